Source: an optimization exercise on an open RTL-to-GDS flow (aim: small area, a short achievable clock period and few clock cycles). Production flows keep margins and buffers that such runs may drop.
The RTL was checked by simulation tests, not by an equivalence proof against the original design.
The runs stand in the order in which they began. Some may have run side by side, so a run need not build on the results above it, and the first need not be the original design.
Not every run is shown, and edits may drop behaviour that the tests do not exercise.

==> design.v <==
module mul #(parameter M=8,parameter N=16,parameter logN=4)
(
	input wire clk,
	input wire valid,
	input wire [M*N-1:0]u,
	output reg ready,
	output reg [N*(M+logN)-1:0]y
);
localparam SPLIT = 2;
localparam W = M+logN;
wire [W-1:0] s [0:logN][0:N-1];
reg  [M+SPLIT-1:0] r [0:N-1];
genvar t, i;
generate
	for (i = 0; i < N; i = i + 1) begin : g_in
		assign s[0][i] = {{logN{u[M*i+M-1]}}, u[M*i +: M]};
	end
	for (t = 0; t < logN; t = t + 1) begin : g_stage
		for (i = 0; i < N; i = i + 1) begin : g_bf
			wire [M+t:0] a, b;
			if (t == SPLIT) begin : g_reg
				assign a = {r[i & ~(1<<t)][M+t-1], r[i & ~(1<<t)]};
				assign b = {r[i | (1<<t)][M+t-1], r[i | (1<<t)]};
			end else begin : g_wire
				assign a = s[t][i & ~(1<<t)][M+t:0];
				assign b = s[t][i | (1<<t)][M+t:0];
			end
			wire [M+t:0] v = (i & (1<<t)) ? a - b : a + b;
			assign s[t+1][i] = {{(W-M-t-1){v[M+t]}}, v};
		end
	end
	for (i = 0; i < N; i = i + 1) begin : g_reg
		always @(posedge clk)
			if (valid)
				r[i] <= s[SPLIT][i][M+SPLIT-1:0];
	end
endgenerate
always @(posedge clk)
	if (valid)
		ready <= 1'b1;
integer k;
always @(*)
	for (k = 0; k < N; k = k + 1)
		y[W*k +: W] = s[logN][k];
endmodule
==> run.sh <==
#!/bin/bash
# synth_recipe.tcl (not shown) runs the flow's synth.tcl, then flattens the netlist and writes it again
# the make line also repeats each setting of config.mk as NAME=value (left out here)
make -C /OpenROAD-flow-scripts/flow DESIGN_CONFIG=/design/flow/config.mk WORK_HOME=/design/flow/orfs CLKGATE_MAP_FILE= SYNTH_SCRIPT=/design/flow/synth_recipe.tcl finish
==> config.mk <==
export PLATFORM = sky130hd
export DESIGN_NAME = mul
export DESIGN_NICKNAME = mul
export VERILOG_FILES = /design/flow/design.v
export SDC_FILE = /design/flow/constraint.sdc
export NUM_CORES = 4
export LEC_CHECK = 0
export CAP_MARGIN = 20
export CORE_MARGIN = 2
export CORE_UTILIZATION = 40
export SLEW_MARGIN = 20
==> constraint.sdc <==
create_clock -name core_clock -period 7.5 [get_ports {clk}]
set_input_delay 1.5000 -clock core_clock [delete_from_list [all_inputs] [get_ports {clk}]]
set_output_delay 1.5000 -clock core_clock [all_outputs]
set_load 0.01 [all_outputs]
==> results of run 1 <==
==> per-layer routing <==
layer	routed length (µm)	GRT usage (%)	share of wire, %	up-vias
met1	44500	32.0	50	12700
met4	448	1.89	0.50	24
met5	139	0	0.16	-
li1	-	-	-	13400
met3	4990	3.44	5.6	58
met2	39500	34.1	44	596
==> final timing paths <==
kind	slack, ns	from	endpoint	depth (start not counted)
max	0.79	r[11][0]	y[190]	16
min	1.64	valid	r[7][5]	1
==> final cells by class <==
type,instances,area (µm²)
Fill cell,7765,41900
Multi-Input combinational cell,3018,24100
Sequential cell,152,4560
Timing Repair Buffer,322,3220
Inverter,462,1730
Tap cell,1040,1300
Clock buffer,20,437
Clock inverter,11,108
Antenna cell,1,2.50
==> synth_stat cells, types with 10 or more instances <==
master,n
clkbuf_1,134
or3_1,20
xnor2_1,340
nand4_1,10
or4_1,13
and2_1,15
o31ai_1,35
a31o_2,18
o31a_1,28
o22ai_1,11
o21a_1,36
nor3b_1,17
a2111oi_0,24
nand3b_1,11
o211ai_1,43
o221ai_1,13
nor3_1,84
and3_1,18
nor2b_1,106
a211oi_1,17
xor2_1,172
o21ai_0,104
o2111ai_1,12
a21o_1,41
buf_4,12
o21ai_1,11
a221oi_1,15
nor4_1,26
o41a_1,12
nand3_1,67
or2_2,30
inv_1,461
buf_2,28
nand2b_1,49
fa_1,64
a31oi_1,29
nand2_1,136
a21oi_1,255
ha_1,594
o21bai_1,72
nor2_1,326
o41ai_1,29
edfxtp_1,152
==> per-stage QoR <==
| stage | hold WS, ns | worst slack [ns] | cell area (µm²) | util, % | std cells |
|---|---|---|---|---|---|
| after CTS | 1.66 | 0.761 | 35500 | 45.8 | 5025 |
| after global placement | 2.14 | 1.48 | 34900 | 45.1 | 4994 |
| after global routing | 1.69 | 0.353 | 35500 | 45.8 | 5025 |
| after detailed placement | 2.15 | 1.27 | 34900 | 45.1 | 4994 |
| after floorplan | 1.61 | 2.37 | 31200 | - | 3817 |
| final | 1.64 | 0.790 | 35500 | 45.8 | 5026 |
==> cell families (layout without fill, tap and decap cells) <==
| group | count (synthesis) | after routing |
|---|---|---|
| and+or+nand+nor | 944 | 944 |
| AOI/OAI and AO/OA | 900 | 900 |
| adders and majority gates | 658 | 658 |
| buffers and inverters | 647 | 815 |
| xor gates and xnor gates | 512 | 512 |
| DFF | 152 | 152 |
| muxes | 3 | 3 |
| other | 1 | 2 |
==> impl_metrics.py, run 1 <==
metrics = {
    "drt": {
        "first_pass_iters": 5,
        "drc": 0,
        "drt-wirelength-per-cell_um": 17.8,
        "antenna_left": 0,
        "vias_per_cell": 5.34,
        "routed_wl_mm": 89.6,
        "drt-initial-drc-count": 1820,
        "vias": 26800,
    },
    "die": {
        "start_util_pct": 40.3,
        "fp.dieH_um": 283,
        "ios": 323,
        "std_cell_rows": 102,
        "core_area_um2": 77300,
        "dieArea_um2": 80200,
        "die_x_um": 283,
    },
    "timing": {
        "hold_viol": 0,
        "worst_slew_pin_slew_ns": 1.02,
        "slew_viol_final": 0,
        "grt_setup_unrepaired": "false",
        "max_freq_mhz": 149,
        "period_needed_ns": 6.71,
        "setup-violations-final": 0,
        "relSlewSlack_pct": 30.5,
        "period_share_pct": 89.5,
        "setup_tns_ns": 0,
    },
    "yosys": {
        "async_flop_share_pct": 0,
        "synthDistinctLibCells": 90,
        "synth_nets": 4605,
        "synth-edff-count": 152,
        "synth_top_family_by_area": "adder cells",
        "synth_simple_gate_area_share_pct": 14.9,
        "synthMuxAreaShare_pct": 0.104,
        "synth_area_leaders": "ha_1 (24%), edfxtp_1 (15%), xnor2_1 (9.6%), inv_1 (5.5%), xor2_1 (4.8%)",
        "synth_cells": 3817,
        "synth_area_per_cell_um2": 8.17,
        "synth_ff_type": "edfxtp_1",
        "synth_compound_area_share_pct": 19.9,
        "ys_seq_area_share_pct": 14.6,
        "synth-seq-cells": 152,
        "synthAdderAreaFrac_pct": 27.9,
        "yosysWarnings": 2,
        "synth_top_area_cell": "ha_1",
        "synth_top_area_share_pct": 23.8,
        "synth_xor_area_share_pct": 14.4,
        "syn_area_um2": 31200,
    },
    "worst_setup_path": {
        "cp_top_family": "compound AO/OA/AOI/OAI gates",
        "critPathMaxStageDelay_ns": 0.57,
        "worst_path_max_delay_cell": "or4_1",
        "crit_chain": "inv_1 > ha_1 > inv_1 > fa_1 > a21o_1 > a2111o_1 > a21o_1 > a21o_1 > xnor2_1 > ha_1 > or4_1 > a2111oi_0 > nor4_1 > o21bai_1 > xnor2_1 > clkdlybuf4s50_1",
        "cp_data_arrival_time_ns": 5.21,
        "path_common_cell": "a21o_1",
        "worstPathMaxFanout": 11,
        "path_class": "flop to output pin",
        "start_kind": "flop",
        "path_buf_inv": 3,
        "worstPathRequired_ns": 6.00,
        "endpoint_kind": "output pin",
    },
    "clock_network": {
        "holdBufCountCts": 0,
        "clkSlewWorstSetupHoldPaths_ns": 0.06,
        "h-tree-depth": 4,
        "post_cts_buffers": 0,
        "cts_tree": "yes",
        "cts_buffers": 17,
        "cts.sinks": 152,
        "root_buffer": "clkbuf_16",
        "cts_resized": 0,
        "clockBufferDepth": 2,
    },
    "final_layout": {
        "largest_reg_flops": 152,
        "final_cell_mix": "ha_1 (594), inv_1 (461), xnor2_1 (340), nor2_1 (326), clkdlybuf4s50_1 (320)",
        "layout_commonest_cell": "ha_1",
        "reg_top3": "r x152",
        "top_register": "r",
        "drive_gt1_share_pct": 2.63,
        "nets": 4761,
        "areaGrowthSynthToFinish_pct": 13.7,
    },
    "flow_run": {
        "cap_violations": 0,
    },
    "status": {
        "outcome": "no timing/DRC/antenna violations",
    },
    "grt": {
        "overflow": 0,
        "grt_pass1_vias": 25000,
        "track_usage_pct": 21.7,
        "antenna_found_initial": 14,
        "grt_max_degree": 100,
        "grt_pass1_wl_mm": 140,
    },
    "placement": {
        "gp_congestion": 0.937,
        "portBuffers": 321,
        "hpwl_mm": 76.9,
    },
    "worst_hold_path": {
        "hold_path.class": "input port to flop",
    },
}
Testbench counts, summed over its fixed seeds: cycles 800.
Power of run 1 is left out: the tool's default activity adds up to more than one toggle a clock period on the data nets, which glitch-free logic cannot reach.
==> inputs of run 2 (changes only) <==
==> design.v (replaced) <==
module mul #(parameter M=8,parameter N=16,parameter logN=4)
(
	input wire clk,
	input wire valid,
	input wire [M*N-1:0]u,
	output reg ready,
	output reg [N*(M+logN)-1:0]y
);
wire p1, c2, s3, k4, s5, k6, s7, k8, s9, k10, s11, k12, s13, k14, n15, s16, k17, c18, n19, s20, k21, n22, s23, k24, n25, s26, k27, n28, s29, k30, n31, s32, k33, n34, s35, k36, n37, s38, k39, p40, c41, s42, k43, s44, k45, s46, k47, s48, k49, s50, k51, s52, k53, n54, s55, k56, c57, n58, s59, k60, n61, s62, k63, n64, s65, k66, n67, s68, k69, n70, s71, k72, n73, s74, k75, n76, s77, k78, p79, c80, s81, k82, s83, k84, s85, k86, s87, k88, s89, k90, s91, k92, n93, s94, k95, c96, n97, s98, k99, n100, s101, k102, n103, s104, k105, n106, s107, k108, n109, s110, k111, n112, s113, k114, n115, s116, k117, p118, c119, s120, k121, s122, k123, s124, k125, s126, k127, s128, k129, s130, k131, n132, s133, k134, c135, n136, s137, k138, n139, s140, k141, n142, s143, k144, n145, s146, k147, n148, s149, k150, n151, s152, k153, n154, s155, k156, p157, c158, s159, k160, s161, k162, s163, k164, s165, k166, s167, k168, s169, k170, n171, s172, k173, c174, n175, s176, k177, n178, s179, k180, n181, s182, k183, n184, s185, k186, n187, s188, k189, n190, s191, k192, n193, s194, k195, p196, c197, s198, k199, s200, k201, s202, k203, s204, k205, s206, k207, s208, k209, n210, s211, k212, c213, n214, s215, k216, n217, s218, k219, n220, s221, k222, n223, s224, k225, n226, s227, k228, n229, s230, k231, n232, s233, k234, p235, c236, s237, k238, s239, k240, s241, k242, s243, k244, s245, k246, s247, k248, n249, s250, k251, c252, n253, s254, k255, n256, s257, k258, n259, s260, k261, n262, s263, k264, n265, s266, k267, n268, s269, k270, n271, s272, k273, p274, c275, s276, k277, s278, k279, s280, k281, s282, k283, s284, k285, s286, k287, n288, s289, k290, c291, n292, s293, k294, n295, s296, k297, n298, s299, k300, n301, s302, k303, n304, s305, k306, n307, s308, k309, n310, s311, k312, p313, c314, s315, k316, s317, k318, s319, k320, s321, k322, s323, k324, s325, k326, n327, s328, k329, s330, k331, c332, n333, s334, k335, n336, s337, k338, n339, s340, k341, n342, s343, k344, n345, s346, k347, n348, s349, k350, n351, s352, k353, n354, s355, k356, c357, s358, k359, s360, k361, s362, k363, s364, k365, s366, k367, s368, k369, s370, k371, s372, k373, c374, n375, s376, k377, n378, s379, k380, n381, s382, k383, n384, s385, k386, n387, s388, k389, n390, s391, k392, n393, s394, k395, n396, s397, k398, p399, c400, s401, k402, s403, k404, s405, k406, s407, k408, s409, k410, s411, k412, n413, s414, k415, s416, k417, c418, n419, s420, k421, n422, s423, k424, n425, s426, k427, n428, s429, k430, n431, s432, k433, n434, s435, k436, n437, s438, k439, n440, s441, k442, c443, s444, k445, s446, k447, s448, k449, s450, k451, s452, k453, s454, k455, s456, k457, s458, k459, c460, n461, s462, k463, n464, s465, k466, n467, s468, k469, n470, s471, k472, n473, s474, k475, n476, s477, k478, n479, s480, k481, n482, s483, k484, p485, c486, s487, k488, s489, k490, s491, k492, s493, k494, s495, k496, s497, k498, n499, s500, k501, s502, k503, c504, n505, s506, k507, n508, s509, k510, n511, s512, k513, n514, s515, k516, n517, s518, k519, n520, s521, k522, n523, s524, k525, n526, s527, k528, c529, s530, k531, s532, k533, s534, k535, s536, k537, s538, k539, s540, k541, s542, k543, s544, k545, c546, n547, s548, k549, n550, s551, k552, n553, s554, k555, n556, s557, k558, n559, s560, k561, n562, s563, k564, n565, s566, k567, n568, s569, k570, p571, c572, s573, k574, s575, k576, s577, k578, s579, k580, s581, k582, s583, k584, n585, s586, k587, s588, k589, c590, n591, s592, k593, n594, s595, k596, n597, s598, k599, n600, s601, k602, n603, s604, k605, n606, s607, k608, n609, s610, k611, n612, s613, k614, c615, s616, k617, s618, k619, s620, k621, s622, k623, s624, k625, s626, k627, s628, k629, s630, k631, c632, n633, s634, k635, n636, s637, k638, n639, s640, k641, n642, s643, k644, n645, s646, k647, n648, s649, k650, n651, s652, k653, n654, s655, k656, p657, c658, s659, k660, s661, k662, s663, k664, s665, k666, s667, k668, s669, k670, n671, s672, k673, s674, k675, s676, k677, c678, n679, s680, k681, n682, s683, k684, n685, s686, k687, n688, s689, k690, n691, s692, k693, n694, s695, k696, n697, s698, k699, n700, s701, k702, n703, s704, k705, c706, s707, k708, s709, k710, s711, k712, s713, k714, s715, k716, s717, k718, s719, k720, s721, k722, s723, k724, c725, n726, s727, k728, n729, s730, k731, n732, s733, k734, n735, s736, k737, n738, s739, k740, n741, s742, k743, n744, s745, k746, n747, s748, k749, n750, s751, k752, c753, s754, k755, s756, k757, s758, k759, s760, k761, s762, k763, s764, k765, s766, k767, s768, k769, s770, k771, c772, n773, s774, k775, n776, s777, k778, n779, s780, k781, n782, s783, k784, n785, s786, k787, n788, s789, k790, n791, s792, k793, n794, s795, k796, n797, s798, k799, c800, s801, k802, s803, k804, s805, k806, s807, k808, s809, k810, s811, k812, s813, k814, s815, k816, s817, k818, c819, n820, s821, k822, n823, s824, k825, n826, s827, k828, n829, s830, k831, n832, s833, k834, n835, s836, k837, n838, s839, k840, n841, s842, k843, n844, s845, k846, p847, c848, s849, k850, s851, k852, s853, k854, s855, k856, s857, k858, s859, k860, n861, s862, k863, s864, k865, s866, k867, c868, n869, s870, k871, n872, s873, k874, n875, s876, k877, n878, s879, k880, n881, s882, k883, n884, s885, k886, n887, s888, k889, n890, s891, k892, n893, s894, k895, c896, s897, k898, s899, k900, s901, k902, s903, k904, s905, k906, s907, k908, s909, k910, s911, k912, s913, k914, c915, n916, s917, k918, n919, s920, k921, n922, s923, k924, n925, s926, k927, n928, s929, k930, n931, s932, k933, n934, s935, k936, n937, s938, k939, n940, s941, k942, c943, s944, k945, s946, k947, s948, k949, s950, k951, s952, k953, s954, k955, s956, k957, s958, k959, s960, k961, c962, n963, s964, k965, n966, s967, k968, n969, s970, k971, n972, s973, k974, n975, s976, k977, n978, s979, k980, n981, s982, k983, n984, s985, k986, n987, s988, k989, c990, s991, k992, s993, k994, s995, k996, s997, k998, s999, k1000, s1001, k1002, s1003, k1004, s1005, k1006, s1007, k1008, c1009, n1010, s1011, k1012, n1013, s1014, k1015, n1016, s1017, k1018, n1019, s1020, k1021, n1022, s1023, k1024, n1025, s1026, k1027, n1028, s1029, k1030, n1031, s1032, k1033, n1034, s1035, k1036, p1037, c1038, s1039, k1040, s1041, k1042, s1043, k1044, s1045, k1046, s1047, k1048, s1049, k1050, n1051, s1052, k1053, s1054, k1055, s1056, k1057, s1058, k1059, c1060, n1061, s1062, k1063, n1064, s1065, k1066, n1067, s1068, k1069, n1070, s1071, k1072, n1073, s1074, k1075, n1076, s1077, k1078, n1079, s1080, k1081, n1082, s1083, k1084, n1085, s1086, k1087, n1088, s1089, k1090, c1091, s1092, k1093, s1094, k1095, s1096, k1097, s1098, k1099, s1100, k1101, s1102, k1103, s1104, k1105, s1106, k1107, s1108, k1109, s1110, k1111, c1112, n1113, s1114, k1115, n1116, s1117, k1118, n1119, s1120, k1121, n1122, s1123, k1124, n1125, s1126, k1127, n1128, s1129, k1130, n1131, s1132, k1133, n1134, s1135, k1136, n1137, s1138, k1139, n1140, s1141, k1142, c1143, s1144, k1145, s1146, k1147, s1148, k1149, s1150, k1151, s1152, k1153, s1154, k1155, s1156, k1157, s1158, k1159, s1160, k1161, s1162, k1163, c1164, n1165, s1166, k1167, n1168, s1169, k1170, n1171, s1172, k1173, n1174, s1175, k1176, n1177, s1178, k1179, n1180, s1181, k1182, n1183, s1184, k1185, n1186, s1187, k1188, n1189, s1190, k1191, n1192, s1193, k1194, c1195, s1196, k1197, s1198, k1199, s1200, k1201, s1202, k1203, s1204, k1205, s1206, k1207, s1208, k1209, s1210, k1211, s1212, k1213, s1214, k1215, c1216, n1217, s1218, k1219, n1220, s1221, k1222, n1223, s1224, k1225, n1226, s1227, k1228, n1229, s1230, k1231, n1232, s1233, k1234, n1235, s1236, k1237, n1238, s1239, k1240, n1241, s1242, k1243, n1244, s1245, k1246, c1247, s1248, k1249, s1250, k1251, s1252, k1253, s1254, k1255, s1256, k1257, s1258, k1259, s1260, k1261, s1262, k1263, s1264, k1265, s1266, k1267, c1268, n1269, s1270, k1271, n1272, s1273, k1274, n1275, s1276, k1277, n1278, s1279, k1280, n1281, s1282, k1283, n1284, s1285, k1286, n1287, s1288, k1289, n1290, s1291, k1292, n1293, s1294, k1295, n1296, s1297, k1298, c1299, s1300, k1301, s1302, k1303, s1304, k1305, s1306, k1307, s1308, k1309, s1310, k1311, s1312, k1313, s1314, k1315, s1316, k1317, s1318, k1319, c1320, n1321, s1322, k1323, n1324, s1325, k1326, n1327, s1328, k1329, n1330, s1331, k1332, n1333, s1334, k1335, n1336, s1337, k1338, n1339, s1340, k1341, n1342, s1343, k1344, n1345, s1346, k1347, n1348, s1349, k1350, c1351, s1352, k1353, s1354, k1355, s1356, k1357, s1358, k1359, s1360, k1361, s1362, k1363, s1364, k1365, s1366, k1367, s1368, k1369, s1370, k1371, c1372, n1373, s1374, k1375, n1376, s1377, k1378, n1379, s1380, k1381, n1382, s1383, k1384, n1385, s1386, k1387, n1388, s1389, k1390, n1391, s1392, k1393, n1394, s1395, k1396, n1397, s1398, k1399, n1400, s1401, k1402, c1403, s1404, k1405, s1406, k1407, s1408, k1409, s1410, k1411, s1412, k1413, s1414, k1415, s1416, k1417, s1418, k1419, s1420, k1421, s1422, k1423, c1424, n1425, s1426, k1427, n1428, s1429, k1430, n1431, s1432, k1433, n1434, s1435, k1436, n1437, s1438, k1439, n1440, s1441, k1442, n1443, s1444, k1445, n1446, s1447, k1448, n1449, s1450, k1451, n1452, s1453, k1454, n1455, n1456, n1457, n1458, n1459, n1460, n1461, n1462, n1463, n1464, n1465, n1466, n1467, n1468, n1469, n1470, n1471, n1472, n1473;
reg rs16;
reg rk17;
reg rs38;
reg rk39;
reg rs55;
reg rk56;
reg rs77;
reg rk78;
reg rs94;
reg rk95;
reg rs116;
reg rk117;
reg rs133;
reg rk134;
reg rs155;
reg rk156;
reg rs172;
reg rk173;
reg rs194;
reg rk195;
reg rs211;
reg rk212;
reg rs233;
reg rk234;
reg rs250;
reg rk251;
reg rs272;
reg rk273;
reg rs289;
reg rk290;
reg rs311;
reg rk312;
reg rs323;
reg rs325;
reg rk326;
reg rs346;
reg rs349;
reg rk350;
reg rs366;
reg rs368;
reg rk369;
reg rs388;
reg rs391;
reg rk392;
reg rs409;
reg rs411;
reg rk412;
reg rs432;
reg rs435;
reg rk436;
reg rs452;
reg rs454;
reg rk455;
reg rs474;
reg rs477;
reg rk478;
reg rs495;
reg rs497;
reg rk498;
reg rs518;
reg rs521;
reg rk522;
reg rs538;
reg rs540;
reg rk541;
reg rs560;
reg rs563;
reg rk564;
reg rs581;
reg rs583;
reg rk584;
reg rs604;
reg rs607;
reg rk608;
reg rs624;
reg rs626;
reg rk627;
reg rs646;
reg rs649;
reg rk650;
reg rs665;
reg rk666;
reg rs689;
reg rk690;
reg rs713;
reg rk714;
reg rs736;
reg rk737;
reg rs760;
reg rk761;
reg rs783;
reg rk784;
reg rs807;
reg rk808;
reg rs830;
reg rk831;
reg rs855;
reg rk856;
reg rs879;
reg rk880;
reg rs903;
reg rk904;
reg rs926;
reg rk927;
reg rs950;
reg rk951;
reg rs973;
reg rk974;
reg rs997;
reg rk998;
reg rs1020;
reg rk1021;
reg rp1037;
reg rs1039;
reg rs1041;
reg rs1043;
reg rk1044;
reg rs1062;
reg rs1065;
reg rs1068;
reg rk1069;
reg rs1092;
reg rs1094;
reg rs1096;
reg rk1097;
reg rs1114;
reg rs1117;
reg rs1120;
reg rk1121;
reg rs1144;
reg rs1146;
reg rs1148;
reg rk1149;
reg rs1166;
reg rs1169;
reg rs1172;
reg rk1173;
reg rs1196;
reg rs1198;
reg rs1200;
reg rk1201;
reg rs1218;
reg rs1221;
reg rs1224;
reg rk1225;
reg rs1248;
reg rs1250;
reg rs1252;
reg rk1253;
reg rs1270;
reg rs1273;
reg rs1276;
reg rk1277;
reg rs1300;
reg rs1302;
reg rs1304;
reg rk1305;
reg rs1322;
reg rs1325;
reg rs1328;
reg rk1329;
reg rs1352;
reg rs1354;
reg rs1356;
reg rk1357;
reg rs1374;
reg rs1377;
reg rs1380;
reg rk1381;
reg rs1404;
reg rs1406;
reg rs1408;
reg rk1409;
reg rs1426;
reg rs1429;
reg rs1432;
reg rk1433;
always @(posedge clk)
	if (valid) begin
		ready <= 1'b1;
		rs16 <= s16;
		rk17 <= k17;
		rs38 <= s38;
		rk39 <= k39;
		rs55 <= s55;
		rk56 <= k56;
		rs77 <= s77;
		rk78 <= k78;
		rs94 <= s94;
		rk95 <= k95;
		rs116 <= s116;
		rk117 <= k117;
		rs133 <= s133;
		rk134 <= k134;
		rs155 <= s155;
		rk156 <= k156;
		rs172 <= s172;
		rk173 <= k173;
		rs194 <= s194;
		rk195 <= k195;
		rs211 <= s211;
		rk212 <= k212;
		rs233 <= s233;
		rk234 <= k234;
		rs250 <= s250;
		rk251 <= k251;
		rs272 <= s272;
		rk273 <= k273;
		rs289 <= s289;
		rk290 <= k290;
		rs311 <= s311;
		rk312 <= k312;
		rs323 <= s323;
		rs325 <= s325;
		rk326 <= k326;
		rs346 <= s346;
		rs349 <= s349;
		rk350 <= k350;
		rs366 <= s366;
		rs368 <= s368;
		rk369 <= k369;
		rs388 <= s388;
		rs391 <= s391;
		rk392 <= k392;
		rs409 <= s409;
		rs411 <= s411;
		rk412 <= k412;
		rs432 <= s432;
		rs435 <= s435;
		rk436 <= k436;
		rs452 <= s452;
		rs454 <= s454;
		rk455 <= k455;
		rs474 <= s474;
		rs477 <= s477;
		rk478 <= k478;
		rs495 <= s495;
		rs497 <= s497;
		rk498 <= k498;
		rs518 <= s518;
		rs521 <= s521;
		rk522 <= k522;
		rs538 <= s538;
		rs540 <= s540;
		rk541 <= k541;
		rs560 <= s560;
		rs563 <= s563;
		rk564 <= k564;
		rs581 <= s581;
		rs583 <= s583;
		rk584 <= k584;
		rs604 <= s604;
		rs607 <= s607;
		rk608 <= k608;
		rs624 <= s624;
		rs626 <= s626;
		rk627 <= k627;
		rs646 <= s646;
		rs649 <= s649;
		rk650 <= k650;
		rs665 <= s665;
		rk666 <= k666;
		rs689 <= s689;
		rk690 <= k690;
		rs713 <= s713;
		rk714 <= k714;
		rs736 <= s736;
		rk737 <= k737;
		rs760 <= s760;
		rk761 <= k761;
		rs783 <= s783;
		rk784 <= k784;
		rs807 <= s807;
		rk808 <= k808;
		rs830 <= s830;
		rk831 <= k831;
		rs855 <= s855;
		rk856 <= k856;
		rs879 <= s879;
		rk880 <= k880;
		rs903 <= s903;
		rk904 <= k904;
		rs926 <= s926;
		rk927 <= k927;
		rs950 <= s950;
		rk951 <= k951;
		rs973 <= s973;
		rk974 <= k974;
		rs997 <= s997;
		rk998 <= k998;
		rs1020 <= s1020;
		rk1021 <= k1021;
		rp1037 <= p1037;
		rs1039 <= s1039;
		rs1041 <= s1041;
		rs1043 <= s1043;
		rk1044 <= k1044;
		rs1062 <= s1062;
		rs1065 <= s1065;
		rs1068 <= s1068;
		rk1069 <= k1069;
		rs1092 <= s1092;
		rs1094 <= s1094;
		rs1096 <= s1096;
		rk1097 <= k1097;
		rs1114 <= s1114;
		rs1117 <= s1117;
		rs1120 <= s1120;
		rk1121 <= k1121;
		rs1144 <= s1144;
		rs1146 <= s1146;
		rs1148 <= s1148;
		rk1149 <= k1149;
		rs1166 <= s1166;
		rs1169 <= s1169;
		rs1172 <= s1172;
		rk1173 <= k1173;
		rs1196 <= s1196;
		rs1198 <= s1198;
		rs1200 <= s1200;
		rk1201 <= k1201;
		rs1218 <= s1218;
		rs1221 <= s1221;
		rs1224 <= s1224;
		rk1225 <= k1225;
		rs1248 <= s1248;
		rs1250 <= s1250;
		rs1252 <= s1252;
		rk1253 <= k1253;
		rs1270 <= s1270;
		rs1273 <= s1273;
		rs1276 <= s1276;
		rk1277 <= k1277;
		rs1300 <= s1300;
		rs1302 <= s1302;
		rs1304 <= s1304;
		rk1305 <= k1305;
		rs1322 <= s1322;
		rs1325 <= s1325;
		rs1328 <= s1328;
		rk1329 <= k1329;
		rs1352 <= s1352;
		rs1354 <= s1354;
		rs1356 <= s1356;
		rk1357 <= k1357;
		rs1374 <= s1374;
		rs1377 <= s1377;
		rs1380 <= s1380;
		rk1381 <= k1381;
		rs1404 <= s1404;
		rs1406 <= s1406;
		rs1408 <= s1408;
		rk1409 <= k1409;
		rs1426 <= s1426;
		rs1429 <= s1429;
		rs1432 <= s1432;
		rk1433 <= k1433;
	end
assign p1 = u[0] ^ u[8];
assign c2 = u[0] & u[8];
mul_fa f1_0_1 (.a(u[1]), .b(u[9]), .c(c2), .s(s3), .co(k4));
mul_fa f1_0_2 (.a(u[2]), .b(u[10]), .c(k4), .s(s5), .co(k6));
mul_fa f1_0_3 (.a(u[3]), .b(u[11]), .c(k6), .s(s7), .co(k8));
mul_fa f1_0_4 (.a(u[4]), .b(u[12]), .c(k8), .s(s9), .co(k10));
mul_fa f1_0_5 (.a(u[5]), .b(u[13]), .c(k10), .s(s11), .co(k12));
mul_fa f1_0_6 (.a(u[6]), .b(u[14]), .c(k12), .s(s13), .co(k14));
assign n15 = ~k14;
mul_fa f1_0_7 (.a(u[7]), .b(u[15]), .c(n15), .s(s16), .co(k17));
assign c18 = u[0] | ~u[8];
assign n19 = ~u[9];
mul_fa f1_1_1 (.a(u[1]), .b(n19), .c(c18), .s(s20), .co(k21));
assign n22 = ~u[10];
mul_fa f1_1_2 (.a(u[2]), .b(n22), .c(k21), .s(s23), .co(k24));
assign n25 = ~u[11];
mul_fa f1_1_3 (.a(u[3]), .b(n25), .c(k24), .s(s26), .co(k27));
assign n28 = ~u[12];
mul_fa f1_1_4 (.a(u[4]), .b(n28), .c(k27), .s(s29), .co(k30));
assign n31 = ~u[13];
mul_fa f1_1_5 (.a(u[5]), .b(n31), .c(k30), .s(s32), .co(k33));
assign n34 = ~u[14];
mul_fa f1_1_6 (.a(u[6]), .b(n34), .c(k33), .s(s35), .co(k36));
assign n37 = ~u[7];
mul_fa f1_1_7 (.a(n37), .b(u[15]), .c(k36), .s(s38), .co(k39));
assign p40 = u[16] ^ u[24];
assign c41 = u[16] & u[24];
mul_fa f1_2_1 (.a(u[17]), .b(u[25]), .c(c41), .s(s42), .co(k43));
mul_fa f1_2_2 (.a(u[18]), .b(u[26]), .c(k43), .s(s44), .co(k45));
mul_fa f1_2_3 (.a(u[19]), .b(u[27]), .c(k45), .s(s46), .co(k47));
mul_fa f1_2_4 (.a(u[20]), .b(u[28]), .c(k47), .s(s48), .co(k49));
mul_fa f1_2_5 (.a(u[21]), .b(u[29]), .c(k49), .s(s50), .co(k51));
mul_fa f1_2_6 (.a(u[22]), .b(u[30]), .c(k51), .s(s52), .co(k53));
assign n54 = ~k53;
mul_fa f1_2_7 (.a(u[23]), .b(u[31]), .c(n54), .s(s55), .co(k56));
assign c57 = u[16] | ~u[24];
assign n58 = ~u[25];
mul_fa f1_3_1 (.a(u[17]), .b(n58), .c(c57), .s(s59), .co(k60));
assign n61 = ~u[26];
mul_fa f1_3_2 (.a(u[18]), .b(n61), .c(k60), .s(s62), .co(k63));
assign n64 = ~u[27];
mul_fa f1_3_3 (.a(u[19]), .b(n64), .c(k63), .s(s65), .co(k66));
assign n67 = ~u[28];
mul_fa f1_3_4 (.a(u[20]), .b(n67), .c(k66), .s(s68), .co(k69));
assign n70 = ~u[29];
mul_fa f1_3_5 (.a(u[21]), .b(n70), .c(k69), .s(s71), .co(k72));
assign n73 = ~u[30];
mul_fa f1_3_6 (.a(u[22]), .b(n73), .c(k72), .s(s74), .co(k75));
assign n76 = ~u[23];
mul_fa f1_3_7 (.a(n76), .b(u[31]), .c(k75), .s(s77), .co(k78));
assign p79 = u[32] ^ u[40];
assign c80 = u[32] & u[40];
mul_fa f1_4_1 (.a(u[33]), .b(u[41]), .c(c80), .s(s81), .co(k82));
mul_fa f1_4_2 (.a(u[34]), .b(u[42]), .c(k82), .s(s83), .co(k84));
mul_fa f1_4_3 (.a(u[35]), .b(u[43]), .c(k84), .s(s85), .co(k86));
mul_fa f1_4_4 (.a(u[36]), .b(u[44]), .c(k86), .s(s87), .co(k88));
mul_fa f1_4_5 (.a(u[37]), .b(u[45]), .c(k88), .s(s89), .co(k90));
mul_fa f1_4_6 (.a(u[38]), .b(u[46]), .c(k90), .s(s91), .co(k92));
assign n93 = ~k92;
mul_fa f1_4_7 (.a(u[39]), .b(u[47]), .c(n93), .s(s94), .co(k95));
assign c96 = u[32] | ~u[40];
assign n97 = ~u[41];
mul_fa f1_5_1 (.a(u[33]), .b(n97), .c(c96), .s(s98), .co(k99));
assign n100 = ~u[42];
mul_fa f1_5_2 (.a(u[34]), .b(n100), .c(k99), .s(s101), .co(k102));
assign n103 = ~u[43];
mul_fa f1_5_3 (.a(u[35]), .b(n103), .c(k102), .s(s104), .co(k105));
assign n106 = ~u[44];
mul_fa f1_5_4 (.a(u[36]), .b(n106), .c(k105), .s(s107), .co(k108));
assign n109 = ~u[45];
mul_fa f1_5_5 (.a(u[37]), .b(n109), .c(k108), .s(s110), .co(k111));
assign n112 = ~u[46];
mul_fa f1_5_6 (.a(u[38]), .b(n112), .c(k111), .s(s113), .co(k114));
assign n115 = ~u[39];
mul_fa f1_5_7 (.a(n115), .b(u[47]), .c(k114), .s(s116), .co(k117));
assign p118 = u[48] ^ u[56];
assign c119 = u[48] & u[56];
mul_fa f1_6_1 (.a(u[49]), .b(u[57]), .c(c119), .s(s120), .co(k121));
mul_fa f1_6_2 (.a(u[50]), .b(u[58]), .c(k121), .s(s122), .co(k123));
mul_fa f1_6_3 (.a(u[51]), .b(u[59]), .c(k123), .s(s124), .co(k125));
mul_fa f1_6_4 (.a(u[52]), .b(u[60]), .c(k125), .s(s126), .co(k127));
mul_fa f1_6_5 (.a(u[53]), .b(u[61]), .c(k127), .s(s128), .co(k129));
mul_fa f1_6_6 (.a(u[54]), .b(u[62]), .c(k129), .s(s130), .co(k131));
assign n132 = ~k131;
mul_fa f1_6_7 (.a(u[55]), .b(u[63]), .c(n132), .s(s133), .co(k134));
assign c135 = u[48] | ~u[56];
assign n136 = ~u[57];
mul_fa f1_7_1 (.a(u[49]), .b(n136), .c(c135), .s(s137), .co(k138));
assign n139 = ~u[58];
mul_fa f1_7_2 (.a(u[50]), .b(n139), .c(k138), .s(s140), .co(k141));
assign n142 = ~u[59];
mul_fa f1_7_3 (.a(u[51]), .b(n142), .c(k141), .s(s143), .co(k144));
assign n145 = ~u[60];
mul_fa f1_7_4 (.a(u[52]), .b(n145), .c(k144), .s(s146), .co(k147));
assign n148 = ~u[61];
mul_fa f1_7_5 (.a(u[53]), .b(n148), .c(k147), .s(s149), .co(k150));
assign n151 = ~u[62];
mul_fa f1_7_6 (.a(u[54]), .b(n151), .c(k150), .s(s152), .co(k153));
assign n154 = ~u[55];
mul_fa f1_7_7 (.a(n154), .b(u[63]), .c(k153), .s(s155), .co(k156));
assign p157 = u[64] ^ u[72];
assign c158 = u[64] & u[72];
mul_fa f1_8_1 (.a(u[65]), .b(u[73]), .c(c158), .s(s159), .co(k160));
mul_fa f1_8_2 (.a(u[66]), .b(u[74]), .c(k160), .s(s161), .co(k162));
mul_fa f1_8_3 (.a(u[67]), .b(u[75]), .c(k162), .s(s163), .co(k164));
mul_fa f1_8_4 (.a(u[68]), .b(u[76]), .c(k164), .s(s165), .co(k166));
mul_fa f1_8_5 (.a(u[69]), .b(u[77]), .c(k166), .s(s167), .co(k168));
mul_fa f1_8_6 (.a(u[70]), .b(u[78]), .c(k168), .s(s169), .co(k170));
assign n171 = ~k170;
mul_fa f1_8_7 (.a(u[71]), .b(u[79]), .c(n171), .s(s172), .co(k173));
assign c174 = u[64] | ~u[72];
assign n175 = ~u[73];
mul_fa f1_9_1 (.a(u[65]), .b(n175), .c(c174), .s(s176), .co(k177));
assign n178 = ~u[74];
mul_fa f1_9_2 (.a(u[66]), .b(n178), .c(k177), .s(s179), .co(k180));
assign n181 = ~u[75];
mul_fa f1_9_3 (.a(u[67]), .b(n181), .c(k180), .s(s182), .co(k183));
assign n184 = ~u[76];
mul_fa f1_9_4 (.a(u[68]), .b(n184), .c(k183), .s(s185), .co(k186));
assign n187 = ~u[77];
mul_fa f1_9_5 (.a(u[69]), .b(n187), .c(k186), .s(s188), .co(k189));
assign n190 = ~u[78];
mul_fa f1_9_6 (.a(u[70]), .b(n190), .c(k189), .s(s191), .co(k192));
assign n193 = ~u[71];
mul_fa f1_9_7 (.a(n193), .b(u[79]), .c(k192), .s(s194), .co(k195));
assign p196 = u[80] ^ u[88];
assign c197 = u[80] & u[88];
mul_fa f1_10_1 (.a(u[81]), .b(u[89]), .c(c197), .s(s198), .co(k199));
mul_fa f1_10_2 (.a(u[82]), .b(u[90]), .c(k199), .s(s200), .co(k201));
mul_fa f1_10_3 (.a(u[83]), .b(u[91]), .c(k201), .s(s202), .co(k203));
mul_fa f1_10_4 (.a(u[84]), .b(u[92]), .c(k203), .s(s204), .co(k205));
mul_fa f1_10_5 (.a(u[85]), .b(u[93]), .c(k205), .s(s206), .co(k207));
mul_fa f1_10_6 (.a(u[86]), .b(u[94]), .c(k207), .s(s208), .co(k209));
assign n210 = ~k209;
mul_fa f1_10_7 (.a(u[87]), .b(u[95]), .c(n210), .s(s211), .co(k212));
assign c213 = u[80] | ~u[88];
assign n214 = ~u[89];
mul_fa f1_11_1 (.a(u[81]), .b(n214), .c(c213), .s(s215), .co(k216));
assign n217 = ~u[90];
mul_fa f1_11_2 (.a(u[82]), .b(n217), .c(k216), .s(s218), .co(k219));
assign n220 = ~u[91];
mul_fa f1_11_3 (.a(u[83]), .b(n220), .c(k219), .s(s221), .co(k222));
assign n223 = ~u[92];
mul_fa f1_11_4 (.a(u[84]), .b(n223), .c(k222), .s(s224), .co(k225));
assign n226 = ~u[93];
mul_fa f1_11_5 (.a(u[85]), .b(n226), .c(k225), .s(s227), .co(k228));
assign n229 = ~u[94];
mul_fa f1_11_6 (.a(u[86]), .b(n229), .c(k228), .s(s230), .co(k231));
assign n232 = ~u[87];
mul_fa f1_11_7 (.a(n232), .b(u[95]), .c(k231), .s(s233), .co(k234));
assign p235 = u[96] ^ u[104];
assign c236 = u[96] & u[104];
mul_fa f1_12_1 (.a(u[97]), .b(u[105]), .c(c236), .s(s237), .co(k238));
mul_fa f1_12_2 (.a(u[98]), .b(u[106]), .c(k238), .s(s239), .co(k240));
mul_fa f1_12_3 (.a(u[99]), .b(u[107]), .c(k240), .s(s241), .co(k242));
mul_fa f1_12_4 (.a(u[100]), .b(u[108]), .c(k242), .s(s243), .co(k244));
mul_fa f1_12_5 (.a(u[101]), .b(u[109]), .c(k244), .s(s245), .co(k246));
mul_fa f1_12_6 (.a(u[102]), .b(u[110]), .c(k246), .s(s247), .co(k248));
assign n249 = ~k248;
mul_fa f1_12_7 (.a(u[103]), .b(u[111]), .c(n249), .s(s250), .co(k251));
assign c252 = u[96] | ~u[104];
assign n253 = ~u[105];
mul_fa f1_13_1 (.a(u[97]), .b(n253), .c(c252), .s(s254), .co(k255));
assign n256 = ~u[106];
mul_fa f1_13_2 (.a(u[98]), .b(n256), .c(k255), .s(s257), .co(k258));
assign n259 = ~u[107];
mul_fa f1_13_3 (.a(u[99]), .b(n259), .c(k258), .s(s260), .co(k261));
assign n262 = ~u[108];
mul_fa f1_13_4 (.a(u[100]), .b(n262), .c(k261), .s(s263), .co(k264));
assign n265 = ~u[109];
mul_fa f1_13_5 (.a(u[101]), .b(n265), .c(k264), .s(s266), .co(k267));
assign n268 = ~u[110];
mul_fa f1_13_6 (.a(u[102]), .b(n268), .c(k267), .s(s269), .co(k270));
assign n271 = ~u[103];
mul_fa f1_13_7 (.a(n271), .b(u[111]), .c(k270), .s(s272), .co(k273));
assign p274 = u[112] ^ u[120];
assign c275 = u[112] & u[120];
mul_fa f1_14_1 (.a(u[113]), .b(u[121]), .c(c275), .s(s276), .co(k277));
mul_fa f1_14_2 (.a(u[114]), .b(u[122]), .c(k277), .s(s278), .co(k279));
mul_fa f1_14_3 (.a(u[115]), .b(u[123]), .c(k279), .s(s280), .co(k281));
mul_fa f1_14_4 (.a(u[116]), .b(u[124]), .c(k281), .s(s282), .co(k283));
mul_fa f1_14_5 (.a(u[117]), .b(u[125]), .c(k283), .s(s284), .co(k285));
mul_fa f1_14_6 (.a(u[118]), .b(u[126]), .c(k285), .s(s286), .co(k287));
assign n288 = ~k287;
mul_fa f1_14_7 (.a(u[119]), .b(u[127]), .c(n288), .s(s289), .co(k290));
assign c291 = u[112] | ~u[120];
assign n292 = ~u[121];
mul_fa f1_15_1 (.a(u[113]), .b(n292), .c(c291), .s(s293), .co(k294));
assign n295 = ~u[122];
mul_fa f1_15_2 (.a(u[114]), .b(n295), .c(k294), .s(s296), .co(k297));
assign n298 = ~u[123];
mul_fa f1_15_3 (.a(u[115]), .b(n298), .c(k297), .s(s299), .co(k300));
assign n301 = ~u[124];
mul_fa f1_15_4 (.a(u[116]), .b(n301), .c(k300), .s(s302), .co(k303));
assign n304 = ~u[125];
mul_fa f1_15_5 (.a(u[117]), .b(n304), .c(k303), .s(s305), .co(k306));
assign n307 = ~u[126];
mul_fa f1_15_6 (.a(u[118]), .b(n307), .c(k306), .s(s308), .co(k309));
assign n310 = ~u[119];
mul_fa f1_15_7 (.a(n310), .b(u[127]), .c(k309), .s(s311), .co(k312));
assign p313 = p1 ^ p40;
assign c314 = p1 & p40;
mul_fa f2_0_1 (.a(s3), .b(s42), .c(c314), .s(s315), .co(k316));
mul_fa f2_0_2 (.a(s5), .b(s44), .c(k316), .s(s317), .co(k318));
mul_fa f2_0_3 (.a(s7), .b(s46), .c(k318), .s(s319), .co(k320));
mul_fa f2_0_4 (.a(s9), .b(s48), .c(k320), .s(s321), .co(k322));
mul_fa f2_0_5 (.a(s11), .b(s50), .c(k322), .s(s323), .co(k324));
mul_fa f2_0_6 (.a(s13), .b(s52), .c(k324), .s(s325), .co(k326));
assign n327 = ~rk326;
mul_fa f2_0_7 (.a(rs16), .b(rs55), .c(n327), .s(s328), .co(k329));
mul_fa f2_0_8 (.a(rk17), .b(rk56), .c(k329), .s(s330), .co(k331));
assign c332 = p1 | ~p40;
assign n333 = ~s42;
mul_fa f2_2_1 (.a(s3), .b(n333), .c(c332), .s(s334), .co(k335));
assign n336 = ~s44;
mul_fa f2_2_2 (.a(s5), .b(n336), .c(k335), .s(s337), .co(k338));
assign n339 = ~s46;
mul_fa f2_2_3 (.a(s7), .b(n339), .c(k338), .s(s340), .co(k341));
assign n342 = ~s48;
mul_fa f2_2_4 (.a(s9), .b(n342), .c(k341), .s(s343), .co(k344));
assign n345 = ~s50;
mul_fa f2_2_5 (.a(s11), .b(n345), .c(k344), .s(s346), .co(k347));
assign n348 = ~s52;
mul_fa f2_2_6 (.a(s13), .b(n348), .c(k347), .s(s349), .co(k350));
assign n351 = ~rs16;
mul_fa f2_2_7 (.a(n351), .b(rs55), .c(rk350), .s(s352), .co(k353));
assign n354 = ~rk17;
mul_fa f2_2_8 (.a(n354), .b(rk56), .c(k353), .s(s355), .co(k356));
assign c357 = p1 & p40;
mul_fa f2_1_1 (.a(s20), .b(s59), .c(c357), .s(s358), .co(k359));
mul_fa f2_1_2 (.a(s23), .b(s62), .c(k359), .s(s360), .co(k361));
mul_fa f2_1_3 (.a(s26), .b(s65), .c(k361), .s(s362), .co(k363));
mul_fa f2_1_4 (.a(s29), .b(s68), .c(k363), .s(s364), .co(k365));
mul_fa f2_1_5 (.a(s32), .b(s71), .c(k365), .s(s366), .co(k367));
mul_fa f2_1_6 (.a(s35), .b(s74), .c(k367), .s(s368), .co(k369));
mul_fa f2_1_7 (.a(rs38), .b(rs77), .c(rk369), .s(s370), .co(k371));
mul_fa f2_1_8 (.a(rk39), .b(rk78), .c(k371), .s(s372), .co(k373));
assign c374 = p1 | ~p40;
assign n375 = ~s59;
mul_fa f2_3_1 (.a(s20), .b(n375), .c(c374), .s(s376), .co(k377));
assign n378 = ~s62;
mul_fa f2_3_2 (.a(s23), .b(n378), .c(k377), .s(s379), .co(k380));
assign n381 = ~s65;
mul_fa f2_3_3 (.a(s26), .b(n381), .c(k380), .s(s382), .co(k383));
assign n384 = ~s68;
mul_fa f2_3_4 (.a(s29), .b(n384), .c(k383), .s(s385), .co(k386));
assign n387 = ~s71;
mul_fa f2_3_5 (.a(s32), .b(n387), .c(k386), .s(s388), .co(k389));
assign n390 = ~s74;
mul_fa f2_3_6 (.a(s35), .b(n390), .c(k389), .s(s391), .co(k392));
assign n393 = ~rs77;
mul_fa f2_3_7 (.a(rs38), .b(n393), .c(rk392), .s(s394), .co(k395));
assign n396 = ~rk78;
mul_fa f2_3_8 (.a(rk39), .b(n396), .c(k395), .s(s397), .co(k398));
assign p399 = p79 ^ p118;
assign c400 = p79 & p118;
mul_fa f2_4_1 (.a(s81), .b(s120), .c(c400), .s(s401), .co(k402));
mul_fa f2_4_2 (.a(s83), .b(s122), .c(k402), .s(s403), .co(k404));
mul_fa f2_4_3 (.a(s85), .b(s124), .c(k404), .s(s405), .co(k406));
mul_fa f2_4_4 (.a(s87), .b(s126), .c(k406), .s(s407), .co(k408));
mul_fa f2_4_5 (.a(s89), .b(s128), .c(k408), .s(s409), .co(k410));
mul_fa f2_4_6 (.a(s91), .b(s130), .c(k410), .s(s411), .co(k412));
assign n413 = ~rk412;
mul_fa f2_4_7 (.a(rs94), .b(rs133), .c(n413), .s(s414), .co(k415));
mul_fa f2_4_8 (.a(rk95), .b(rk134), .c(k415), .s(s416), .co(k417));
assign c418 = p79 | ~p118;
assign n419 = ~s120;
mul_fa f2_6_1 (.a(s81), .b(n419), .c(c418), .s(s420), .co(k421));
assign n422 = ~s122;
mul_fa f2_6_2 (.a(s83), .b(n422), .c(k421), .s(s423), .co(k424));
assign n425 = ~s124;
mul_fa f2_6_3 (.a(s85), .b(n425), .c(k424), .s(s426), .co(k427));
assign n428 = ~s126;
mul_fa f2_6_4 (.a(s87), .b(n428), .c(k427), .s(s429), .co(k430));
assign n431 = ~s128;
mul_fa f2_6_5 (.a(s89), .b(n431), .c(k430), .s(s432), .co(k433));
assign n434 = ~s130;
mul_fa f2_6_6 (.a(s91), .b(n434), .c(k433), .s(s435), .co(k436));
assign n437 = ~rs94;
mul_fa f2_6_7 (.a(n437), .b(rs133), .c(rk436), .s(s438), .co(k439));
assign n440 = ~rk95;
mul_fa f2_6_8 (.a(n440), .b(rk134), .c(k439), .s(s441), .co(k442));
assign c443 = p79 & p118;
mul_fa f2_5_1 (.a(s98), .b(s137), .c(c443), .s(s444), .co(k445));
mul_fa f2_5_2 (.a(s101), .b(s140), .c(k445), .s(s446), .co(k447));
mul_fa f2_5_3 (.a(s104), .b(s143), .c(k447), .s(s448), .co(k449));
mul_fa f2_5_4 (.a(s107), .b(s146), .c(k449), .s(s450), .co(k451));
mul_fa f2_5_5 (.a(s110), .b(s149), .c(k451), .s(s452), .co(k453));
mul_fa f2_5_6 (.a(s113), .b(s152), .c(k453), .s(s454), .co(k455));
mul_fa f2_5_7 (.a(rs116), .b(rs155), .c(rk455), .s(s456), .co(k457));
mul_fa f2_5_8 (.a(rk117), .b(rk156), .c(k457), .s(s458), .co(k459));
assign c460 = p79 | ~p118;
assign n461 = ~s137;
mul_fa f2_7_1 (.a(s98), .b(n461), .c(c460), .s(s462), .co(k463));
assign n464 = ~s140;
mul_fa f2_7_2 (.a(s101), .b(n464), .c(k463), .s(s465), .co(k466));
assign n467 = ~s143;
mul_fa f2_7_3 (.a(s104), .b(n467), .c(k466), .s(s468), .co(k469));
assign n470 = ~s146;
mul_fa f2_7_4 (.a(s107), .b(n470), .c(k469), .s(s471), .co(k472));
assign n473 = ~s149;
mul_fa f2_7_5 (.a(s110), .b(n473), .c(k472), .s(s474), .co(k475));
assign n476 = ~s152;
mul_fa f2_7_6 (.a(s113), .b(n476), .c(k475), .s(s477), .co(k478));
assign n479 = ~rs155;
mul_fa f2_7_7 (.a(rs116), .b(n479), .c(rk478), .s(s480), .co(k481));
assign n482 = ~rk156;
mul_fa f2_7_8 (.a(rk117), .b(n482), .c(k481), .s(s483), .co(k484));
assign p485 = p157 ^ p196;
assign c486 = p157 & p196;
mul_fa f2_8_1 (.a(s159), .b(s198), .c(c486), .s(s487), .co(k488));
mul_fa f2_8_2 (.a(s161), .b(s200), .c(k488), .s(s489), .co(k490));
mul_fa f2_8_3 (.a(s163), .b(s202), .c(k490), .s(s491), .co(k492));
mul_fa f2_8_4 (.a(s165), .b(s204), .c(k492), .s(s493), .co(k494));
mul_fa f2_8_5 (.a(s167), .b(s206), .c(k494), .s(s495), .co(k496));
mul_fa f2_8_6 (.a(s169), .b(s208), .c(k496), .s(s497), .co(k498));
assign n499 = ~rk498;
mul_fa f2_8_7 (.a(rs172), .b(rs211), .c(n499), .s(s500), .co(k501));
mul_fa f2_8_8 (.a(rk173), .b(rk212), .c(k501), .s(s502), .co(k503));
assign c504 = p157 | ~p196;
assign n505 = ~s198;
mul_fa f2_10_1 (.a(s159), .b(n505), .c(c504), .s(s506), .co(k507));
assign n508 = ~s200;
mul_fa f2_10_2 (.a(s161), .b(n508), .c(k507), .s(s509), .co(k510));
assign n511 = ~s202;
mul_fa f2_10_3 (.a(s163), .b(n511), .c(k510), .s(s512), .co(k513));
assign n514 = ~s204;
mul_fa f2_10_4 (.a(s165), .b(n514), .c(k513), .s(s515), .co(k516));
assign n517 = ~s206;
mul_fa f2_10_5 (.a(s167), .b(n517), .c(k516), .s(s518), .co(k519));
assign n520 = ~s208;
mul_fa f2_10_6 (.a(s169), .b(n520), .c(k519), .s(s521), .co(k522));
assign n523 = ~rs172;
mul_fa f2_10_7 (.a(n523), .b(rs211), .c(rk522), .s(s524), .co(k525));
assign n526 = ~rk173;
mul_fa f2_10_8 (.a(n526), .b(rk212), .c(k525), .s(s527), .co(k528));
assign c529 = p157 & p196;
mul_fa f2_9_1 (.a(s176), .b(s215), .c(c529), .s(s530), .co(k531));
mul_fa f2_9_2 (.a(s179), .b(s218), .c(k531), .s(s532), .co(k533));
mul_fa f2_9_3 (.a(s182), .b(s221), .c(k533), .s(s534), .co(k535));
mul_fa f2_9_4 (.a(s185), .b(s224), .c(k535), .s(s536), .co(k537));
mul_fa f2_9_5 (.a(s188), .b(s227), .c(k537), .s(s538), .co(k539));
mul_fa f2_9_6 (.a(s191), .b(s230), .c(k539), .s(s540), .co(k541));
mul_fa f2_9_7 (.a(rs194), .b(rs233), .c(rk541), .s(s542), .co(k543));
mul_fa f2_9_8 (.a(rk195), .b(rk234), .c(k543), .s(s544), .co(k545));
assign c546 = p157 | ~p196;
assign n547 = ~s215;
mul_fa f2_11_1 (.a(s176), .b(n547), .c(c546), .s(s548), .co(k549));
assign n550 = ~s218;
mul_fa f2_11_2 (.a(s179), .b(n550), .c(k549), .s(s551), .co(k552));
assign n553 = ~s221;
mul_fa f2_11_3 (.a(s182), .b(n553), .c(k552), .s(s554), .co(k555));
assign n556 = ~s224;
mul_fa f2_11_4 (.a(s185), .b(n556), .c(k555), .s(s557), .co(k558));
assign n559 = ~s227;
mul_fa f2_11_5 (.a(s188), .b(n559), .c(k558), .s(s560), .co(k561));
assign n562 = ~s230;
mul_fa f2_11_6 (.a(s191), .b(n562), .c(k561), .s(s563), .co(k564));
assign n565 = ~rs233;
mul_fa f2_11_7 (.a(rs194), .b(n565), .c(rk564), .s(s566), .co(k567));
assign n568 = ~rk234;
mul_fa f2_11_8 (.a(rk195), .b(n568), .c(k567), .s(s569), .co(k570));
assign p571 = p235 ^ p274;
assign c572 = p235 & p274;
mul_fa f2_12_1 (.a(s237), .b(s276), .c(c572), .s(s573), .co(k574));
mul_fa f2_12_2 (.a(s239), .b(s278), .c(k574), .s(s575), .co(k576));
mul_fa f2_12_3 (.a(s241), .b(s280), .c(k576), .s(s577), .co(k578));
mul_fa f2_12_4 (.a(s243), .b(s282), .c(k578), .s(s579), .co(k580));
mul_fa f2_12_5 (.a(s245), .b(s284), .c(k580), .s(s581), .co(k582));
mul_fa f2_12_6 (.a(s247), .b(s286), .c(k582), .s(s583), .co(k584));
assign n585 = ~rk584;
mul_fa f2_12_7 (.a(rs250), .b(rs289), .c(n585), .s(s586), .co(k587));
mul_fa f2_12_8 (.a(rk251), .b(rk290), .c(k587), .s(s588), .co(k589));
assign c590 = p235 | ~p274;
assign n591 = ~s276;
mul_fa f2_14_1 (.a(s237), .b(n591), .c(c590), .s(s592), .co(k593));
assign n594 = ~s278;
mul_fa f2_14_2 (.a(s239), .b(n594), .c(k593), .s(s595), .co(k596));
assign n597 = ~s280;
mul_fa f2_14_3 (.a(s241), .b(n597), .c(k596), .s(s598), .co(k599));
assign n600 = ~s282;
mul_fa f2_14_4 (.a(s243), .b(n600), .c(k599), .s(s601), .co(k602));
assign n603 = ~s284;
mul_fa f2_14_5 (.a(s245), .b(n603), .c(k602), .s(s604), .co(k605));
assign n606 = ~s286;
mul_fa f2_14_6 (.a(s247), .b(n606), .c(k605), .s(s607), .co(k608));
assign n609 = ~rs250;
mul_fa f2_14_7 (.a(n609), .b(rs289), .c(rk608), .s(s610), .co(k611));
assign n612 = ~rk251;
mul_fa f2_14_8 (.a(n612), .b(rk290), .c(k611), .s(s613), .co(k614));
assign c615 = p235 & p274;
mul_fa f2_13_1 (.a(s254), .b(s293), .c(c615), .s(s616), .co(k617));
mul_fa f2_13_2 (.a(s257), .b(s296), .c(k617), .s(s618), .co(k619));
mul_fa f2_13_3 (.a(s260), .b(s299), .c(k619), .s(s620), .co(k621));
mul_fa f2_13_4 (.a(s263), .b(s302), .c(k621), .s(s622), .co(k623));
mul_fa f2_13_5 (.a(s266), .b(s305), .c(k623), .s(s624), .co(k625));
mul_fa f2_13_6 (.a(s269), .b(s308), .c(k625), .s(s626), .co(k627));
mul_fa f2_13_7 (.a(rs272), .b(rs311), .c(rk627), .s(s628), .co(k629));
mul_fa f2_13_8 (.a(rk273), .b(rk312), .c(k629), .s(s630), .co(k631));
assign c632 = p235 | ~p274;
assign n633 = ~s293;
mul_fa f2_15_1 (.a(s254), .b(n633), .c(c632), .s(s634), .co(k635));
assign n636 = ~s296;
mul_fa f2_15_2 (.a(s257), .b(n636), .c(k635), .s(s637), .co(k638));
assign n639 = ~s299;
mul_fa f2_15_3 (.a(s260), .b(n639), .c(k638), .s(s640), .co(k641));
assign n642 = ~s302;
mul_fa f2_15_4 (.a(s263), .b(n642), .c(k641), .s(s643), .co(k644));
assign n645 = ~s305;
mul_fa f2_15_5 (.a(s266), .b(n645), .c(k644), .s(s646), .co(k647));
assign n648 = ~s308;
mul_fa f2_15_6 (.a(s269), .b(n648), .c(k647), .s(s649), .co(k650));
assign n651 = ~rs311;
mul_fa f2_15_7 (.a(rs272), .b(n651), .c(rk650), .s(s652), .co(k653));
assign n654 = ~rk312;
mul_fa f2_15_8 (.a(rk273), .b(n654), .c(k653), .s(s655), .co(k656));
assign p657 = p313 ^ p399;
assign c658 = p313 & p399;
mul_fa f3_0_1 (.a(s315), .b(s401), .c(c658), .s(s659), .co(k660));
mul_fa f3_0_2 (.a(s317), .b(s403), .c(k660), .s(s661), .co(k662));
mul_fa f3_0_3 (.a(s319), .b(s405), .c(k662), .s(s663), .co(k664));
mul_fa f3_0_4 (.a(s321), .b(s407), .c(k664), .s(s665), .co(k666));
mul_fa f3_0_5 (.a(rs323), .b(rs409), .c(rk666), .s(s667), .co(k668));
mul_fa f3_0_6 (.a(rs325), .b(rs411), .c(k668), .s(s669), .co(k670));
assign n671 = ~k670;
mul_fa f3_0_7 (.a(s328), .b(s414), .c(n671), .s(s672), .co(k673));
mul_fa f3_0_8 (.a(s330), .b(s416), .c(k673), .s(s674), .co(k675));
mul_fa f3_0_9 (.a(k331), .b(k417), .c(k675), .s(s676), .co(k677));
assign c678 = p313 | ~p399;
assign n679 = ~s401;
mul_fa f3_4_1 (.a(s315), .b(n679), .c(c678), .s(s680), .co(k681));
assign n682 = ~s403;
mul_fa f3_4_2 (.a(s317), .b(n682), .c(k681), .s(s683), .co(k684));
assign n685 = ~s405;
mul_fa f3_4_3 (.a(s319), .b(n685), .c(k684), .s(s686), .co(k687));
assign n688 = ~s407;
mul_fa f3_4_4 (.a(s321), .b(n688), .c(k687), .s(s689), .co(k690));
assign n691 = ~rs409;
mul_fa f3_4_5 (.a(rs323), .b(n691), .c(rk690), .s(s692), .co(k693));
assign n694 = ~rs411;
mul_fa f3_4_6 (.a(rs325), .b(n694), .c(k693), .s(s695), .co(k696));
assign n697 = ~s328;
mul_fa f3_4_7 (.a(n697), .b(s414), .c(k696), .s(s698), .co(k699));
assign n700 = ~s330;
mul_fa f3_4_8 (.a(n700), .b(s416), .c(k699), .s(s701), .co(k702));
assign n703 = ~k331;
mul_fa f3_4_9 (.a(n703), .b(k417), .c(k702), .s(s704), .co(k705));
assign c706 = p313 & p399;
mul_fa f3_1_1 (.a(s358), .b(s444), .c(c706), .s(s707), .co(k708));
mul_fa f3_1_2 (.a(s360), .b(s446), .c(k708), .s(s709), .co(k710));
mul_fa f3_1_3 (.a(s362), .b(s448), .c(k710), .s(s711), .co(k712));
mul_fa f3_1_4 (.a(s364), .b(s450), .c(k712), .s(s713), .co(k714));
mul_fa f3_1_5 (.a(rs366), .b(rs452), .c(rk714), .s(s715), .co(k716));
mul_fa f3_1_6 (.a(rs368), .b(rs454), .c(k716), .s(s717), .co(k718));
mul_fa f3_1_7 (.a(s370), .b(s456), .c(k718), .s(s719), .co(k720));
mul_fa f3_1_8 (.a(s372), .b(s458), .c(k720), .s(s721), .co(k722));
mul_fa f3_1_9 (.a(k373), .b(k459), .c(k722), .s(s723), .co(k724));
assign c725 = p313 | ~p399;
assign n726 = ~s444;
mul_fa f3_5_1 (.a(s358), .b(n726), .c(c725), .s(s727), .co(k728));
assign n729 = ~s446;
mul_fa f3_5_2 (.a(s360), .b(n729), .c(k728), .s(s730), .co(k731));
assign n732 = ~s448;
mul_fa f3_5_3 (.a(s362), .b(n732), .c(k731), .s(s733), .co(k734));
assign n735 = ~s450;
mul_fa f3_5_4 (.a(s364), .b(n735), .c(k734), .s(s736), .co(k737));
assign n738 = ~rs452;
mul_fa f3_5_5 (.a(rs366), .b(n738), .c(rk737), .s(s739), .co(k740));
assign n741 = ~rs454;
mul_fa f3_5_6 (.a(rs368), .b(n741), .c(k740), .s(s742), .co(k743));
assign n744 = ~s456;
mul_fa f3_5_7 (.a(s370), .b(n744), .c(k743), .s(s745), .co(k746));
assign n747 = ~s458;
mul_fa f3_5_8 (.a(s372), .b(n747), .c(k746), .s(s748), .co(k749));
assign n750 = ~k459;
mul_fa f3_5_9 (.a(k373), .b(n750), .c(k749), .s(s751), .co(k752));
assign c753 = p313 & p399;
mul_fa f3_2_1 (.a(s334), .b(s420), .c(c753), .s(s754), .co(k755));
mul_fa f3_2_2 (.a(s337), .b(s423), .c(k755), .s(s756), .co(k757));
mul_fa f3_2_3 (.a(s340), .b(s426), .c(k757), .s(s758), .co(k759));
mul_fa f3_2_4 (.a(s343), .b(s429), .c(k759), .s(s760), .co(k761));
mul_fa f3_2_5 (.a(rs346), .b(rs432), .c(rk761), .s(s762), .co(k763));
mul_fa f3_2_6 (.a(rs349), .b(rs435), .c(k763), .s(s764), .co(k765));
mul_fa f3_2_7 (.a(s352), .b(s438), .c(k765), .s(s766), .co(k767));
mul_fa f3_2_8 (.a(s355), .b(s441), .c(k767), .s(s768), .co(k769));
mul_fa f3_2_9 (.a(k356), .b(k442), .c(k769), .s(s770), .co(k771));
assign c772 = p313 | ~p399;
assign n773 = ~s420;
mul_fa f3_6_1 (.a(s334), .b(n773), .c(c772), .s(s774), .co(k775));
assign n776 = ~s423;
mul_fa f3_6_2 (.a(s337), .b(n776), .c(k775), .s(s777), .co(k778));
assign n779 = ~s426;
mul_fa f3_6_3 (.a(s340), .b(n779), .c(k778), .s(s780), .co(k781));
assign n782 = ~s429;
mul_fa f3_6_4 (.a(s343), .b(n782), .c(k781), .s(s783), .co(k784));
assign n785 = ~rs432;
mul_fa f3_6_5 (.a(rs346), .b(n785), .c(rk784), .s(s786), .co(k787));
assign n788 = ~rs435;
mul_fa f3_6_6 (.a(rs349), .b(n788), .c(k787), .s(s789), .co(k790));
assign n791 = ~s438;
mul_fa f3_6_7 (.a(s352), .b(n791), .c(k790), .s(s792), .co(k793));
assign n794 = ~s441;
mul_fa f3_6_8 (.a(s355), .b(n794), .c(k793), .s(s795), .co(k796));
assign n797 = ~k442;
mul_fa f3_6_9 (.a(k356), .b(n797), .c(k796), .s(s798), .co(k799));
assign c800 = p313 & p399;
mul_fa f3_3_1 (.a(s376), .b(s462), .c(c800), .s(s801), .co(k802));
mul_fa f3_3_2 (.a(s379), .b(s465), .c(k802), .s(s803), .co(k804));
mul_fa f3_3_3 (.a(s382), .b(s468), .c(k804), .s(s805), .co(k806));
mul_fa f3_3_4 (.a(s385), .b(s471), .c(k806), .s(s807), .co(k808));
mul_fa f3_3_5 (.a(rs388), .b(rs474), .c(rk808), .s(s809), .co(k810));
mul_fa f3_3_6 (.a(rs391), .b(rs477), .c(k810), .s(s811), .co(k812));
mul_fa f3_3_7 (.a(s394), .b(s480), .c(k812), .s(s813), .co(k814));
mul_fa f3_3_8 (.a(s397), .b(s483), .c(k814), .s(s815), .co(k816));
mul_fa f3_3_9 (.a(k398), .b(k484), .c(k816), .s(s817), .co(k818));
assign c819 = p313 | ~p399;
assign n820 = ~s462;
mul_fa f3_7_1 (.a(s376), .b(n820), .c(c819), .s(s821), .co(k822));
assign n823 = ~s465;
mul_fa f3_7_2 (.a(s379), .b(n823), .c(k822), .s(s824), .co(k825));
assign n826 = ~s468;
mul_fa f3_7_3 (.a(s382), .b(n826), .c(k825), .s(s827), .co(k828));
assign n829 = ~s471;
mul_fa f3_7_4 (.a(s385), .b(n829), .c(k828), .s(s830), .co(k831));
assign n832 = ~rs474;
mul_fa f3_7_5 (.a(rs388), .b(n832), .c(rk831), .s(s833), .co(k834));
assign n835 = ~rs477;
mul_fa f3_7_6 (.a(rs391), .b(n835), .c(k834), .s(s836), .co(k837));
assign n838 = ~s480;
mul_fa f3_7_7 (.a(s394), .b(n838), .c(k837), .s(s839), .co(k840));
assign n841 = ~s483;
mul_fa f3_7_8 (.a(s397), .b(n841), .c(k840), .s(s842), .co(k843));
assign n844 = ~k484;
mul_fa f3_7_9 (.a(k398), .b(n844), .c(k843), .s(s845), .co(k846));
assign p847 = p485 ^ p571;
assign c848 = p485 & p571;
mul_fa f3_8_1 (.a(s487), .b(s573), .c(c848), .s(s849), .co(k850));
mul_fa f3_8_2 (.a(s489), .b(s575), .c(k850), .s(s851), .co(k852));
mul_fa f3_8_3 (.a(s491), .b(s577), .c(k852), .s(s853), .co(k854));
mul_fa f3_8_4 (.a(s493), .b(s579), .c(k854), .s(s855), .co(k856));
mul_fa f3_8_5 (.a(rs495), .b(rs581), .c(rk856), .s(s857), .co(k858));
mul_fa f3_8_6 (.a(rs497), .b(rs583), .c(k858), .s(s859), .co(k860));
assign n861 = ~k860;
mul_fa f3_8_7 (.a(s500), .b(s586), .c(n861), .s(s862), .co(k863));
mul_fa f3_8_8 (.a(s502), .b(s588), .c(k863), .s(s864), .co(k865));
mul_fa f3_8_9 (.a(k503), .b(k589), .c(k865), .s(s866), .co(k867));
assign c868 = p485 | ~p571;
assign n869 = ~s573;
mul_fa f3_12_1 (.a(s487), .b(n869), .c(c868), .s(s870), .co(k871));
assign n872 = ~s575;
mul_fa f3_12_2 (.a(s489), .b(n872), .c(k871), .s(s873), .co(k874));
assign n875 = ~s577;
mul_fa f3_12_3 (.a(s491), .b(n875), .c(k874), .s(s876), .co(k877));
assign n878 = ~s579;
mul_fa f3_12_4 (.a(s493), .b(n878), .c(k877), .s(s879), .co(k880));
assign n881 = ~rs581;
mul_fa f3_12_5 (.a(rs495), .b(n881), .c(rk880), .s(s882), .co(k883));
assign n884 = ~rs583;
mul_fa f3_12_6 (.a(rs497), .b(n884), .c(k883), .s(s885), .co(k886));
assign n887 = ~s500;
mul_fa f3_12_7 (.a(n887), .b(s586), .c(k886), .s(s888), .co(k889));
assign n890 = ~s502;
mul_fa f3_12_8 (.a(n890), .b(s588), .c(k889), .s(s891), .co(k892));
assign n893 = ~k503;
mul_fa f3_12_9 (.a(n893), .b(k589), .c(k892), .s(s894), .co(k895));
assign c896 = p485 & p571;
mul_fa f3_9_1 (.a(s530), .b(s616), .c(c896), .s(s897), .co(k898));
mul_fa f3_9_2 (.a(s532), .b(s618), .c(k898), .s(s899), .co(k900));
mul_fa f3_9_3 (.a(s534), .b(s620), .c(k900), .s(s901), .co(k902));
mul_fa f3_9_4 (.a(s536), .b(s622), .c(k902), .s(s903), .co(k904));
mul_fa f3_9_5 (.a(rs538), .b(rs624), .c(rk904), .s(s905), .co(k906));
mul_fa f3_9_6 (.a(rs540), .b(rs626), .c(k906), .s(s907), .co(k908));
mul_fa f3_9_7 (.a(s542), .b(s628), .c(k908), .s(s909), .co(k910));
mul_fa f3_9_8 (.a(s544), .b(s630), .c(k910), .s(s911), .co(k912));
mul_fa f3_9_9 (.a(k545), .b(k631), .c(k912), .s(s913), .co(k914));
assign c915 = p485 | ~p571;
assign n916 = ~s616;
mul_fa f3_13_1 (.a(s530), .b(n916), .c(c915), .s(s917), .co(k918));
assign n919 = ~s618;
mul_fa f3_13_2 (.a(s532), .b(n919), .c(k918), .s(s920), .co(k921));
assign n922 = ~s620;
mul_fa f3_13_3 (.a(s534), .b(n922), .c(k921), .s(s923), .co(k924));
assign n925 = ~s622;
mul_fa f3_13_4 (.a(s536), .b(n925), .c(k924), .s(s926), .co(k927));
assign n928 = ~rs624;
mul_fa f3_13_5 (.a(rs538), .b(n928), .c(rk927), .s(s929), .co(k930));
assign n931 = ~rs626;
mul_fa f3_13_6 (.a(rs540), .b(n931), .c(k930), .s(s932), .co(k933));
assign n934 = ~s628;
mul_fa f3_13_7 (.a(s542), .b(n934), .c(k933), .s(s935), .co(k936));
assign n937 = ~s630;
mul_fa f3_13_8 (.a(s544), .b(n937), .c(k936), .s(s938), .co(k939));
assign n940 = ~k631;
mul_fa f3_13_9 (.a(k545), .b(n940), .c(k939), .s(s941), .co(k942));
assign c943 = p485 & p571;
mul_fa f3_10_1 (.a(s506), .b(s592), .c(c943), .s(s944), .co(k945));
mul_fa f3_10_2 (.a(s509), .b(s595), .c(k945), .s(s946), .co(k947));
mul_fa f3_10_3 (.a(s512), .b(s598), .c(k947), .s(s948), .co(k949));
mul_fa f3_10_4 (.a(s515), .b(s601), .c(k949), .s(s950), .co(k951));
mul_fa f3_10_5 (.a(rs518), .b(rs604), .c(rk951), .s(s952), .co(k953));
mul_fa f3_10_6 (.a(rs521), .b(rs607), .c(k953), .s(s954), .co(k955));
mul_fa f3_10_7 (.a(s524), .b(s610), .c(k955), .s(s956), .co(k957));
mul_fa f3_10_8 (.a(s527), .b(s613), .c(k957), .s(s958), .co(k959));
mul_fa f3_10_9 (.a(k528), .b(k614), .c(k959), .s(s960), .co(k961));
assign c962 = p485 | ~p571;
assign n963 = ~s592;
mul_fa f3_14_1 (.a(s506), .b(n963), .c(c962), .s(s964), .co(k965));
assign n966 = ~s595;
mul_fa f3_14_2 (.a(s509), .b(n966), .c(k965), .s(s967), .co(k968));
assign n969 = ~s598;
mul_fa f3_14_3 (.a(s512), .b(n969), .c(k968), .s(s970), .co(k971));
assign n972 = ~s601;
mul_fa f3_14_4 (.a(s515), .b(n972), .c(k971), .s(s973), .co(k974));
assign n975 = ~rs604;
mul_fa f3_14_5 (.a(rs518), .b(n975), .c(rk974), .s(s976), .co(k977));
assign n978 = ~rs607;
mul_fa f3_14_6 (.a(rs521), .b(n978), .c(k977), .s(s979), .co(k980));
assign n981 = ~s610;
mul_fa f3_14_7 (.a(s524), .b(n981), .c(k980), .s(s982), .co(k983));
assign n984 = ~s613;
mul_fa f3_14_8 (.a(s527), .b(n984), .c(k983), .s(s985), .co(k986));
assign n987 = ~k614;
mul_fa f3_14_9 (.a(k528), .b(n987), .c(k986), .s(s988), .co(k989));
assign c990 = p485 & p571;
mul_fa f3_11_1 (.a(s548), .b(s634), .c(c990), .s(s991), .co(k992));
mul_fa f3_11_2 (.a(s551), .b(s637), .c(k992), .s(s993), .co(k994));
mul_fa f3_11_3 (.a(s554), .b(s640), .c(k994), .s(s995), .co(k996));
mul_fa f3_11_4 (.a(s557), .b(s643), .c(k996), .s(s997), .co(k998));
mul_fa f3_11_5 (.a(rs560), .b(rs646), .c(rk998), .s(s999), .co(k1000));
mul_fa f3_11_6 (.a(rs563), .b(rs649), .c(k1000), .s(s1001), .co(k1002));
mul_fa f3_11_7 (.a(s566), .b(s652), .c(k1002), .s(s1003), .co(k1004));
mul_fa f3_11_8 (.a(s569), .b(s655), .c(k1004), .s(s1005), .co(k1006));
mul_fa f3_11_9 (.a(k570), .b(k656), .c(k1006), .s(s1007), .co(k1008));
assign c1009 = p485 | ~p571;
assign n1010 = ~s634;
mul_fa f3_15_1 (.a(s548), .b(n1010), .c(c1009), .s(s1011), .co(k1012));
assign n1013 = ~s637;
mul_fa f3_15_2 (.a(s551), .b(n1013), .c(k1012), .s(s1014), .co(k1015));
assign n1016 = ~s640;
mul_fa f3_15_3 (.a(s554), .b(n1016), .c(k1015), .s(s1017), .co(k1018));
assign n1019 = ~s643;
mul_fa f3_15_4 (.a(s557), .b(n1019), .c(k1018), .s(s1020), .co(k1021));
assign n1022 = ~rs646;
mul_fa f3_15_5 (.a(rs560), .b(n1022), .c(rk1021), .s(s1023), .co(k1024));
assign n1025 = ~rs649;
mul_fa f3_15_6 (.a(rs563), .b(n1025), .c(k1024), .s(s1026), .co(k1027));
assign n1028 = ~s652;
mul_fa f3_15_7 (.a(s566), .b(n1028), .c(k1027), .s(s1029), .co(k1030));
assign n1031 = ~s655;
mul_fa f3_15_8 (.a(s569), .b(n1031), .c(k1030), .s(s1032), .co(k1033));
assign n1034 = ~k656;
mul_fa f3_15_9 (.a(k570), .b(n1034), .c(k1033), .s(s1035), .co(k1036));
assign p1037 = p657 ^ p847;
assign c1038 = p657 & p847;
mul_fa f4_0_1 (.a(s659), .b(s849), .c(c1038), .s(s1039), .co(k1040));
mul_fa f4_0_2 (.a(s661), .b(s851), .c(k1040), .s(s1041), .co(k1042));
mul_fa f4_0_3 (.a(s663), .b(s853), .c(k1042), .s(s1043), .co(k1044));
mul_fa f4_0_4 (.a(rs665), .b(rs855), .c(rk1044), .s(s1045), .co(k1046));
mul_fa f4_0_5 (.a(s667), .b(s857), .c(k1046), .s(s1047), .co(k1048));
mul_fa f4_0_6 (.a(s669), .b(s859), .c(k1048), .s(s1049), .co(k1050));
assign n1051 = ~k1050;
mul_fa f4_0_7 (.a(s672), .b(s862), .c(n1051), .s(s1052), .co(k1053));
mul_fa f4_0_8 (.a(s674), .b(s864), .c(k1053), .s(s1054), .co(k1055));
mul_fa f4_0_9 (.a(s676), .b(s866), .c(k1055), .s(s1056), .co(k1057));
mul_fa f4_0_10 (.a(k677), .b(k867), .c(k1057), .s(s1058), .co(k1059));
assign c1060 = p657 | ~p847;
assign n1061 = ~s849;
mul_fa f4_8_1 (.a(s659), .b(n1061), .c(c1060), .s(s1062), .co(k1063));
assign n1064 = ~s851;
mul_fa f4_8_2 (.a(s661), .b(n1064), .c(k1063), .s(s1065), .co(k1066));
assign n1067 = ~s853;
mul_fa f4_8_3 (.a(s663), .b(n1067), .c(k1066), .s(s1068), .co(k1069));
assign n1070 = ~rs855;
mul_fa f4_8_4 (.a(rs665), .b(n1070), .c(rk1069), .s(s1071), .co(k1072));
assign n1073 = ~s857;
mul_fa f4_8_5 (.a(s667), .b(n1073), .c(k1072), .s(s1074), .co(k1075));
assign n1076 = ~s859;
mul_fa f4_8_6 (.a(s669), .b(n1076), .c(k1075), .s(s1077), .co(k1078));
assign n1079 = ~s672;
mul_fa f4_8_7 (.a(n1079), .b(s862), .c(k1078), .s(s1080), .co(k1081));
assign n1082 = ~s674;
mul_fa f4_8_8 (.a(n1082), .b(s864), .c(k1081), .s(s1083), .co(k1084));
assign n1085 = ~s676;
mul_fa f4_8_9 (.a(n1085), .b(s866), .c(k1084), .s(s1086), .co(k1087));
assign n1088 = ~k677;
mul_fa f4_8_10 (.a(n1088), .b(k867), .c(k1087), .s(s1089), .co(k1090));
assign c1091 = p657 & p847;
mul_fa f4_1_1 (.a(s707), .b(s897), .c(c1091), .s(s1092), .co(k1093));
mul_fa f4_1_2 (.a(s709), .b(s899), .c(k1093), .s(s1094), .co(k1095));
mul_fa f4_1_3 (.a(s711), .b(s901), .c(k1095), .s(s1096), .co(k1097));
mul_fa f4_1_4 (.a(rs713), .b(rs903), .c(rk1097), .s(s1098), .co(k1099));
mul_fa f4_1_5 (.a(s715), .b(s905), .c(k1099), .s(s1100), .co(k1101));
mul_fa f4_1_6 (.a(s717), .b(s907), .c(k1101), .s(s1102), .co(k1103));
mul_fa f4_1_7 (.a(s719), .b(s909), .c(k1103), .s(s1104), .co(k1105));
mul_fa f4_1_8 (.a(s721), .b(s911), .c(k1105), .s(s1106), .co(k1107));
mul_fa f4_1_9 (.a(s723), .b(s913), .c(k1107), .s(s1108), .co(k1109));
mul_fa f4_1_10 (.a(k724), .b(k914), .c(k1109), .s(s1110), .co(k1111));
assign c1112 = p657 | ~p847;
assign n1113 = ~s897;
mul_fa f4_9_1 (.a(s707), .b(n1113), .c(c1112), .s(s1114), .co(k1115));
assign n1116 = ~s899;
mul_fa f4_9_2 (.a(s709), .b(n1116), .c(k1115), .s(s1117), .co(k1118));
assign n1119 = ~s901;
mul_fa f4_9_3 (.a(s711), .b(n1119), .c(k1118), .s(s1120), .co(k1121));
assign n1122 = ~rs903;
mul_fa f4_9_4 (.a(rs713), .b(n1122), .c(rk1121), .s(s1123), .co(k1124));
assign n1125 = ~s905;
mul_fa f4_9_5 (.a(s715), .b(n1125), .c(k1124), .s(s1126), .co(k1127));
assign n1128 = ~s907;
mul_fa f4_9_6 (.a(s717), .b(n1128), .c(k1127), .s(s1129), .co(k1130));
assign n1131 = ~s909;
mul_fa f4_9_7 (.a(s719), .b(n1131), .c(k1130), .s(s1132), .co(k1133));
assign n1134 = ~s911;
mul_fa f4_9_8 (.a(s721), .b(n1134), .c(k1133), .s(s1135), .co(k1136));
assign n1137 = ~s913;
mul_fa f4_9_9 (.a(s723), .b(n1137), .c(k1136), .s(s1138), .co(k1139));
assign n1140 = ~k914;
mul_fa f4_9_10 (.a(k724), .b(n1140), .c(k1139), .s(s1141), .co(k1142));
assign c1143 = p657 & p847;
mul_fa f4_2_1 (.a(s754), .b(s944), .c(c1143), .s(s1144), .co(k1145));
mul_fa f4_2_2 (.a(s756), .b(s946), .c(k1145), .s(s1146), .co(k1147));
mul_fa f4_2_3 (.a(s758), .b(s948), .c(k1147), .s(s1148), .co(k1149));
mul_fa f4_2_4 (.a(rs760), .b(rs950), .c(rk1149), .s(s1150), .co(k1151));
mul_fa f4_2_5 (.a(s762), .b(s952), .c(k1151), .s(s1152), .co(k1153));
mul_fa f4_2_6 (.a(s764), .b(s954), .c(k1153), .s(s1154), .co(k1155));
mul_fa f4_2_7 (.a(s766), .b(s956), .c(k1155), .s(s1156), .co(k1157));
mul_fa f4_2_8 (.a(s768), .b(s958), .c(k1157), .s(s1158), .co(k1159));
mul_fa f4_2_9 (.a(s770), .b(s960), .c(k1159), .s(s1160), .co(k1161));
mul_fa f4_2_10 (.a(k771), .b(k961), .c(k1161), .s(s1162), .co(k1163));
assign c1164 = p657 | ~p847;
assign n1165 = ~s944;
mul_fa f4_10_1 (.a(s754), .b(n1165), .c(c1164), .s(s1166), .co(k1167));
assign n1168 = ~s946;
mul_fa f4_10_2 (.a(s756), .b(n1168), .c(k1167), .s(s1169), .co(k1170));
assign n1171 = ~s948;
mul_fa f4_10_3 (.a(s758), .b(n1171), .c(k1170), .s(s1172), .co(k1173));
assign n1174 = ~rs950;
mul_fa f4_10_4 (.a(rs760), .b(n1174), .c(rk1173), .s(s1175), .co(k1176));
assign n1177 = ~s952;
mul_fa f4_10_5 (.a(s762), .b(n1177), .c(k1176), .s(s1178), .co(k1179));
assign n1180 = ~s954;
mul_fa f4_10_6 (.a(s764), .b(n1180), .c(k1179), .s(s1181), .co(k1182));
assign n1183 = ~s956;
mul_fa f4_10_7 (.a(s766), .b(n1183), .c(k1182), .s(s1184), .co(k1185));
assign n1186 = ~s958;
mul_fa f4_10_8 (.a(s768), .b(n1186), .c(k1185), .s(s1187), .co(k1188));
assign n1189 = ~s960;
mul_fa f4_10_9 (.a(s770), .b(n1189), .c(k1188), .s(s1190), .co(k1191));
assign n1192 = ~k961;
mul_fa f4_10_10 (.a(k771), .b(n1192), .c(k1191), .s(s1193), .co(k1194));
assign c1195 = p657 & p847;
mul_fa f4_3_1 (.a(s801), .b(s991), .c(c1195), .s(s1196), .co(k1197));
mul_fa f4_3_2 (.a(s803), .b(s993), .c(k1197), .s(s1198), .co(k1199));
mul_fa f4_3_3 (.a(s805), .b(s995), .c(k1199), .s(s1200), .co(k1201));
mul_fa f4_3_4 (.a(rs807), .b(rs997), .c(rk1201), .s(s1202), .co(k1203));
mul_fa f4_3_5 (.a(s809), .b(s999), .c(k1203), .s(s1204), .co(k1205));
mul_fa f4_3_6 (.a(s811), .b(s1001), .c(k1205), .s(s1206), .co(k1207));
mul_fa f4_3_7 (.a(s813), .b(s1003), .c(k1207), .s(s1208), .co(k1209));
mul_fa f4_3_8 (.a(s815), .b(s1005), .c(k1209), .s(s1210), .co(k1211));
mul_fa f4_3_9 (.a(s817), .b(s1007), .c(k1211), .s(s1212), .co(k1213));
mul_fa f4_3_10 (.a(k818), .b(k1008), .c(k1213), .s(s1214), .co(k1215));
assign c1216 = p657 | ~p847;
assign n1217 = ~s991;
mul_fa f4_11_1 (.a(s801), .b(n1217), .c(c1216), .s(s1218), .co(k1219));
assign n1220 = ~s993;
mul_fa f4_11_2 (.a(s803), .b(n1220), .c(k1219), .s(s1221), .co(k1222));
assign n1223 = ~s995;
mul_fa f4_11_3 (.a(s805), .b(n1223), .c(k1222), .s(s1224), .co(k1225));
assign n1226 = ~rs997;
mul_fa f4_11_4 (.a(rs807), .b(n1226), .c(rk1225), .s(s1227), .co(k1228));
assign n1229 = ~s999;
mul_fa f4_11_5 (.a(s809), .b(n1229), .c(k1228), .s(s1230), .co(k1231));
assign n1232 = ~s1001;
mul_fa f4_11_6 (.a(s811), .b(n1232), .c(k1231), .s(s1233), .co(k1234));
assign n1235 = ~s1003;
mul_fa f4_11_7 (.a(s813), .b(n1235), .c(k1234), .s(s1236), .co(k1237));
assign n1238 = ~s1005;
mul_fa f4_11_8 (.a(s815), .b(n1238), .c(k1237), .s(s1239), .co(k1240));
assign n1241 = ~s1007;
mul_fa f4_11_9 (.a(s817), .b(n1241), .c(k1240), .s(s1242), .co(k1243));
assign n1244 = ~k1008;
mul_fa f4_11_10 (.a(k818), .b(n1244), .c(k1243), .s(s1245), .co(k1246));
assign c1247 = p657 & p847;
mul_fa f4_4_1 (.a(s680), .b(s870), .c(c1247), .s(s1248), .co(k1249));
mul_fa f4_4_2 (.a(s683), .b(s873), .c(k1249), .s(s1250), .co(k1251));
mul_fa f4_4_3 (.a(s686), .b(s876), .c(k1251), .s(s1252), .co(k1253));
mul_fa f4_4_4 (.a(rs689), .b(rs879), .c(rk1253), .s(s1254), .co(k1255));
mul_fa f4_4_5 (.a(s692), .b(s882), .c(k1255), .s(s1256), .co(k1257));
mul_fa f4_4_6 (.a(s695), .b(s885), .c(k1257), .s(s1258), .co(k1259));
mul_fa f4_4_7 (.a(s698), .b(s888), .c(k1259), .s(s1260), .co(k1261));
mul_fa f4_4_8 (.a(s701), .b(s891), .c(k1261), .s(s1262), .co(k1263));
mul_fa f4_4_9 (.a(s704), .b(s894), .c(k1263), .s(s1264), .co(k1265));
mul_fa f4_4_10 (.a(k705), .b(k895), .c(k1265), .s(s1266), .co(k1267));
assign c1268 = p657 | ~p847;
assign n1269 = ~s870;
mul_fa f4_12_1 (.a(s680), .b(n1269), .c(c1268), .s(s1270), .co(k1271));
assign n1272 = ~s873;
mul_fa f4_12_2 (.a(s683), .b(n1272), .c(k1271), .s(s1273), .co(k1274));
assign n1275 = ~s876;
mul_fa f4_12_3 (.a(s686), .b(n1275), .c(k1274), .s(s1276), .co(k1277));
assign n1278 = ~rs879;
mul_fa f4_12_4 (.a(rs689), .b(n1278), .c(rk1277), .s(s1279), .co(k1280));
assign n1281 = ~s882;
mul_fa f4_12_5 (.a(s692), .b(n1281), .c(k1280), .s(s1282), .co(k1283));
assign n1284 = ~s885;
mul_fa f4_12_6 (.a(s695), .b(n1284), .c(k1283), .s(s1285), .co(k1286));
assign n1287 = ~s888;
mul_fa f4_12_7 (.a(s698), .b(n1287), .c(k1286), .s(s1288), .co(k1289));
assign n1290 = ~s891;
mul_fa f4_12_8 (.a(s701), .b(n1290), .c(k1289), .s(s1291), .co(k1292));
assign n1293 = ~s894;
mul_fa f4_12_9 (.a(s704), .b(n1293), .c(k1292), .s(s1294), .co(k1295));
assign n1296 = ~k895;
mul_fa f4_12_10 (.a(k705), .b(n1296), .c(k1295), .s(s1297), .co(k1298));
assign c1299 = p657 & p847;
mul_fa f4_5_1 (.a(s727), .b(s917), .c(c1299), .s(s1300), .co(k1301));
mul_fa f4_5_2 (.a(s730), .b(s920), .c(k1301), .s(s1302), .co(k1303));
mul_fa f4_5_3 (.a(s733), .b(s923), .c(k1303), .s(s1304), .co(k1305));
mul_fa f4_5_4 (.a(rs736), .b(rs926), .c(rk1305), .s(s1306), .co(k1307));
mul_fa f4_5_5 (.a(s739), .b(s929), .c(k1307), .s(s1308), .co(k1309));
mul_fa f4_5_6 (.a(s742), .b(s932), .c(k1309), .s(s1310), .co(k1311));
mul_fa f4_5_7 (.a(s745), .b(s935), .c(k1311), .s(s1312), .co(k1313));
mul_fa f4_5_8 (.a(s748), .b(s938), .c(k1313), .s(s1314), .co(k1315));
mul_fa f4_5_9 (.a(s751), .b(s941), .c(k1315), .s(s1316), .co(k1317));
mul_fa f4_5_10 (.a(k752), .b(k942), .c(k1317), .s(s1318), .co(k1319));
assign c1320 = p657 | ~p847;
assign n1321 = ~s917;
mul_fa f4_13_1 (.a(s727), .b(n1321), .c(c1320), .s(s1322), .co(k1323));
assign n1324 = ~s920;
mul_fa f4_13_2 (.a(s730), .b(n1324), .c(k1323), .s(s1325), .co(k1326));
assign n1327 = ~s923;
mul_fa f4_13_3 (.a(s733), .b(n1327), .c(k1326), .s(s1328), .co(k1329));
assign n1330 = ~rs926;
mul_fa f4_13_4 (.a(rs736), .b(n1330), .c(rk1329), .s(s1331), .co(k1332));
assign n1333 = ~s929;
mul_fa f4_13_5 (.a(s739), .b(n1333), .c(k1332), .s(s1334), .co(k1335));
assign n1336 = ~s932;
mul_fa f4_13_6 (.a(s742), .b(n1336), .c(k1335), .s(s1337), .co(k1338));
assign n1339 = ~s935;
mul_fa f4_13_7 (.a(s745), .b(n1339), .c(k1338), .s(s1340), .co(k1341));
assign n1342 = ~s938;
mul_fa f4_13_8 (.a(s748), .b(n1342), .c(k1341), .s(s1343), .co(k1344));
assign n1345 = ~s941;
mul_fa f4_13_9 (.a(s751), .b(n1345), .c(k1344), .s(s1346), .co(k1347));
assign n1348 = ~k942;
mul_fa f4_13_10 (.a(k752), .b(n1348), .c(k1347), .s(s1349), .co(k1350));
assign c1351 = p657 & p847;
mul_fa f4_6_1 (.a(s774), .b(s964), .c(c1351), .s(s1352), .co(k1353));
mul_fa f4_6_2 (.a(s777), .b(s967), .c(k1353), .s(s1354), .co(k1355));
mul_fa f4_6_3 (.a(s780), .b(s970), .c(k1355), .s(s1356), .co(k1357));
mul_fa f4_6_4 (.a(rs783), .b(rs973), .c(rk1357), .s(s1358), .co(k1359));
mul_fa f4_6_5 (.a(s786), .b(s976), .c(k1359), .s(s1360), .co(k1361));
mul_fa f4_6_6 (.a(s789), .b(s979), .c(k1361), .s(s1362), .co(k1363));
mul_fa f4_6_7 (.a(s792), .b(s982), .c(k1363), .s(s1364), .co(k1365));
mul_fa f4_6_8 (.a(s795), .b(s985), .c(k1365), .s(s1366), .co(k1367));
mul_fa f4_6_9 (.a(s798), .b(s988), .c(k1367), .s(s1368), .co(k1369));
mul_fa f4_6_10 (.a(k799), .b(k989), .c(k1369), .s(s1370), .co(k1371));
assign c1372 = p657 | ~p847;
assign n1373 = ~s964;
mul_fa f4_14_1 (.a(s774), .b(n1373), .c(c1372), .s(s1374), .co(k1375));
assign n1376 = ~s967;
mul_fa f4_14_2 (.a(s777), .b(n1376), .c(k1375), .s(s1377), .co(k1378));
assign n1379 = ~s970;
mul_fa f4_14_3 (.a(s780), .b(n1379), .c(k1378), .s(s1380), .co(k1381));
assign n1382 = ~rs973;
mul_fa f4_14_4 (.a(rs783), .b(n1382), .c(rk1381), .s(s1383), .co(k1384));
assign n1385 = ~s976;
mul_fa f4_14_5 (.a(s786), .b(n1385), .c(k1384), .s(s1386), .co(k1387));
assign n1388 = ~s979;
mul_fa f4_14_6 (.a(s789), .b(n1388), .c(k1387), .s(s1389), .co(k1390));
assign n1391 = ~s982;
mul_fa f4_14_7 (.a(s792), .b(n1391), .c(k1390), .s(s1392), .co(k1393));
assign n1394 = ~s985;
mul_fa f4_14_8 (.a(s795), .b(n1394), .c(k1393), .s(s1395), .co(k1396));
assign n1397 = ~s988;
mul_fa f4_14_9 (.a(s798), .b(n1397), .c(k1396), .s(s1398), .co(k1399));
assign n1400 = ~k989;
mul_fa f4_14_10 (.a(k799), .b(n1400), .c(k1399), .s(s1401), .co(k1402));
assign c1403 = p657 & p847;
mul_fa f4_7_1 (.a(s821), .b(s1011), .c(c1403), .s(s1404), .co(k1405));
mul_fa f4_7_2 (.a(s824), .b(s1014), .c(k1405), .s(s1406), .co(k1407));
mul_fa f4_7_3 (.a(s827), .b(s1017), .c(k1407), .s(s1408), .co(k1409));
mul_fa f4_7_4 (.a(rs830), .b(rs1020), .c(rk1409), .s(s1410), .co(k1411));
mul_fa f4_7_5 (.a(s833), .b(s1023), .c(k1411), .s(s1412), .co(k1413));
mul_fa f4_7_6 (.a(s836), .b(s1026), .c(k1413), .s(s1414), .co(k1415));
mul_fa f4_7_7 (.a(s839), .b(s1029), .c(k1415), .s(s1416), .co(k1417));
mul_fa f4_7_8 (.a(s842), .b(s1032), .c(k1417), .s(s1418), .co(k1419));
mul_fa f4_7_9 (.a(s845), .b(s1035), .c(k1419), .s(s1420), .co(k1421));
mul_fa f4_7_10 (.a(k846), .b(k1036), .c(k1421), .s(s1422), .co(k1423));
assign c1424 = p657 | ~p847;
assign n1425 = ~s1011;
mul_fa f4_15_1 (.a(s821), .b(n1425), .c(c1424), .s(s1426), .co(k1427));
assign n1428 = ~s1014;
mul_fa f4_15_2 (.a(s824), .b(n1428), .c(k1427), .s(s1429), .co(k1430));
assign n1431 = ~s1017;
mul_fa f4_15_3 (.a(s827), .b(n1431), .c(k1430), .s(s1432), .co(k1433));
assign n1434 = ~rs1020;
mul_fa f4_15_4 (.a(rs830), .b(n1434), .c(rk1433), .s(s1435), .co(k1436));
assign n1437 = ~s1023;
mul_fa f4_15_5 (.a(s833), .b(n1437), .c(k1436), .s(s1438), .co(k1439));
assign n1440 = ~s1026;
mul_fa f4_15_6 (.a(s836), .b(n1440), .c(k1439), .s(s1441), .co(k1442));
assign n1443 = ~s1029;
mul_fa f4_15_7 (.a(s839), .b(n1443), .c(k1442), .s(s1444), .co(k1445));
assign n1446 = ~s1032;
mul_fa f4_15_8 (.a(s842), .b(n1446), .c(k1445), .s(s1447), .co(k1448));
assign n1449 = ~s1035;
mul_fa f4_15_9 (.a(s845), .b(n1449), .c(k1448), .s(s1450), .co(k1451));
assign n1452 = ~k1036;
mul_fa f4_15_10 (.a(k846), .b(n1452), .c(k1451), .s(s1453), .co(k1454));
assign n1455 = ~s1052;
assign n1456 = ~s1054;
assign n1457 = ~s1056;
assign n1458 = ~s1058;
assign n1459 = ~k1111;
assign n1460 = ~k1163;
assign n1461 = ~k1215;
assign n1462 = ~k1267;
assign n1463 = ~k1319;
assign n1464 = ~k1371;
assign n1465 = ~k1423;
assign n1466 = ~k1090;
assign n1467 = ~k1142;
assign n1468 = ~k1194;
assign n1469 = ~k1246;
assign n1470 = ~k1298;
assign n1471 = ~k1350;
assign n1472 = ~k1402;
assign n1473 = ~k1454;
always @(*) begin
		y[0] = rp1037;
		y[1] = rs1039;
		y[2] = rs1041;
		y[3] = rs1043;
		y[4] = s1045;
		y[5] = s1047;
		y[6] = s1049;
		y[7] = n1455;
		y[8] = n1456;
		y[9] = n1457;
		y[10] = n1458;
		y[11] = k1059;
		y[12] = rp1037;
		y[13] = rs1092;
		y[14] = rs1094;
		y[15] = rs1096;
		y[16] = s1098;
		y[17] = s1100;
		y[18] = s1102;
		y[19] = s1104;
		y[20] = s1106;
		y[21] = s1108;
		y[22] = s1110;
		y[23] = n1459;
		y[24] = rp1037;
		y[25] = rs1144;
		y[26] = rs1146;
		y[27] = rs1148;
		y[28] = s1150;
		y[29] = s1152;
		y[30] = s1154;
		y[31] = s1156;
		y[32] = s1158;
		y[33] = s1160;
		y[34] = s1162;
		y[35] = n1460;
		y[36] = rp1037;
		y[37] = rs1196;
		y[38] = rs1198;
		y[39] = rs1200;
		y[40] = s1202;
		y[41] = s1204;
		y[42] = s1206;
		y[43] = s1208;
		y[44] = s1210;
		y[45] = s1212;
		y[46] = s1214;
		y[47] = n1461;
		y[48] = rp1037;
		y[49] = rs1248;
		y[50] = rs1250;
		y[51] = rs1252;
		y[52] = s1254;
		y[53] = s1256;
		y[54] = s1258;
		y[55] = s1260;
		y[56] = s1262;
		y[57] = s1264;
		y[58] = s1266;
		y[59] = n1462;
		y[60] = rp1037;
		y[61] = rs1300;
		y[62] = rs1302;
		y[63] = rs1304;
		y[64] = s1306;
		y[65] = s1308;
		y[66] = s1310;
		y[67] = s1312;
		y[68] = s1314;
		y[69] = s1316;
		y[70] = s1318;
		y[71] = n1463;
		y[72] = rp1037;
		y[73] = rs1352;
		y[74] = rs1354;
		y[75] = rs1356;
		y[76] = s1358;
		y[77] = s1360;
		y[78] = s1362;
		y[79] = s1364;
		y[80] = s1366;
		y[81] = s1368;
		y[82] = s1370;
		y[83] = n1464;
		y[84] = rp1037;
		y[85] = rs1404;
		y[86] = rs1406;
		y[87] = rs1408;
		y[88] = s1410;
		y[89] = s1412;
		y[90] = s1414;
		y[91] = s1416;
		y[92] = s1418;
		y[93] = s1420;
		y[94] = s1422;
		y[95] = n1465;
		y[96] = rp1037;
		y[97] = rs1062;
		y[98] = rs1065;
		y[99] = rs1068;
		y[100] = s1071;
		y[101] = s1074;
		y[102] = s1077;
		y[103] = s1080;
		y[104] = s1083;
		y[105] = s1086;
		y[106] = s1089;
		y[107] = n1466;
		y[108] = rp1037;
		y[109] = rs1114;
		y[110] = rs1117;
		y[111] = rs1120;
		y[112] = s1123;
		y[113] = s1126;
		y[114] = s1129;
		y[115] = s1132;
		y[116] = s1135;
		y[117] = s1138;
		y[118] = s1141;
		y[119] = n1467;
		y[120] = rp1037;
		y[121] = rs1166;
		y[122] = rs1169;
		y[123] = rs1172;
		y[124] = s1175;
		y[125] = s1178;
		y[126] = s1181;
		y[127] = s1184;
		y[128] = s1187;
		y[129] = s1190;
		y[130] = s1193;
		y[131] = n1468;
		y[132] = rp1037;
		y[133] = rs1218;
		y[134] = rs1221;
		y[135] = rs1224;
		y[136] = s1227;
		y[137] = s1230;
		y[138] = s1233;
		y[139] = s1236;
		y[140] = s1239;
		y[141] = s1242;
		y[142] = s1245;
		y[143] = n1469;
		y[144] = rp1037;
		y[145] = rs1270;
		y[146] = rs1273;
		y[147] = rs1276;
		y[148] = s1279;
		y[149] = s1282;
		y[150] = s1285;
		y[151] = s1288;
		y[152] = s1291;
		y[153] = s1294;
		y[154] = s1297;
		y[155] = n1470;
		y[156] = rp1037;
		y[157] = rs1322;
		y[158] = rs1325;
		y[159] = rs1328;
		y[160] = s1331;
		y[161] = s1334;
		y[162] = s1337;
		y[163] = s1340;
		y[164] = s1343;
		y[165] = s1346;
		y[166] = s1349;
		y[167] = n1471;
		y[168] = rp1037;
		y[169] = rs1374;
		y[170] = rs1377;
		y[171] = rs1380;
		y[172] = s1383;
		y[173] = s1386;
		y[174] = s1389;
		y[175] = s1392;
		y[176] = s1395;
		y[177] = s1398;
		y[178] = s1401;
		y[179] = n1472;
		y[180] = rp1037;
		y[181] = rs1426;
		y[182] = rs1429;
		y[183] = rs1432;
		y[184] = s1435;
		y[185] = s1438;
		y[186] = s1441;
		y[187] = s1444;
		y[188] = s1447;
		y[189] = s1450;
		y[190] = s1453;
		y[191] = n1473;
end
endmodule
module mul_fa(input wire a, input wire b, input wire c, output wire s, output wire co);
assign s = a ^ b ^ c;
assign co = (a & b) | (a & c) | (b & c);
endmodule
--- a/config.mk
+++ b/config.mk
@@ -9,3 +9,5 @@
 export CORE_MARGIN = 2
 export CORE_UTILIZATION = 40
 export SLEW_MARGIN = 20
+export SYNTH_HIERARCHICAL = 1
+export SYNTH_MINIMUM_KEEP_SIZE = 0
==> impl_metrics.py, run 2 <==
metrics = {
    "worst_hold_path": {
        "hold_path.class": "input port to flop",
        "min_path_cells": 1,
    },
    "yosys": {
        "synthDistinctLibCells": 6,
        "synth_ff_type": "edfxtp_1",
        "synth-edff-count": 177,
        "synth_area_per_cell_um2": 15.0,
        "synth-seq-cells": 177,
        "yosysMostFrequentCell": "fa_1",
        "synthTopCellsByCount": "fa_1 (544), inv_1 (344), buf_4 (193)",
        "synth_nets": 1993,
        "syn_area_um2": 19300,
        "synth_area_leaders": "fa_1 (56%), edfxtp_1 (28%), buf_4 (7.5%), inv_1 (6.7%), ha_1 (1.9%)",
        "synth_top_area_cell": "fa_1",
        "ys_seq_area_share_pct": 27.5,
        "synth_cells": 1289,
        "async_flop_share_pct": 0,
        "synth_top_area_share_pct": 56.4,
        "yosysWarnings": 7,
    },
    "clock_network": {
        "clockBufferDepth": 2,
        "cts.sinks": 177,
        "clkSlewWorstSetupHoldPaths_ns": 0.07,
        "cts_resized": 0,
        "root_buffer": "clkbuf_16",
        "cts_buffers": 17,
        "post_cts_buffers": 0,
        "cts_tree": "yes",
        "holdBufCountCts": 0,
        "h-tree-depth": 4,
    },
    "grt": {
        "track_usage_pct": 20.0,
        "antenna_found_initial": 13,
        "overflow": 0,
        "grt_pass1_vias": 11200,
        "grt_pass1_wl_mm": 69.9,
        "grt_max_degree": 86,
    },
    "final_layout": {
        "drive_gt1_share_pct": 2.34,
        "nets": 2142,
        "final_cell_mix": "fa_1 (544), inv_1 (344), clkdlybuf4s50_1 (320), edfxtp_1 (177), ha_1 (30)",
        "layout_commonest_cell": "fa_1",
        "areaGrowthSynthToFinish_pct": 16.1,
    },
    "placement": {
        "gp_congestion": 0.879,
        "hpwl_mm": 43.0,
        "portBuffers": 321,
    },
    "timing": {
        "relSlewSlack_pct": 40.0,
        "period_share_pct": 83.0,
        "slew_viol_final": 0,
        "setup-violations-final": 0,
        "hold_viol": 0,
        "grt_setup_unrepaired": "false",
        "setup_tns_ns": 0,
        "worst_slew_pin_slew_ns": 0.899,
        "period_needed_ns": 6.22,
        "max_freq_mhz": 161,
    },
    "worst_setup_path": {
        "path_buf_inv": 2,
        "start_kind": "flop",
        "cp_top_family": "adder cells",
        "cp_data_arrival_time_ns": 4.72,
        "critPathMaxStageDelay_ns": 0.62,
        "worstPathRequired_ns": 6.00,
        "path_depth": 9,
        "worstPathMaxFanout": 2,
        "endpoint_kind": "output pin",
        "path_common_cell": "fa_1",
        "crit_chain": "fa_1 > inv_1 > fa_1 > fa_1 > fa_1 > fa_1 > fa_1 > fa_1 > clkdlybuf4s50_1",
        "worst_path_max_delay_cell": "fa_1",
        "path_class": "flop to output pin",
    },
    "die": {
        "dieArea_um2": 50100,
        "start_util_pct": 40.5,
        "std_cell_rows": 80,
        "fp.dieH_um": 224,
        "ios": 323,
        "die_x_um": 224,
        "core_area_um2": 47700,
    },
    "drt": {
        "antenna_left": 0,
        "vias_per_cell": 4.39,
        "drt-initial-drc-count": 457,
        "routed_wl_mm": 46.7,
        "drt-wirelength-per-cell_um": 22.5,
        "vias": 9095,
        "drc": 0,
        "first_pass_iters": 5,
    },
    "status": {
        "outcome": "no timing/DRC/antenna violations",
    },
    "flow_run": {
        "cap_violations": 0,
    },
}
==> run 2: cell count changes after synthesis, sizes merged, moves of 142 or more <==
cell / delta
nor2: -326
buf: +142
xor2: -172
fa: +480
xnor2: -340
a21oi: -255
ha: -564
==> run 2: Yosys stat by module (local to each module, per instance) <==
module	cells	area [µm²]
mul_fa	1	20.0
mul	745	8430
==> run 2: metal layers <==
metal / routed length [µm] / share of wire [%] / GRT usage [%] / up-vias
met1: 18700 / 40 / 24.9 / 4938
met4: 739 / 1.6 / 4.45 / 10
met5: 66 / 0.14 / 0 / -
met3: 2890 / 6.2 / 5.40 / 39
li1: - / - / - / 3857
met2: 24300 / 52 / 34.9 / 251
==> run 2: worst paths after layout <==
path / startpoint / end / slack [ns]
worst max-delay path: rs495 / y[106] / 1.28
worst min-delay path: valid / rk650 / 1.62
==> run 2: cells by family (layout without fill, tap and decap cells) <==
kind of cell,after synthesis,in the layout,share of synthesized area [%]
flops,177,177,27.5
fa+ha+maj,574,574,58.3
other cells,1,9,0.0194
buf+inv,537,698,14.2
==> run 2: layout make-up <==
cell class | instances | area, µm²
clock inverters | 14 | 125
repair buffers | 323 | 3230
multi-input cells | 575 | 11300
diodes | 8 | 20.0
inverters | 344 | 1290
well taps | 615 | 769
clock buffers | 17 | 425
fillers | 4150 | 25300
flip-flops and latches | 177 | 5320
==> run 2: through the flow <==
step                setup slack, ns  cell area [µm²]  cells  hold slack [ns]  util, %
finish                         1.28            22400   2073             1.62     47.0
global route                   1.11            22400   2065             1.64     47.0
CTS                            1.23            22400   2065             1.62     47.0
detailed placement             1.73            21900   2034             2.13     45.8
global placement               1.76            21900   2034             2.13     45.8
floorplan                      2.42            19300   1289             1.61        -
Testbench counts for the RTL of run 2, summed over its fixed seeds: cycles 800.
Power of run 2 is left out for the same reason.

==> static timing again, ports no longer ideal <==
Ports are ideal in the flow. The routed layouts listed here were re-timed in OpenROAD.
Step 1 sets driving cells, clkbuf_16 on the clock port and buf_2 on the other inputs (assumed; they add their load-dependent delay and slew).
Step 2 times the ports against the registers' clock, not the clock port: input delays grow and output delays shrink by t, the midpoint of the rising clock arrivals with the driver on.
Three values: ideal ports, drivers, drivers and shift; two values: the first two.
run | t, ns | setup WS [ns] | worst register clock-pin slew, ns
run 1 | 0.506 | 0.790 / 0.732 / 1.238 | 0.06 / 0.06
run 2 | 0.520 | 1.278 / 1.224 / 1.742 | 0.08 / 0.08
After both steps setup and hold are still met in every run listed.
